Source: an optimization exercise on an open RTL-to-GDS flow (aim: small area). Production flows keep margins and buffers that such runs may drop.
At most, simulation tests tie the RTL to the original design; equivalence was not proved.
Runs are listed by start time; runs that overlapped did not see each other's results, and the first one shown may already differ from the original design.
Some runs may be left out. An edit can pass the tests and still lose a function that they never use.
Only the layout flow was run in runs 1, 3 to 5, 8 and 9; the RTL was not checked for function there.

File: design/flow/config.mk
export PLATFORM = sky130hd
export DESIGN_NAME = UART_FPGA
export DESIGN_NICKNAME = UART_FPGA
export VERILOG_FILES = /design/flow/design.v
export SDC_FILE = /design/flow/constraint.sdc
export NUM_CORES = 4
export LEC_CHECK = 0
export CAP_MARGIN = 20
export CORE_MARGIN = 2
export CORE_UTILIZATION = 40
export SLEW_MARGIN = 20
File: design/flow/constraint.sdc
create_clock -name core_clock -period 10.0 [get_ports {clock}]
set_input_delay 2.0000 -clock core_clock [delete_from_list [all_inputs] [get_ports {clock}]]
set_output_delay 2.0000 -clock core_clock [all_outputs]
set_load 0.01 [all_outputs]
File: design/flow/design.v
module UART_FPGA(
	input clock,
	input reset,
	input baud_sel,
	input TXstart,
	input [7:0] TX_data_in,
	output TXbusy,
	output parity_error,
	output stop_bit_error,
	output [1:0] BAUD_RATE,
	output [6:0] segment_data,
	output [3:0] AN
	);
reg [13:0] lo;
reg [4:0] hi;
wire lo_z = ~|lo[12:0];
wire lo_fb = lo[13] ^ lo[0] ^ lo[2] ^ lo[4] ^ lo_z;
always @(posedge clock or posedge reset)
	if (reset) begin
		lo <= 14'd0;
		hi <= 5'd0;
	end else begin
		lo <= {lo[12:0], lo_fb};
		if (lo_z & ~lo[13])
			hi <= hi + 5'd1;
	end
wire tick = lo_z & lo[13] & (hi == 5'd0);
localparam [2:0] WAIT_FOR_PRESS = 3'b000, PRESSED_1 = 3'b001, PRESSED_2 = 3'b010,
	PRESSED = 3'b011, WAIT_FOR_RELEASE = 3'b100, RELEASED_1 = 3'b101,
	RELEASED_2 = 3'b110, RELEASED = 3'b111;
reg [2:0] db_state, db_next;
always @(posedge clock or posedge reset)
	if (reset) db_state <= WAIT_FOR_PRESS;
	else db_state <= db_next;
always @(*) begin
	db_next = db_state;
	case (db_state)
		WAIT_FOR_PRESS: if (baud_sel) db_next = PRESSED_1;
		PRESSED_1: if (~baud_sel) db_next = WAIT_FOR_PRESS; else if (tick) db_next = PRESSED_2;
		PRESSED_2: if (~baud_sel) db_next = WAIT_FOR_PRESS; else if (tick) db_next = PRESSED;
		PRESSED: if (~baud_sel) db_next = WAIT_FOR_PRESS; else if (tick) db_next = WAIT_FOR_RELEASE;
		WAIT_FOR_RELEASE: if (~baud_sel) db_next = RELEASED_1;
		RELEASED_1: if (baud_sel) db_next = WAIT_FOR_RELEASE; else if (tick) db_next = RELEASED_2;
		RELEASED_2: if (baud_sel) db_next = WAIT_FOR_RELEASE; else if (tick) db_next = RELEASED;
		RELEASED: if (baud_sel) db_next = WAIT_FOR_RELEASE; else if (tick) db_next = WAIT_FOR_PRESS;
	endcase
end
wire press = (db_next == WAIT_FOR_RELEASE) & (db_state != WAIT_FOR_RELEASE);
reg [1:0] sel;
always @(posedge clock or posedge reset)
	if (reset) sel <= 2'd0;
	else if (press) sel <= sel + 2'd1;
assign BAUD_RATE = sel;
reg [11:0] bc;
reg [11:0] bmod;
always @(*)
	case (sel)
		2'd0: bmod = 12'b001010110100;	 
		2'd1: bmod = 12'b110110010101;	 
		2'd2: bmod = 12'b011001010111;	 
		default: bmod = 12'b010101110100;	 
	endcase
wire btick = (bc == bmod);
wire bc_fb = bc[11] ^ bc[2] ^ bc[4] ^ bc[5] ^ ~|bc[10:0];
always @(posedge clock or posedge reset)
	if (reset) bc <= 12'd0;
	else if (btick) bc <= 12'd0;
	else bc <= {bc[10:0], bc_fb};
reg [3:0] bcount;
always @(posedge clock or posedge reset)
	if (reset) bcount <= 4'd0;
	else if (btick) bcount <= bcount + 4'd1;
wire next_bit = btick & (bcount == 4'd14);
reg [3:0] f;
always @(posedge clock or posedge reset)
	if (reset) f <= 4'd0;
	else if (next_bit) begin
		if (f == 4'd0 || f == 4'd11) f <= TXstart ? 4'd1 : 4'd0;
		else f <= f + 4'd1;
	end
assign TXbusy = (f != 4'd0);
reg [7:0] txd;
always @(posedge clock or posedge reset)
	if (reset) txd <= 8'd0;
	else if (next_bit && f == 4'd1) txd <= TX_data_in;
reg [7:0] rxd;
always @(posedge clock or posedge reset)
	if (reset) rxd <= 8'd0;
	else if (f == 4'd0 || f == 4'd1) rxd <= txd;
assign parity_error = 1'b0;
assign stop_bit_error = 1'b0;
reg valid;	 
always @(posedge clock or posedge reset)
	if (reset) valid <= 1'b0;
	else valid <= 1'b1;
wire [1:0] k = hi[1:0] - 2'd1;
assign AN = {4{valid}} & ~(4'b0001 << k);
reg [3:0] hund, tens, units;
always @(*) begin
	hund = rxd / 8'd100;
	tens = (rxd / 8'd10) % 8'd10;
	units = rxd % 8'd10;
end
reg [3:0] digit;
always @(*)
	case (k)
		2'd0: digit = 4'd0;
		2'd1: digit = hund;
		2'd2: digit = tens;
		default: digit = units;
	endcase
reg [6:0] seg;
always @(*)
	case (digit)
		4'd0: seg = 7'b0000001;
		4'd1: seg = 7'b1001111;
		4'd2: seg = 7'b0010010;
		4'd3: seg = 7'b0000110;
		4'd4: seg = 7'b1001100;
		4'd5: seg = 7'b0100100;
		4'd6: seg = 7'b1100000;
		4'd7: seg = 7'b0001111;
		4'd8: seg = 7'b0000000;
		4'd9: seg = 7'b0000100;
		default: seg = 7'b0110000;
	endcase
assign segment_data = seg;
endmodule
File: design/flow/run.sh
#!/bin/bash
# synth_recipe.tcl (not shown) runs the flow's synth.tcl, then flattens the netlist and writes it again
# the make line also repeats each setting of config.mk as NAME=value (left out here)
make -C /OpenROAD-flow-scripts/flow DESIGN_CONFIG=/design/flow/config.mk WORK_HOME=/design/flow/orfs CLKGATE_MAP_FILE= SYNTH_SCRIPT=/design/flow/synth_recipe.tcl finish
==> results of run 1 <==
final cells by class:
type,instances,area [um2],area share (%)
Inverter,22,82.6,1.76
Tap cell,136,170,3.62
Sequential cell,61,1530,32.4
Clock inverter,5,27.5,0.585
Multi-Input combinational cell,322,2490,53.0
Timing Repair Buffer,28,273,5.80
Clock buffer,11,131,2.79
state kept, by name (all words and copies together) (netlist names):
signal	count
bc	12
bcount	4
db_state	3
f	4
hi	5
lo	14
rxd	8
sel	2
txd	8
valid	1
per-stage QoR:
| stage | hold slack [ns] | instance area (um2) |
|---|---|---|
| floorplan | 0.354 | 4320 |
| global placement | 0.361 | 4550 |
| CTS | 0.377 | 4700 |
| finish | 0.377 | 4700 |
| global route | 0.388 | 4700 |
| detailed placement | 0.364 | 4550 |
worst max-delay path: cells and delay by family, from the launching register on:
family	cells	cell delay (ns)
buffers and inverters	4	0.92
and+or+nand+nor	8	1.51
AOI/OAI and AO/OA	6	1.49
adders and majority gates	4	1.44
DFF	1	0.42
logic make-up (layout without fill, tap and decap cells):
| kind of cell | count (synthesis) | after routing | synth area share [%] |
|---|---|---|---|
| AO/OA/AOI/OAI | 90 | 90 | 17.6 |
| XOR/XNOR | 28 | 28 | 5.68 |
| adder cells (fa/ha/maj) | 27 | 27 | 7.82 |
| buffers and inverters | 44 | 66 | 6.98 |
| flip-flops | 61 | 61 | 35.4 |
| multiplexers | 21 | 21 | 5.45 |
| other | 2 | 3 | 0.174 |
| AND/OR/NAND/NOR | 153 | 153 | 20.9 |
metal layers:
layer / share of wire [%] / vias to the layer above / global-route usage (%)
met3: 2.5 / 10 / 3.03
met2: 48 / 30 / 24.1
li1: - / 1552 / -
met5: 0 / - / 0
met1: 48 / 1532 / 19.9
met4: 1.3 / 0 / 4.85
cell usage after synthesis (3+ instances only):
cell type	n	area (um2)
nand4_1	5	31.3
xor2_1	6	52.6
nor2_1	24	90.1
nand2b_1	3	18.8
o21ai_0	18	90.1
and2_1	3	18.8
nand2_1	26	97.6
xnor2_1	22	193
and2_4	3	26.3
a31oi_1	3	18.8
buf_4	3	22.5
nor4_1	6	37.5
nand3_1	13	65.1
mux2_2	16	180
buf_6	9	101
clkbuf_1	5	18.8
mux2i_1	4	40.0
inv_1	21	78.8
nor2b_1	18	113
o21a_1	4	30.0
dfrtp_1	61	1530
ha_1	27	338
and3_1	3	18.8
clkbuf_8	3	41.3
a21oi_1	12	60.1
o22ai_1	3	18.8
nor3_1	14	70.1
o31ai_1	4	30.0
a21oi_2	3	26.3
how the worst max path moves through the flow:
stage               startpoint              end  slack, ns  cells past startpoint
floorplan                hi[0]  segment_data[0]       3.64                     23
global placement         hi[0]  segment_data[1]       2.47                     22
detailed placement       hi[0]  segment_data[1]       2.20                     22
CTS                      hi[0]  segment_data[1]       1.84                     22
global route             hi[0]  segment_data[1]       1.31                     22
finish                   hi[0]  segment_data[1]       1.86                     22
==> run summary, run 1 <==
* Hpwl dp at 5790 um
* Final WS setup at 1.86 ns
* Root buf cell: clkbuf_8
* DR vias at 3124
* Worst-path cell chain: ha_1 -> inv_1 -> nand2_1 -> ha_1 -> nand2_2 -> a211oi_1 -> o221ai_2 -> and2_4 -> nor2_1 -> ha_1 -> inv_1 -> nor4_1 -> nor4_2 -> o211ai_2 -> and2_4 -> o21ai_0 -> o21ai_0 -> ha_1 -> inv_1 -> or2_1 -> a21oi_1 -> clkdlybuf4s50_1
* R2R Path Start: sel[0]
* Initial core utilization at 41.5%
* Min-Delay Path Class: reg -> reg
* Dpl ws at 2.20 ns
* Core area at 0.0104 mm2
* Clock sink total at 61
* First-pass GRT wire length at 14200 um
* DR iter-0 viols at 122
* Most frequent cells in the layout: 61 x dfrtp_1, 27 x ha_1, 26 x nand2_1, 25 x clkdlybuf4s50_1, 24 x nor2_1
* Share of cells above drive strength 1 at 18.0%
* Die X at 108 um
* Post-synthesis sequential element count at 61
* Post-synthesis sequential area ratio at 35.4%
* CTS tree: done
* Worst r2r path cells at 11
* Residual DRC at 0
* Outcome: finished clean
* Resized cells post-CTS at 0
* Worst hold path startpoint: lo[12]
* Slowest Stage Delay on Critical Path at 0.69 ns
* Flop-to-flop setup slack at 6.88 ns
* DR WL/cell at 13.8 um
* Chip height at 108 um
* Slew Viols, Final at 0
* Setup bufs post-CTS at 0
* WS Path Type: reg -> out
* Crit share post-route at 81.4%
* Clock skew at 0.00569 ns
* Initial antenna violation count at 0
* Max-cap violations at 0
* Rows at 37
* Number of enable flip-flop cells after synthesis at 0
* TritonRoute pass-1 iters at 4
* CP max-delay cell: ha_1
* Ys flop type: dfrtp_1
* Max clock buf depth at 2
* Aggregate routed wire length at 8060 um
* Worst-path clk slew at 0.07 ns
* Vias in the first global route at 3025
* Layout Cells excl Fill at 585
* Peak Freq at 123 MHz
* CP required at 8.00 ns
* Synth Instances at 426
* Grt total ovfl at 0
* Worst-path fanout max at 19
* Synthesized area at 0.00432 mm2
* Synth Warn # at 1
* H-tree depth at 3
* Worst hold path depth at 0
* TNS Setup at 0 ns
* FF-to-FF End: txd[2]
* Area Overhead vs Synth at 8.95%
* Hold Vio Cnt, Final at 0
* RSZ-0062 raised after global routing: false
* Yosys cell types at 99
* Relative slew slack at 41.5%
* Layout net count at 483
* Ys async rst share at 100%
* IO buf count at 25
* Vias per cell at 5.34
* Syn avg cell area at 10.1 um2
* Fill cells at 971
* Crit path time final at 8.14 ns
* Routed Antenna Nets at 0
* # diodes at 0
* Total GRT Usage at 14.9%
* Largest net degree at the start of global routing at 62
* Worst-Skew Late Latency at 0.33 ns
* Total CTS buffers at 9
* Crit start category: flip-flop
* Final setup viols at 0
* Die area at 0.0116 mm2
* Final Core Density at 45.2%
* Inst Count DP at 569
* Cts hold-fix bufs at 0
* Placer Congestion at 0.877
* CP Capture Type: primary output
* Worst slew pin tran at 0.878 ns
* # IOs at 28
* Crit path DAT at 6.14 ns
* Crit-path most repeated cell: ha_1
* Leading cell type in the layout, fill and taps excluded: dfrtp_1
* Hold EP: lo[13]
Power of run 1 is not shown: the default activity estimate is doubtful for this run.
==> run 2, diff against run 1 <==
--- a/design/flow/design.v
+++ b/design/flow/design.v
@@ -23,4 +23,3 @@
 		lo <= {lo[12:0], lo_fb};
-		if (lo_z & ~lo[13])
-			hi <= hi + 5'd1;
+		hi <= hi ^ {&hi[3:0], &hi[2:0], &hi[1:0], hi[0], 1'b1} & {5{lo_z & ~lo[13]}};
 	end
@@ -51,3 +50,3 @@
 	if (reset) sel <= 2'd0;
-	else if (press) sel <= sel + 2'd1;
+	else sel <= sel ^ {sel[0] & press, press};
 assign BAUD_RATE = sel;
@@ -71,3 +70,3 @@
 	if (reset) bcount <= 4'd0;
-	else if (btick) bcount <= bcount + 4'd1;
+	else bcount <= bcount ^ {&bcount[2:0], &bcount[1:0], bcount[0], 1'b1} & {4{btick}};
 wire next_bit = btick & (bcount == 4'd14);
@@ -78,3 +77,3 @@
 		if (f == 4'd0 || f == 4'd11) f <= TXstart ? 4'd1 : 4'd0;
-		else f <= f + 4'd1;
+		else f <= f ^ {&f[2:0], &f[1:0], f[0], 1'b1};
 	end
@@ -95,10 +94,28 @@
 	else valid <= 1'b1;
-wire [1:0] k = hi[1:0] - 2'd1;
+wire [1:0] k = {hi[1] ~^ hi[0], ~hi[0]};	 
 assign AN = {4{valid}} & ~(4'b0001 << k);
-reg [3:0] hund, tens, units;
+function [3:0] add3(input [3:0] d);
+	case (d)
+		4'd5: add3 = 4'd8;
+		4'd6: add3 = 4'd9;
+		4'd7: add3 = 4'd10;
+		4'd8: add3 = 4'd11;
+		4'd9: add3 = 4'd12;
+		4'd10: add3 = 4'd13;
+		4'd11: add3 = 4'd14;
+		4'd12: add3 = 4'd15;
+		default: add3 = d;
+	endcase
+endfunction
+reg [19:0] sh;
+integer i;
 always @(*) begin
-	hund = rxd / 8'd100;
-	tens = (rxd / 8'd10) % 8'd10;
-	units = rxd % 8'd10;
+	sh = {12'd0, rxd};
+	for (i = 0; i < 8; i = i + 1) begin
+		sh[11:8] = add3(sh[11:8]);
+		sh[15:12] = add3(sh[15:12]);
+		sh = sh << 1;
+	end
 end
+wire [3:0] hund = sh[19:16], tens = sh[15:12], units = sh[11:8];
 reg [3:0] digit;
==> design/flow/flow/run.sh (new file) <==
#!/bin/bash
# Own layout flow: the standard flow (standard.sh) with
#  - synthesis: flow/my_synth.tcl (stronger ABC area script, no adder extraction;
#    same registers, names and cell types as the standard synthesis)
#  - port buffers: buf_1 instead of clkdlybuf4s50_1
#  - CTS: small clock buffers, no dummy loads
set -euo pipefail
FD=$(cd "$(dirname "${BASH_SOURCE[0]}")" && pwd)
bash standard.sh \
  SYNTH_SCRIPT=$FD/my_synth.tcl \
  ABC_AREA=1 \
  BUFFER_PORTS_ARGS="-buffer_cell sky130_fd_sc_hd__buf_1" \
  CTS_ARGS="-sink_clustering_enable -repair_clock_nets -buf_list sky130_fd_sc_hd__clkbuf_4 -root_buf sky130_fd_sc_hd__clkbuf_4 -sink_clustering_size 20 -dont_use_dummy_load" \
  finish > standard.log 2>&1
==> design/flow/flow/abc_area.script (new file) <==
strash
&get -n
&deepsyn -T 30
&put
dch -f
&get -n
&nf -R 1000
&put
topo
==> design/flow/flow/my_synth.tcl (new file) <==
# The standard flow's synthesis script (synth_recipe.tcl) with two changes that touch only
# combinational logic: ABC runs flow/abc_area.script instead of ORFS's, and
# full/half adders are not extracted (ABC sees the adder logic as plain gates).
set my_flow_dir [file dirname [file normalize [info script]]]
proc synth {args} { yosys synth -nofsm -noshare {*}$args }
proc abc {args} {
  global my_flow_dir
  set i [lsearch -exact $args -script]
  if { $i >= 0 } { lset args [expr { $i + 1 }] $my_flow_dir/abc_area.script }
  yosys abc {*}$args
}
proc extract_fa {args} { puts "extract_fa skipped" }
source $::env(SCRIPTS_DIR)/synth.tcl
# left out here: clear keep_hierarchy, flatten, clean up, hide names made inside functions, write 1_2_yosys.v
==> design/flow/standard.sh (new file) <==
#!/bin/bash
# synth_recipe.tcl (not shown) runs the flow's synth.tcl, then flattens the netlist and writes it again
# the make line also repeats each setting of config.mk as NAME=value (left out here)
make -C /OpenROAD-flow-scripts/flow DESIGN_CONFIG=/design/flow/config.mk WORK_HOME=/design/flow/orfs CLKGATE_MAP_FILE= SYNTH_SCRIPT=/design/flow/synth_recipe.tcl "${@:-finish}"
removed: design/flow/run.sh
==> run 2 against run 1 <==
  * Critical path type unchanged
  * Routed wire length down 41%
  * Global-route usage down 0.79 points
  * Die area down 35%
  * Synthesized cell count down 41%
==> run summary, run 2 <==
* CP max-delay cell: dfrtp_1
* Worst-path clk slew at 0.10 ns (+0.03 ns)
* DR vias at 1905 (-39%)
* Yosys cell types at 41 (-59%)
* Residual DRC at 0 (unchanged)
* Cell accounting for the most synthesized area: dfrtp_1
* Biggest register: lo
* Worst slew pin tran at 0.735 ns (-0.143 ns)
* IO buf count at 25 (unchanged)
* Setup bufs post-CTS at 0 (unchanged)
* CP Capture Type: primary output
* Area contributors post-synth: dfrtp_1 56%, mux2_1 7.4%, nor2b_1 3.9%
* Cts hold-fix bufs at 0 (unchanged)
* Slowest Stage Delay on Critical Path at 0.48 ns (-0.21 ns)
* Fill cells at 645 (-34%)
* Worst Path Buf+Inv at 1 (-3)
* # diodes at 0 (unchanged)
* Total CTS buffers at 9 (unchanged)
* Worst-path cell chain: nor2_1 -> nand2_1 -> a21oi_1 -> a21oi_1 -> or2_0 -> a21oi_1 -> nor2_1 -> nor3_1 -> o21ai_0 -> o21ai_0 -> mux2_1 -> o21ai_0 -> a21oi_1 -> nor2b_1 -> nor3b_1 -> buf_1
* Area Overhead vs Synth at 9.53%
* H-tree depth at 3 (unchanged)
* Aggregate routed wire length at 4730 um (-41%)
* Crit start category: flip-flop
* Largest net degree at the start of global routing at 62 (unchanged)
* Hpwl dp at 3440 um (-41%)
* Crit-path most repeated cell: a21oi_1
* Ys flop type: dfrtp_1
* Die area at 0.00754 mm2 (-35%)
* Vias per cell at 5.19 (-2.8%)
* Clock sink total at 61 (unchanged)
* Synth Instances at 253 (-41%)
* Core area at 0.00672 mm2 (-35%)
* WS Path Type: reg -> out
* Leading registers by flop count: lo: 14 flops, bc: 12 flops
* Synth Warn # at 1 (unchanged)
* Root buf cell: clkbuf_4
* Resized cells post-CTS at 0 (unchanged)
* Leading cell type in the layout, fill and taps excluded: dfrtp_1
* Worst-path fanout max at 9 (-10)
* Die X at 86.8 um (-20%)
* Min-Delay Path Class: reg -> reg
* Crit path DAT at 3.85 ns (-2.29 ns)
* Total GRT Usage at 14.1% (-0.79 points)
* Rows at 30 (-19%)
* Count leader, synth: dfrtp_1
* First-pass GRT wire length at 8270 um (-42%)
* Outcome: finished clean
* Post-synth top cells: 61 x dfrtp_1, 23 x nor2_1, 18 x mux2_1
* DR iter-0 viols at 82 (-33%)
* Most frequent cells in the layout: 61 x dfrtp_1, 25 x buf_1, 23 x nor2_1, 18 x mux2_1
* Yosys top cell area share at 55.6% (+20 points)
* Chip height at 86.8 um (-20%)
* Placer Congestion at 0.845 (-3.7%)
* Final setup viols at 0 (unchanged)
* CP delay by family, top: simple AND/OR/NAND/NOR gates
* RSZ-0062 raised after global routing: false
* CTS tree: done
* Dpl ws at 4.61 ns (+2.41 ns)
* Crit path time final at 5.85 ns (-2.29 ns)
* Number of flip-flops in the largest register at 14 (unchanged)
* Final WS setup at 4.15 ns (+2.29 ns)
* Max-cap violations at 0 (unchanged)
* Ys async rst share at 100% (unchanged)
* TritonRoute pass-1 iters at 4 (unchanged)
* Vias in the first global route at 1839 (-39%)
* Syn avg cell area at 10.8 um2 (+7.0%)
* Post-synthesis sequential element count at 61 (unchanged)
* Routed Antenna Nets at 0 (unchanged)
* Initial antenna violation count at 0 (unchanged)
* Clock skew at 0.0285 ns (+0.0229 ns)
* Synthesized area at 0.00274 mm2 (-36%)
* CP required at 8.00 ns (about the same)
* TNS Setup at 0 ns (unchanged)
* Relative slew slack at 51.0% (+9.5 points)
* Slew Viols, Final at 0 (unchanged)
* DR WL/cell at 12.9 um (-6.4%)
* Worst-Skew Late Latency at 0.38 ns (+0.05 ns)
* Post-synthesis sequential area ratio at 55.6% (+20 points)
* # IOs at 28 (unchanged)
* Initial core utilization at 40.8% (-0.62 points)
* Peak Freq at 171 MHz (+39%)
* Crit share post-route at 58.5% (-23 points)
* Hold Vio Cnt, Final at 0 (unchanged)
* Max clock buf depth at 2 (unchanged)
* Layout net count at 301 (-38%)
* Share of cells above drive strength 1 at 4.18% (-14 points)
* Grt total ovfl at 0 (unchanged)
* Number of enable flip-flop cells after synthesis at 0 (unchanged)
==> run 2: changes by cell type in the layout (fill, tap and decap cells not counted), moves of 7 or more <==
cell	change
ha_1	-27
buf_1	+25
clkdlybuf4s50_1	-25
inv_1	-20
mux2_1	+18
mux2_2	-16
nand2_1	-12
o21ai_0	-11
xnor2_1	-10
clkbuf_4	+9
clkbuf_8	-9
nand3_1	-8
clkinv_1	+7
==> run 2: cells by family after synthesis <==
group | share of synthesized area (%)
AOI/OAI and AO/OA | 10.4
muxes | 7.75
other | 0.274
buffers and inverters | 1.78
and+or+nand+nor | 19.0
xor gates and xnor gates | 5.11
DFF | 55.6
==> run 2: cell type report <==
cell class                 instances  area (um2)  share of cell area [%]
multi-input combinational        182        1170                    39.0
sequential                        61        1530                    50.8
timing repair buffer              27         109                    3.62
inverter                           8        30.0                   0.999
clock buffer                       9        67.6                    2.25
tap                               80         100                    3.33
==> run 2: worst paths after layout <==
path	from	endpoint	slack [ns]	cells after the start
setup / recovery	rxd[5]	segment_data[3]	4.15	16
hold / removal	lo[11]	lo[12]	0.38	0
setup reg to reg	sel[1]	txd[0]	7.10	8
hold reg to reg	lo[11]	lo[12]	0.38	0
max in group asynchronous	reset	f[1]	7.69	3
min in group asynchronous	reset	f[3]	1.81	3
==> run 2: worst register-to-register path: cells and delay by family, from the launching register on <==
kind,cells,cell delay [ns]
AO/OA/AOI/OAI,2,0.36
flip-flops,1,0.44
multiplexers,1,0.38
AND/OR/NAND/NOR,5,1.59
==> run 2: per-stage QoR <==
step	utilization (%)	instances	area [um2]	hold slack, ns
after floorplan	-	254	2750	0.354
after global placement	43.7	358	2940	0.360
after detailed placement	43.7	358	2940	0.364
after CTS	44.7	367	3010	0.375
after global routing	44.7	367	3010	0.383
final	44.7	367	3010	0.381
==> run 2: per-layer routing <==
layer,GRT usage (%),vias up,wire length (um)
met2,21.7,32,2190
met5,0,-,0
li1,-,960,-
met3,4.76,4,180
met4,5.68,0,34
met1,18.4,909,2320
Power of run 2 is not shown: the default activity estimate is doubtful for this run.
==> run 3, diff against run 2 <==
--- a/design/flow/design.v
+++ b/design/flow/design.v
@@ -97,13 +97,6 @@
 function [3:0] add3(input [3:0] d);
-	case (d)
-		4'd5: add3 = 4'd8;
-		4'd6: add3 = 4'd9;
-		4'd7: add3 = 4'd10;
-		4'd8: add3 = 4'd11;
-		4'd9: add3 = 4'd12;
-		4'd10: add3 = 4'd13;
-		4'd11: add3 = 4'd14;
-		4'd12: add3 = 4'd15;
-		default: add3 = d;
-	endcase
+	add3 = {d[3] | d[2] & (d[1] | d[0]),
+	        d[3] & d[0] | d[2] & ~d[1] & ~d[0],
+	        d[1] & (d[0] | ~d[2]) | d[3] & ~d[0],
+	        ~d[0] & (d[3] | d[2] & d[1]) | d[0] & ~d[2] & ~d[3]};
 endfunction
@@ -120,25 +113,17 @@
 wire [3:0] hund = sh[19:16], tens = sh[15:12], units = sh[11:8];
-reg [3:0] digit;
+reg [3:0] d;
 always @(*)
 	case (k)
-		2'd0: digit = 4'd0;
-		2'd1: digit = hund;
-		2'd2: digit = tens;
-		default: digit = units;
+		2'd0: d = 4'd0;
+		2'd1: d = hund;
+		2'd2: d = tens;
+		default: d = units;
 	endcase
-reg [6:0] seg;
-always @(*)
-	case (digit)
-		4'd0: seg = 7'b0000001;
-		4'd1: seg = 7'b1001111;
-		4'd2: seg = 7'b0010010;
-		4'd3: seg = 7'b0000110;
-		4'd4: seg = 7'b1001100;
-		4'd5: seg = 7'b0100100;
-		4'd6: seg = 7'b1100000;
-		4'd7: seg = 7'b0001111;
-		4'd8: seg = 7'b0000000;
-		4'd9: seg = 7'b0000100;
-		default: seg = 7'b0110000;
-	endcase
+wire [6:0] seg = {~d[0] & d[2] | d[0] & ~d[1] & ~d[2] & ~d[3],
+                  d[2] & (d[0] ^ d[1]),
+                  ~d[0] & d[1] & ~d[2],
+                  ~d[0] & ~d[1] & d[2] | d[0] & d[1] & d[2] | d[0] & ~d[1] & ~d[2] & ~d[3],
+                  d[0] | ~d[1] & d[2],
+                  d[0] & d[1] | d[1] & ~d[2] | d[0] & ~d[2] & ~d[3],
+                  d[0] & d[1] & d[2] | ~d[1] & ~d[2] & ~d[3]};
 assign segment_data = seg;
--- a/design/flow/flow/run.sh
+++ b/design/flow/flow/run.sh
@@ -12,3 +12,3 @@
   BUFFER_PORTS_ARGS="-buffer_cell sky130_fd_sc_hd__buf_1" \
-  CTS_ARGS="-sink_clustering_enable -repair_clock_nets -buf_list sky130_fd_sc_hd__clkbuf_4 -root_buf sky130_fd_sc_hd__clkbuf_4 -sink_clustering_size 20 -dont_use_dummy_load" \
+  CTS_ARGS="-sink_clustering_enable -repair_clock_nets -buf_list sky130_fd_sc_hd__clkbuf_4 -root_buf sky130_fd_sc_hd__clkbuf_8 -sink_clustering_size 30 -sink_clustering_max_diameter 200 -dont_use_dummy_load" \
   finish > standard.log 2>&1
==> design/flow/flow/abc_area.script (replaced) <==
strash
 &get -n
 &deepsyn -T 30
 &put
 dch -f
 amap
 topo
==> run 3 against run 2 <==
  * Global-route usage is 1.2 points higher
  * Hold slack got worse by 0.027 ns
  * Utilization is 1.7 points higher
  * Synthesized cell count up 15%
  * Sequential cell count stayed put
  * Non-clock buffer count down 1
  * Sequential share of layout area increased by 0.43 points
  * Clock skew shrank 0.011 ns
  * Register-to-register slack worse by 1.2 ns
  * First-iteration DRC count grew 33%
  * Cell count increased by 9.5%
  * Area after synthesis down 2.6%
  * Critical endpoint is now segment_data[6]
  * Highest routed layer unchanged
==> run summary, run 3 <==
* Outcome: finished clean
* Hold Vio Cnt, Final at 0 (unchanged)
* Final setup viols at 0 (unchanged)
* Relative slew slack at 40.3% (-11 points)
* Max clock buf depth at 2 (unchanged)
* Biggest register: lo
* Residual DRC at 0 (unchanged)
* WS Path Type: reg -> out
* Grt total ovfl at 0 (unchanged)
* Worst slew pin tran at 0.896 ns (+0.160 ns)
* Clock skew at 0.0174 ns (-0.0111 ns)
* Synth Warn # at 1 (unchanged)
* Yosys cell types at 33 (-20%)
* Total CTS buffers at 9 (unchanged)
* H-tree depth at 3 (unchanged)
* Resized cells post-CTS at 0 (unchanged)
* Cell accounting for the most synthesized area: dfrtp_1
* Die X at 85.8 um (-1.2%)
* IO buf count at 25 (unchanged)
* Leading registers by flop count: lo: 14 flops, bc: 12 flops
* Worst-path clk slew at 0.07 ns (-0.03 ns)
* Synthesized area at 0.00267 mm2 (-2.6%)
* Leading cell type in the layout, fill and taps excluded: nor2_1
* Ys flop type: dfrtp_1
* Post-synthesis sequential area ratio at 57.1% (+1.5 points)
* Syn avg cell area at 9.16 um2 (-16%)
* Area Overhead vs Synth at 11.5%
* Share of cells above drive strength 1 at 3.38% (-0.80 points)
* Largest net degree at the start of global routing at 62 (unchanged)
* Placed inst area at 0.00286 mm2 (-2.8%)
* Core area at 0.00642 mm2 (-4.4%)
* Post-synthesis sequential element count at 61 (unchanged)
* Inst Count DP at 393 (+9.8%)
* Slew Viols, Final at 0 (unchanged)
* Crit-path most repeated cell: o21ai_0
* Count leader, synth: nor2_1
* # diodes at 0 (unchanged)
* CP Capture Type: primary output
* CP max-delay cell: dfrtp_1
* Crit path DAT at 3.92 ns (+0.07 ns)
* Synth Instances at 292 (+15%)
* Setup bufs post-CTS at 0 (unchanged)
* Reg area at 0.00153 mm2 (unchanged)
* Ys async rst share at 100% (unchanged)
* Vias in the first global route at 2057 (+12%)
* Routed Antenna Nets at 0 (unchanged)
* Placer Congestion at 0.807 (-4.5%)
* # IOs at 28 (unchanged)
* Crit path time final at 5.92 ns (+0.0756 ns)
* Cts hold-fix bufs at 0 (unchanged)
* Max-cap violations at 0 (unchanged)
* Fill cells at 627 (-2.8%)
* Rows at 29 (-3.3%)
* Initial antenna violation count at 0 (unchanged)
* Aggregate routed wire length at 4830 um (+2.1%)
* First-pass GRT wire length at 8930 um (+8.0%)
* Multi-input combinational cell area at 982 um2 (-16%)
* Yosys top cell area share at 57.1% (+1.5 points)
* Die area at 0.00735 mm2 (-2.4%)
* Worst-path cell chain: clkinv_1 -> nor2_1 -> o22ai_1 -> and3_1 -> a211oi_1 -> o21ai_0 -> o31ai_1 -> clkinv_1 -> o22ai_1 -> o21ai_0 -> o21ai_0 -> a21oi_1 -> a32oi_1 -> nor2_1 -> a31oi_1 -> nor2_1 -> nand2_1 -> o21ai_0 -> buf_1
* Worst Path Buf+Inv at 3 (+2)
* TritonRoute pass-1 iters at 20 (+16)
* Post-synth top cells: 63 x nor2_1, 61 x dfrtp_1, 40 x clkinv_1
* CP delay by family, top: compound AO/OA/AOI/OAI gates
* Most frequent cells in the layout: 63 x nor2_1, 61 x dfrtp_1, 39 x clkinv_1, 27 x a21oi_1, 25 x buf_1
* Area contributors post-synth: dfrtp_1 57%, nor2_1 8.8%, clkinv_1 5.6%
* Number of enable flip-flop cells after synthesis at 0 (unchanged)
* Min-Delay Path Class: reg -> reg
* Layout net count at 339 (+13%)
* Total GRT Usage at 15.4% (+1.2 points)
* RSZ-0062 raised after global routing: false
* Peak Freq at 169 MHz (-1.3%)
* DR vias at 2113 (+11%)
* CP required at 8.00 ns (about the same)
* DR WL/cell at 12.0 um (-6.8%)
* Vias per cell at 5.26 (+1.3%)
* Hpwl dp at 3440 um (about the same)
* Chip height at 85.8 um (-1.2%)
* Crit start category: flip-flop
* Number of flip-flops in the largest register at 14 (unchanged)
* DR iter-0 viols at 109 (+33%)
* Clock sink total at 61 (unchanged)
* Worst-Skew Late Latency at 0.33 ns (-0.05 ns)
* TNS Setup at 0 ns (unchanged)
* Cell area after layout at 0.00298 mm2 (-0.83%)
* Worst-path fanout max at 7 (-2)
* Layout Cells excl Fill at 402 (+9.5%)
* Slowest Stage Delay on Critical Path at 0.44 ns (-0.04 ns)
* Root buf cell: clkbuf_8
* CTS tree: done
* Initial core utilization at 41.6% (+0.79 points)
* Crit share post-route at 59.2% (+0.76 points)
run 3: worst paths after layout:
check                        from              end  slack, ns  cells past startpoint
setup / recovery           rxd[7]  segment_data[6]       4.08                     19
hold / removal              lo[7]            lo[8]       0.35                      0
setup reg to reg            bc[4]           txd[1]       5.94                      9
hold reg to reg             lo[7]            lo[8]       0.35                      0
max in group asynchronous   reset            bc[8]       7.63                      3
min in group asynchronous   reset            bc[1]       1.85                      3
run 3: kinds of logic after synthesis:
group	Yosys count	share of synthesized area (%)
DFF	61	57.1
buffers and inverters	43	6.32
other	2	0.281
AOI/OAI and AO/OA	79	18.8
and+or+nand+nor	107	17.5
run 3: routing by layer:
metal	part of all wire [%]	up-vias	wire [um]	global-route usage, %
li1	-	1069	-	-
met4	0.95	0	46	7.36
met3	4.5	4	219	4.43
met1	50	1002	2400	20.3
met5	0	-	0	0
met2	45	38	2160	23.4
run 3: layout make-up:
| cell class | instances | share of cell area [%] |
|---|---|---|
| tap | 77 | 3.23 |
| timing repair buffer | 26 | 3.40 |
| multi-input combinational | 189 | 33.0 |
| inverter | 40 | 5.04 |
| clock buffer | 9 | 4.16 |
| sequential | 61 | 51.2 |
run 3: through the flow:
stage	utilization (%)	worst slack, ns	hold WS [ns]
3_3_place_gp	44.5	4.62	0.361
6_report	46.4	4.08	0.354
5_1_grt	46.4	3.42	0.366
4_1_cts	46.4	4.10	0.355
2_1_floorplan	-	4.98	0.354
3_5_place_dp	44.5	4.48	0.364
Power of run 3 is not shown: the default activity estimate is doubtful for this run.
==> run 4, diff against run 3 <==
--- a/design/flow/flow/run.sh
+++ b/design/flow/flow/run.sh
@@ -12,3 +12,3 @@
   BUFFER_PORTS_ARGS="-buffer_cell sky130_fd_sc_hd__buf_1" \
-  CTS_ARGS="-sink_clustering_enable -repair_clock_nets -buf_list sky130_fd_sc_hd__clkbuf_4 -root_buf sky130_fd_sc_hd__clkbuf_8 -sink_clustering_size 30 -sink_clustering_max_diameter 200 -dont_use_dummy_load" \
+  CTS_ARGS="-sink_clustering_enable -repair_clock_nets -buf_list sky130_fd_sc_hd__clkbuf_8 -root_buf sky130_fd_sc_hd__clkbuf_8 -sink_clustering_size 64 -sink_clustering_max_diameter 200 -dont_use_dummy_load" \
   finish > standard.log 2>&1
==> run 4 against run 3 <==
  * Routed wire length unchanged
  * Critical path type unchanged
  * Synthesized cell count is the same
  * Largest cell class unchanged
  * Via count did not move
  * First-iteration DRC count unchanged
==> run summary, run 4 <==
* Leading cell type in the layout, fill and taps excluded: nor2_1
* Total CTS buffers at 9 (unchanged)
* Min-Delay Path Class: reg -> reg
* DR vias at 2113 (unchanged)
* IO buf count at 25 (unchanged)
* Hpwl dp at 3440 um (unchanged)
* Ys async rst share at 100% (unchanged)
* Max-cap violations at 0 (unchanged)
* Number of flip-flops in the largest register at 14 (unchanged)
* Resized cells post-CTS at 0 (unchanged)
* Worst slew pin tran at 0.896 ns (unchanged)
* Initial core utilization at 41.6% (unchanged)
* Synth Warn # at 1 (unchanged)
* Count leader, synth: nor2_1
* Grt total ovfl at 0 (unchanged)
* Clock skew at 0.0174 ns (unchanged)
* Max clock buf depth at 2 (unchanged)
* Synth Instances at 292 (unchanged)
* Layout Cells excl Fill at 402 (unchanged)
* Aggregate routed wire length at 4830 um (unchanged)
* Routed Antenna Nets at 0 (unchanged)
* Hold Vio Cnt, Final at 0 (unchanged)
* Outcome: finished clean
* Vias per cell at 5.26 (unchanged)
* Yosys cell types at 33 (unchanged)
* DR iter-0 viols at 109 (unchanged)
* Residual DRC at 0 (unchanged)
* Layout net count at 339 (unchanged)
* Slew Viols, Final at 0 (unchanged)
* Die area at 0.00735 mm2 (unchanged)
* Worst-path fanout max at 7 (unchanged)
* Worst hold path depth at 0 (unchanged)
* Xor/xnor share of the synthesized area at 0% (unchanged)
* Cell accounting for the most synthesized area: dfrtp_1
* Post-synthesis sequential area ratio at 57.1% (unchanged)
* Largest net degree at the start of global routing at 62 (unchanged)
* Main combinational cell family by area after synthesis: compound AO/OA/AOI/OAI gates
* TritonRoute pass-1 iters at 20 (unchanged)
* Relative slew slack at 40.3% (unchanged)
* Worst-path clk slew at 0.07 ns (about the same)
* Post-synth top cells: 63 x nor2_1, 61 x dfrtp_1, 40 x clkinv_1
* Area contributors post-synth: dfrtp_1 57%, nor2_1 8.8%, clkinv_1 5.6%
* # diodes at 0 (unchanged)
* RSZ-0062 raised after global routing: false
* Share of cells above drive strength 1 at 3.38% (unchanged)
* Vias in the first global route at 2057 (unchanged)
* Die X at 85.8 um (unchanged)
* Setup bufs post-CTS at 0 (unchanged)
* Crit share post-route at 59.2% (unchanged)
* Peak Freq at 169 MHz (unchanged)
* Crit path time final at 5.92 ns (unchanged)
* Cts hold-fix bufs at 0 (unchanged)
* Root buf cell: clkbuf_8
* Crit start category: flip-flop
* Initial antenna violation count at 0 (unchanged)
* R2R Path Start: bc[4]
* Mux contribution to synthesized area at 0% (unchanged)
* Post-synthesis adder-cell area fraction at 0% (unchanged)
* Chip height at 85.8 um (unchanged)
* First-pass GRT wire length at 8930 um (unchanged)
* Compound-Gate Fraction of Synth Area at 18.8% (unchanged)
* Simple-gate share of the synthesized area at 17.5% (unchanged)
* Final setup viols at 0 (unchanged)
* WS Path Type: reg -> out
* Synthesized area at 0.00267 mm2 (unchanged)
* CP required at 8.00 ns (about the same)
* Inst Count DP at 393 (unchanged)
* Most frequent cells in the layout: 63 x nor2_1, 61 x dfrtp_1, 39 x clkinv_1, 27 x a21oi_1, 25 x buf_1
* TNS Setup at 0 ns (unchanged)
* Flop-to-flop setup slack at 5.94 ns (about the same)
* Placer Congestion at 0.807 (unchanged)
* Biggest register: lo
* Total GRT Usage at 15.4% (unchanged)
* Worst-Skew Late Latency at 0.33 ns (about the same)
* Leading registers by flop count: lo: 14 flops, bc: 12 flops
* Area Overhead vs Synth at 11.5% (unchanged)
* CTS tree: done
* Crit path DAT at 3.92 ns (about the same)
* Rows at 29 (unchanged)
* Syn avg cell area at 9.16 um2 (unchanged)
* Worst hold path startpoint: lo[7]
* DR WL/cell at 12.0 um (unchanged)
* Number of enable flip-flop cells after synthesis at 0 (unchanged)
* H-tree depth at 3 (unchanged)
* Ys flop type: dfrtp_1
* Post-synthesis sequential element count at 61 (unchanged)
* Worst r2r path cells at 9 (unchanged)
* # IOs at 28 (unchanged)
* Clock sink total at 61 (unchanged)
* CP Capture Type: primary output
* Yosys top cell area share at 57.1% (unchanged)
* Hold EP: lo[8]
* FF-to-FF End: txd[1]
* Core area at 0.00642 mm2 (unchanged)
==> run 4: cell counts after synthesis <==
Identical to the previous run, type by type.
==> run 4: kinds of logic (layout without fill, tap and decap cells) <==
logic type             after synthesis  count (layout)
and+or+nand+nor                    107             107
DFF                                 61              61
buffers and inverters               43              75
AOI/OAI and AO/OA                   79              79
other                                2               3
==> run 4: cell type report <==
cell class,instances,area (um2)
repair buffers,26,101
flip-flops and latches,61,1530
clock buffers,9,124
multi-input cells,189,982
well taps,77,96.3
fillers,627,3440
inverters,40,150
==> run 4: worst max-delay path, stage by stage, from the launching register on <==
cell and delay, ns:
dfrtp_1 0.44, clkinv_1 0.17, nor2_1 0.16, o22ai_1 0.09, and3_1 0.20, a211oi_1 0.36
o21ai_0 0.15, o31ai_1 0.14, clkinv_1 0.20, o22ai_1 0.18, o21ai_0 0.13, o21ai_0 0.13
a21oi_1 0.10, a32oi_1 0.38, nor2_1 0.12, a31oi_1 0.26, nor2_1 0.07, nand2_1 0.08
o21ai_0 0.08, buf_1 0.15
==> run 4: worst max-delay path by stage <==
stage | slack [ns] | start | endpoint | cells after the start
3_5_place_dp | 4.48 | rxd[7] | segment_data[6] | 19
3_3_place_gp | 4.62 | rxd[7] | segment_data[6] | 19
6_report | 4.08 | rxd[7] | segment_data[6] | 19
4_1_cts | 4.10 | rxd[7] | segment_data[6] | 19
2_1_floorplan | 4.98 | rxd[7] | segment_data[3] | 18
5_1_grt | 3.42 | rxd[5] | segment_data[3] | 18
==> run 4: stage by stage <==
stage,area [um2],setup WS (ns),utilization [%],hold slack (ns)
after detailed placement,2860,4.48,44.5,0.364
after global placement,2860,4.62,44.5,0.361
final,2980,4.08,46.4,0.354
after global routing,2980,3.42,46.4,0.366
after CTS,2980,4.10,46.4,0.355
after floorplan,2680,4.98,-,0.354
==> run 4: metal layers <==
metal / global-route usage, % / vias to the layer above / part of all wire, %
met5: 0 / - / 0
li1: - / 1069 / -
met3: 4.43 / 4 / 4.5
met1: 20.3 / 1002 / 50
met2: 23.4 / 38 / 45
met4: 7.36 / 0 / 0.95
Power of run 4 is not shown: the default activity estimate is doubtful for this run.
==> run 5, diff against run 4 <==
--- a/design/flow/design.v
+++ b/design/flow/design.v
@@ -14,14 +14,14 @@
 reg [13:0] lo;
-reg [4:0] hi;
 wire lo_z = ~|lo[12:0];
 wire lo_fb = lo[13] ^ lo[0] ^ lo[2] ^ lo[4] ^ lo_z;
+wire hi_en = lo_z & ~lo[13];
 always @(posedge clock or posedge reset)
-	if (reset) begin
-		lo <= 14'd0;
-		hi <= 5'd0;
-	end else begin
-		lo <= {lo[12:0], lo_fb};
-		hi <= hi ^ {&hi[3:0], &hi[2:0], &hi[1:0], hi[0], 1'b1} & {5{lo_z & ~lo[13]}};
-	end
+	if (reset) lo <= 14'd0;
+	else lo <= {lo[12:0], lo_fb};
+reg [4:0] hi;
+always @(posedge clock or posedge reset)
+	if (reset) hi <= 5'd0;
+	else hi <= hi ^ {&hi[3:0], &hi[2:0], &hi[1:0], hi[0], 1'b1} & {5{hi_en}};
 wire tick = lo_z & lo[13] & (hi == 5'd0);
+wire [1:0] k = {hi[1] ~^ hi[0], ~hi[0]};	 
 localparam [2:0] WAIT_FOR_PRESS = 3'b000, PRESSED_1 = 3'b001, PRESSED_2 = 3'b010,
@@ -72,10 +72,21 @@
 wire next_bit = btick & (bcount == 4'd14);
+localparam [3:0] F_IDLE = 4'd0;
+localparam [3:0] F_START = 4'd1;
+localparam [3:0] F_D1 = 4'd2;
+localparam [3:0] F_D2 = 4'd3;
+localparam [3:0] F_D3 = 4'd4;
+localparam [3:0] F_D4 = 4'd5;
+localparam [3:0] F_D5 = 4'd6;
+localparam [3:0] F_D6 = 4'd7;
+localparam [3:0] F_D7 = 4'd8;
+localparam [3:0] F_D8 = 4'd9;
+localparam [3:0] F_PAR = 4'd10;
+localparam [3:0] F_STOP = 4'd11;
 reg [3:0] f;
 always @(posedge clock or posedge reset)
-	if (reset) f <= 4'd0;
-	else if (next_bit) begin
-		if (f == 4'd0 || f == 4'd11) f <= TXstart ? 4'd1 : 4'd0;
+	if (reset) f <= F_IDLE;
+	else if (next_bit)
+		if (f == F_IDLE || f == F_STOP) f <= TXstart ? F_START : F_IDLE;
 		else f <= f ^ {&f[2:0], &f[1:0], f[0], 1'b1};
-	end
-assign TXbusy = (f != 4'd0);
+assign TXbusy = (f != F_IDLE);
 reg [7:0] txd;
@@ -83,3 +94,3 @@
 	if (reset) txd <= 8'd0;
-	else if (next_bit && f == 4'd1) txd <= TX_data_in;
+	else if (next_bit && f == F_START) txd <= TX_data_in;
 reg [7:0] rxd;
@@ -87,3 +98,3 @@
 	if (reset) rxd <= 8'd0;
-	else if (f == 4'd0 || f == 4'd1) rxd <= txd;
+	else if (f == F_IDLE || f == F_START) rxd <= txd;
 assign parity_error = 1'b0;
@@ -94,3 +105,2 @@
 	else valid <= 1'b1;
-wire [1:0] k = {hi[1] ~^ hi[0], ~hi[0]};	 
 assign AN = {4{valid}} & ~(4'b0001 << k);
@@ -121,10 +131,9 @@
 	endcase
-wire [6:0] seg = {~d[0] & d[2] | d[0] & ~d[1] & ~d[2] & ~d[3],
-                  d[2] & (d[0] ^ d[1]),
-                  ~d[0] & d[1] & ~d[2],
-                  ~d[0] & ~d[1] & d[2] | d[0] & d[1] & d[2] | d[0] & ~d[1] & ~d[2] & ~d[3],
-                  d[0] | ~d[1] & d[2],
-                  d[0] & d[1] | d[1] & ~d[2] | d[0] & ~d[2] & ~d[3],
-                  d[0] & d[1] & d[2] | ~d[1] & ~d[2] & ~d[3]};
-assign segment_data = seg;
+assign segment_data = {~d[0] & d[2] | d[0] & ~d[1] & ~d[2] & ~d[3],
+                       d[2] & (d[0] ^ d[1]),
+                       ~d[0] & d[1] & ~d[2],
+                       ~d[0] & ~d[1] & d[2] | d[0] & d[1] & d[2] | d[0] & ~d[1] & ~d[2] & ~d[3],
+                       d[0] | ~d[1] & d[2],
+                       d[0] & d[1] | d[1] & ~d[2] | d[0] & ~d[2] & ~d[3],
+                       d[0] & d[1] & d[2] | ~d[1] & ~d[2] & ~d[3]};
 endmodule
==> design/flow/flow/run.sh (replaced) <==
#!/bin/bash
# Own layout flow: the standard flow (standard.sh) with
#  - synthesis: flow/my_synth.tcl (several ABC area scripts, the smallest result
#    kept; no adder extraction; same registers, names and cell types as the
#    standard synthesis)
#  - port buffers: buf_1 instead of clkdlybuf4s50_1
#  - CTS: clkbuf_4 clock buffers, no dummy loads
# Each tool's output is in orfs/logs/; make's own output in standard.log.
set -euo pipefail
FD=$(cd "$(dirname "${BASH_SOURCE[0]}")" && pwd)
bash standard.sh \
  SYNTH_SCRIPT=$FD/my_synth.tcl \
  ABC_AREA=1 \
  BUFFER_PORTS_ARGS="-buffer_cell sky130_fd_sc_hd__buf_1" \
  CTS_ARGS="-sink_clustering_enable -repair_clock_nets -buf_list sky130_fd_sc_hd__clkbuf_4 -root_buf sky130_fd_sc_hd__clkbuf_4 -sink_clustering_size 20 -dont_use_dummy_load" \
  finish > standard.log 2>&1
==> design/flow/flow/abc_b3.script (new file) <==
strash
 dc2
 dch -f
 amap
 topo
==> design/flow/flow/abc_b8.script (new file) <==
strash
 &get -n
 &deepsyn -T 30
 &put
 dch -f
 &get -n
 &nf -R 1000
 &put
 topo
==> design/flow/flow/abc_c2.script (new file) <==
strash
 &get -n
 &deepsyn -T 30
 &put
 dch -f
 amap
 topo
==> design/flow/flow/abc_d1.script (new file) <==
strash
 dc2
 if -K 6
 mfs2 -W 4 -M 5000
 strash
 &get -n
 &deepsyn -T 30
 &put
 dch -f
 amap
 topo
==> design/flow/flow/abc_e3.script (new file) <==
strash
 &get -n
 &deepsyn -T 30 -S 1
 &put
 dch -f
 amap
 topo
==> design/flow/flow/abc_e4.script (new file) <==
strash
 &get -n
 &deepsyn -T 30 -S 2
 &put
 dch -f
 amap
 topo
==> design/flow/flow/abc_e5.script (new file) <==
strash
 &get -n
 &deepsyn -T 30 -S 3
 &put
 dch -f
 amap
 topo
==> design/flow/flow/abc_g4.script (new file) <==
strash
 &get -n
 &deepsyn -T 120 -S 5
 &put
 dch -f
 amap
 topo
==> design/flow/flow/my_synth.tcl (replaced) <==
# The standard flow's synthesis script (synth_recipe.tcl) with two changes that touch only
# combinational logic: full/half adders are not extracted (ABC sees the adder
# logic as plain gates), and ABC is run with each script flow/abc_*.script,
# keeping the result with the smallest cell area. Registers, their names and
# cell types are those of the standard synthesis.
set my_flow_dir [file dirname [file normalize [info script]]]
proc synth {args} { yosys synth -nofsm -noshare {*}$args }
proc my_area {} {
  set lib [lindex $::env(LIB_FILES) 0]
  set s [tee -q -s result.string stat -liberty $lib]
  if { [regexp {Chip area for module [^:]*: ([0-9.]+)} $s -> a] } { return $a }
  return 1e30
}
proc abc {args} {
  global my_flow_dir
  set i [lsearch -exact $args -script]
  yosys design -save my_pre_abc
  set best 1e30
  foreach script [lsort [glob $my_flow_dir/abc_*.script]] {
    yosys design -load my_pre_abc
    set a $args
    lset a [expr { $i + 1 }] $script
    yosys abc {*}$a
    yosys opt_clean
    set area [my_area]
    puts "my_synth: [file tail $script]: area $area"
    if { $area < $best } {
      set best $area
      set best_script $script
      yosys design -save my_best_abc
    }
  }
  yosys design -load my_best_abc
  puts "my_synth: using [file tail $best_script] (area $best)"
}
proc extract_fa {args} { puts "extract_fa skipped" }
source $::env(SCRIPTS_DIR)/synth.tcl
# left out here: clear keep_hierarchy, flatten, clean up, hide names made inside functions, write 1_2_yosys.v
removed: design/flow/flow/abc_area.script
==> run 5 against run 4 <==
  * Largest cell class unchanged
  * Synthesized cell count increased by 1.0%
  * Non-clock buffer count unchanged
  * Still clean on timing, DRC and antenna
  * Highest routed layer unchanged
  * Critical endpoint is now segment_data[3]
  * Maximum frequency decreased by 13%
  * Global-route usage increased by 0.31 points
  * Hold slack improved by 0.021 ns
  * Setup slack got worse by 0.86 ns
  * Cell count increased by 0.75%
==> run summary, run 5 <==
* CP Capture Type: primary output
* Routed Antenna Nets at 0 (unchanged)
* Max clock buf depth at 2 (unchanged)
* Ys flop type: dfrtp_1
* Initial antenna violation count at 0 (unchanged)
* Post-synthesis sequential area ratio at 57.2% (+0.13 points)
* Initial core utilization at 41.8% (+0.14 points)
* H-tree depth at 3 (unchanged)
* # diodes at 0 (unchanged)
* RSZ-0062 raised after global routing: false
* Root buf cell: clkbuf_4
* Setup bufs post-CTS at 0 (unchanged)
* Synth Warn # at 1 (unchanged)
* Post-synth top cells: 69 x nor2_1, 61 x dfrtp_1, 43 x clkinv_1
* Slew Viols, Final at 0 (unchanged)
* Final setup viols at 0 (unchanged)
* Die area at 0.00734 mm2 (-0.22%)
* Total CTS buffers at 9 (unchanged)
* First-pass GRT wire length at 9000 um (+0.85%)
* CP required at 8.00 ns (about the same)
* Worst-path fanout max at 4 (-3)
* Peak Freq at 147 MHz (-13%)
* Yosys top cell area share at 57.2% (+0.13 points)
* Cts hold-fix bufs at 0 (unchanged)
* Synth Instances at 295 (+1.0%)
* Area contributors post-synth: dfrtp_1 57%, nor2_1 9.7%, clkinv_1 6.1%
* Post-synthesis sequential element count at 61 (unchanged)
* DR WL/cell at 11.9 um (-0.86%)
* Core area at 0.00639 mm2 (-0.57%)
* Max-cap violations at 0 (unchanged)
* Crit start category: flip-flop
* Residual DRC at 0 (unchanged)
* Syn avg cell area at 9.04 um2 (-1.2%)
* Min-Delay Path Class: reg -> reg
* DR iter-0 viols at 94 (-14%)
* Count leader, synth: nor2_1
* Largest net degree at the start of global routing at 62 (unchanged)
* Multi-input combinational cell area at 965 um2 (-1.8%)
* Layout net count at 342 (+0.88%)
* Biggest register: lo
* Hpwl dp at 3490 um (+1.3%)
* WS Path Type: reg -> out
* Total GRT Usage at 15.7% (+0.31 points)
* Worst-path clk slew at 0.09 ns (+0.02 ns)
* Fill cells at 623 (-0.64%)
* DR vias at 2072 (-1.9%)
* Crit path DAT at 4.78 ns (+0.86 ns)
* # IOs at 28 (unchanged)
* Crit path time final at 6.78 ns (+0.862 ns)
* Leading registers by flop count: lo: 14 flops, bc: 12 flops
* Clock skew at 0.0251 ns (+0.00763 ns)
* Grt total ovfl at 0 (unchanged)
* Die X at 85.7 um (-0.11%)
* Number of flip-flops in the largest register at 14 (unchanged)
* Rows at 29 (unchanged)
* Worst-Skew Late Latency at 0.39 ns (+0.06 ns)
* Vias in the first global route at 2032 (-1.2%)
* Clock sink total at 61 (unchanged)
* TritonRoute pass-1 iters at 4 (-80%)
* Outcome: finished clean
* Placer Congestion at 0.833 (+3.2%)
* Resized cells post-CTS at 0 (unchanged)
* Reg area at 0.00153 mm2 (unchanged)
* Aggregate routed wire length at 4830 um (-0.12%)
* Yosys cell types at 28 (-15%)
* Share of cells above drive strength 1 at 3.35% (-0.031 points)
* Area Overhead vs Synth at 9.38%
* Leading cell type in the layout, fill and taps excluded: nor2_1
* Hold Vio Cnt, Final at 0 (unchanged)
* Chip height at 85.7 um (-0.11%)
* Worst slew pin tran at 0.740 ns (-0.156 ns)
* Number of enable flip-flop cells after synthesis at 0 (unchanged)
* Synthesized area at 0.00267 mm2 (-0.23%)
* TNS Setup at 0 ns (unchanged)
* CTS tree: done
* Vias per cell at 5.12 (-2.7%)
* Most frequent cells in the layout: 69 x nor2_1, 61 x dfrtp_1, 42 x clkinv_1, 31 x a21oi_1, 25 x buf_1
* Relative slew slack at 50.7% (+10 points)
* Crit share post-route at 67.8% (+8.6 points)
* Ys async rst share at 100% (unchanged)
* IO buf count at 25 (unchanged)
* Cell accounting for the most synthesized area: dfrtp_1
## run 5: kinds of logic after synthesis
| logic type | after synthesis | synth area share (%) |
|---|---|---|
| and+or+nand+nor | 108 | 17.2 |
| AOI/OAI and AO/OA | 78 | 18.6 |
| DFF | 61 | 57.2 |
| buffers and inverters | 46 | 6.75 |
| other | 2 | 0.282 |
## run 5: stage by stage
stage / utilization (%) / worst slack, ns / area (um2) / instances / hold slack (ns)
2_1_floorplan: - / 4.14 / 2670 / 296 / 0.354
3_3_place_gp: 44.6 / 3.88 / 2850 / 396 / 0.355
3_5_place_dp: 44.6 / 3.67 / 2850 / 396 / 0.362
4_1_cts: 45.7 / 3.21 / 2920 / 405 / 0.374
5_1_grt: 45.7 / 2.51 / 2920 / 405 / 0.398
6_report: 45.7 / 3.22 / 2920 / 405 / 0.375
## run 5: final timing paths
check	start	end	slack, ns	depth (start not counted)
max	rxd[6]	segment_data[3]	3.22	22
min	lo[8]	lo[9]	0.37	0
max reg2reg	bc[5]	txd[4]	6.84	10
min reg2reg	lo[8]	lo[9]	0.37	0
max in group asynchronous	reset	bc[1]	7.70	3
min in group asynchronous	reset	bc[6]	1.78	3
## run 5: layout make-up
| type | instances | area share [%] |
|---|---|---|
| multi-input combinational | 189 | 33.1 |
| clock buffer | 9 | 2.32 |
| sequential | 61 | 52.3 |
| inverter | 43 | 5.53 |
| tap | 77 | 3.30 |
| timing repair buffer | 26 | 3.47 |
## run 5: per-layer routing
metal | vias up | part of all wire (%) | track usage (%)
met2 | 30 | 44 | 24.0
met3 | 10 | 3.3 | 4.43
met1 | 954 | 50 | 20.3
met4 | 0 | 2.1 | 8.08
li1 | 1078 | - | -
met5 | - | 0 | 0
## run 5: critical path, stage by stage, from the launching register on
cell and delay [ns]:
dfrtp_1 0.40, clkinv_1 0.13, nor3_1 0.25, a21oi_1 0.14
o21ai_0 0.14, nor2b_1 0.20, nor2_1 0.06, a32oi_1 0.26
clkinv_1 0.14, o32ai_1 0.39, clkinv_1 0.15, o22ai_1 0.26
nor2_1 0.11, a311oi_1 0.40, nor2_1 0.09, o32ai_1 0.33
clkinv_1 0.20, nor2_1 0.16, a31oi_1 0.05, a21oi_1 0.16
nand2_1 0.10, o21ai_0 0.10, buf_1 0.17
Power of run 5 is not shown: the default activity estimate is doubtful for this run.
==> run 6, diff against run 5 <==
--- a/design/flow/design.v
+++ b/design/flow/design.v
@@ -20,29 +20,36 @@
 	else lo <= {lo[12:0], lo_fb};
-reg [4:0] hi;
+reg [1:0] hg;
+reg [2:0] hb;
+wire hb_en = hi_en & hg[1] & ~hg[0];
 always @(posedge clock or posedge reset)
-	if (reset) hi <= 5'd0;
-	else hi <= hi ^ {&hi[3:0], &hi[2:0], &hi[1:0], hi[0], 1'b1} & {5{hi_en}};
-wire tick = lo_z & lo[13] & (hi == 5'd0);
-wire [1:0] k = {hi[1] ~^ hi[0], ~hi[0]};	 
-localparam [2:0] WAIT_FOR_PRESS = 3'b000, PRESSED_1 = 3'b001, PRESSED_2 = 3'b010,
-	PRESSED = 3'b011, WAIT_FOR_RELEASE = 3'b100, RELEASED_1 = 3'b101,
-	RELEASED_2 = 3'b110, RELEASED = 3'b111;
-reg [2:0] db_state, db_next;
+	if (reset) begin
+		hg <= 2'b00;
+		hb <= 3'd0;
+	end else begin
+		if (hi_en) hg <= {hg[0], ~hg[1]};
+		hb <= hb ^ {&hb[1:0], hb[0], 1'b1} & {3{hb_en}};
+	end
+wire tick = lo_z & lo[13] & (hg == 2'b00) & (hb == 3'd0);
+reg [1:0] k;
+always @(*)
+	case (hg)
+		2'b00: k = 2'd3;
+		2'b01: k = 2'd0;
+		2'b11: k = 2'd1;
+		default: k = 2'd2;
+	endcase
+reg db_side;
+reg [1:0] db_cnt;
+wire held = baud_sel ^ db_side;
+wire db_step = held & (tick | db_cnt == 2'd0);
 always @(posedge clock or posedge reset)
-	if (reset) db_state <= WAIT_FOR_PRESS;
-	else db_state <= db_next;
-always @(*) begin
-	db_next = db_state;
-	case (db_state)
-		WAIT_FOR_PRESS: if (baud_sel) db_next = PRESSED_1;
-		PRESSED_1: if (~baud_sel) db_next = WAIT_FOR_PRESS; else if (tick) db_next = PRESSED_2;
-		PRESSED_2: if (~baud_sel) db_next = WAIT_FOR_PRESS; else if (tick) db_next = PRESSED;
-		PRESSED: if (~baud_sel) db_next = WAIT_FOR_PRESS; else if (tick) db_next = WAIT_FOR_RELEASE;
-		WAIT_FOR_RELEASE: if (~baud_sel) db_next = RELEASED_1;
-		RELEASED_1: if (baud_sel) db_next = WAIT_FOR_RELEASE; else if (tick) db_next = RELEASED_2;
-		RELEASED_2: if (baud_sel) db_next = WAIT_FOR_RELEASE; else if (tick) db_next = RELEASED;
-		RELEASED: if (baud_sel) db_next = WAIT_FOR_RELEASE; else if (tick) db_next = WAIT_FOR_PRESS;
-	endcase
-end
-wire press = (db_next == WAIT_FOR_RELEASE) & (db_state != WAIT_FOR_RELEASE);
+	if (reset) begin
+		db_side <= 1'b0;
+		db_cnt <= 2'd0;
+	end else begin
+		if (~held) db_cnt <= 2'd0;
+		else if (db_step) db_cnt <= {db_cnt[1] ^ db_cnt[0], ~db_cnt[0]};
+		if (held & tick & (db_cnt == 2'd3)) db_side <= ~db_side;
+	end
+wire press = ~db_side & held & tick & (db_cnt == 2'd3) | db_side & ~held & (db_cnt != 2'd0);
 reg [1:0] sel;
@@ -67,7 +74,7 @@
 	else bc <= {bc[10:0], bc_fb};
-reg [3:0] bcount;
+reg [3:0] bq;
 always @(posedge clock or posedge reset)
-	if (reset) bcount <= 4'd0;
-	else bcount <= bcount ^ {&bcount[2:0], &bcount[1:0], bcount[0], 1'b1} & {4{btick}};
-wire next_bit = btick & (bcount == 4'd14);
+	if (reset) bq <= 4'd1;
+	else bq <= bq ^ {&bq[2:0], &bq[1:0], bq[0], 1'b1} & {4{btick}};
+wire next_bit = btick & (&bq);
 localparam [3:0] F_IDLE = 4'd0;
==> run 6 against run 5 <==
  * Setup slack improved by 0.52 ns
  * Synthesized cell count fell by 3.7%
  * Highest routed layer unchanged
  * Maximum frequency rose by 8.3%
==> run summary, run 6 <==
* TNS Setup at 0 ns (unchanged)
* # diodes at 0 (unchanged)
* Worst-path fanout max at 7 (+3)
* Area contributors post-synth: dfrtp_1 56%, nor2_1 8.5%, clkinv_1 5.4%
* Min-Delay Path Class: reg -> reg
* Final Core Density at 45.6% (-0.14 points)
* Number of enable flip-flop cells after synthesis at 0 (unchanged)
* Hold Vio Cnt, Final at 0 (unchanged)
* DR WL/cell at 12.1 um (+1.6%)
* Most frequent cells in the layout: 60 x nor2_1, 60 x dfrtp_1, 37 x clkinv_1, 25 x buf_1, 20 x o21ai_0
* Vias per cell at 5.18 (+1.2%)
* Area Overhead vs Synth at 9.41% (about the same)
* Yosys top cell area share at 56.5% (-0.75 points)
* First-pass GRT wire length at 8420 um (-6.5%)
* Crit path DAT at 4.27 ns (-0.51 ns)
* Crit share post-route at 62.7% (-5.2 points)
* DR iter-0 viols at 73 (-22%)
* Cts hold-fix bufs at 0 (unchanged)
* # IOs at 28 (unchanged)
* Post-synth top cells: 60 x dfrtp_1, 60 x nor2_1, 38 x clkinv_1
* RSZ-0062 raised after global routing: false
* Placer Congestion at 0.824 (-1.0%)
* Flop-to-flop setup slack at 6.09 ns (-0.75 ns)
* Outcome: finished clean
* Rows at 29 (unchanged)
* Clock skew at 0.0196 ns (-0.00548 ns)
* Crit path time final at 6.27 ns (-0.518 ns)
* Root buf cell: clkbuf_4
* DR vias at 2040 (-1.5%)
* Yosys cell types at 38 (+36%)
* Synth Warn # at 1 (unchanged)
* Slew Viols, Final at 0 (unchanged)
* Relative slew slack at 50.9% (+0.18 points)
* Ys flop type: dfrtp_1
* Syn avg cell area at 9.36 um2 (+3.5%)
* Chip height at 85.5 um (-0.16%)
* Crit start category: flip-flop
* Cell accounting for the most synthesized area: dfrtp_1
* Number of flip-flops in the largest register at 14 (unchanged)
* CP required at 8.00 ns (about the same)
* CTS tree: done
* Largest net degree at the start of global routing at 62 (unchanged)
* IO buf count at 25 (unchanged)
* Synthesized area at 0.00266 mm2 (-0.33%)
* Residual DRC at 0 (unchanged)
* Dpl ws at 4.19 ns (+0.517 ns)
* Vias in the first global route at 1938 (-4.6%)
* Hpwl dp at 3450 um (-1.1%)
* Core area at 0.00639 mm2 (unchanged)
* Initial antenna violation count at 0 (unchanged)
* Share of cells above drive strength 1 at 3.79% (+0.43 points)
* Final setup viols at 0 (unchanged)
* Biggest register: lo
* CP Capture Type: primary output
* Post-synthesis sequential element count at 61 (unchanged)
* H-tree depth at 3 (unchanged)
* Worst-Skew Late Latency at 0.39 ns (about the same)
* Post-synthesis sequential area ratio at 57.5% (+0.24 points)
* Max clock buf depth at 2 (unchanged)
* WS Path Type: reg -> out
* Aggregate routed wire length at 4770 um (-1.2%)
* Peak Freq at 160 MHz (+8.3%)
* Die area at 0.00732 mm2 (-0.31%)
* Total CTS buffers at 9 (unchanged)
* Worst slew pin tran at 0.737 ns (-0.00269 ns)
* Grt total ovfl at 0 (unchanged)
* Setup bufs post-CTS at 0 (unchanged)
* TritonRoute pass-1 iters at 4 (unchanged)
* Synth Instances at 284 (-3.7%)
* Leading registers by flop count: lo: 14 flops, bc: 12 flops
* Layout net count at 331 (-3.2%)
* Max-cap violations at 0 (unchanged)
* Worst-path clk slew at 0.10 ns (about the same)
* Total GRT Usage at 14.8% (-0.84 points)
* Resized cells post-CTS at 0 (unchanged)
* Die X at 85.5 um (-0.16%)
* Initial core utilization at 41.6% (-0.14 points)
* Final WS setup at 3.73 ns (+0.518 ns)
* Clock sink total at 61 (unchanged)
* Ys async rst share at 100% (unchanged)
* Routed Antenna Nets at 0 (unchanged)
run 6: cell count changes in the layout (fill, tap and decap cells not counted), moves of 4 or more:
cell	previous run	this run
o32ai_1	5	1
clkinv_1	42	37
o21ai_0	14	20
nor2_1	69	60
a21oi_1	31	15
run 6: through the flow:
stage          cell area [um2]  hold slack (ns)  cells
4_1_cts                   2910            0.371    394
3_3_place_gp              2840            0.361    385
2_1_floorplan             2660            0.354    285
5_1_grt                   2910            0.369    394
6_report                  2910            0.372    394
3_5_place_dp              2840            0.361    385
run 6: path summary, 6_finish.rpt:
path | startpoint | to | cells past startpoint
max in group asynchronous | reset | txd[5] | 3
setup / recovery | rxd[7] | segment_data[5] | 19
hold reg to reg | lo[3] | lo[4] | 0
min in group asynchronous | reset | hb[2] | 3
setup reg to reg | bc[10] | txd[4] | 14
hold / removal | lo[3] | lo[4] | 0
run 6: worst max-delay path, stage by stage, from the launching register on:
cell and delay, ns:
dfrtp_1 0.47, nand2_1 0.11, nor2_1 0.06, or2_0 0.24, o21ai_0 0.36, o21ai_0 0.23, o21ai_0 0.39, clkinv_1 0.16
o221ai_1 0.20, o21ai_0 0.13, or4_1 0.40, o311ai_0 0.10, nand3_1 0.20, nor2_1 0.18, nor2_1 0.09, clkinv_1 0.08
or2_0 0.12, o21ai_0 0.11, nor2_1 0.10, buf_1 0.15
run 6: layout make-up:
class | instances | area, um2
fillers | 621 | 3480
flip-flops and latches | 61 | 1530
multi-input cells | 183 | 973
inverters | 38 | 143
repair buffers | 26 | 101
well taps | 77 | 96.3
clock buffers | 9 | 67.6
run 6: kinds of logic after synthesis:
| group | count (synthesis) | share of synthesized area (%) |
|---|---|---|
| and+or+nand+nor | 107 | 17.7 |
| AOI/OAI and AO/OA | 73 | 18.4 |
| DFF | 61 | 57.5 |
| buffers and inverters | 41 | 6.07 |
| other | 2 | 0.282 |
run 6: layer usage:
layer	up-vias	share of wire [%]	global-route usage (%)	wire length (um)
met3	2	5.3	6.64	255
met5	-	0	0	0
met1	949	47	18.7	2230
li1	1050	-	-	-
met2	39	47	23.2	2260
met4	0	0.50	4.33	24
Power of run 6 is not shown: the default activity estimate is doubtful for this run.
==> run 7, diff against run 6 <==
--- a/design/flow/flow/run.sh
+++ b/design/flow/flow/run.sh
@@ -14,3 +14,3 @@
   BUFFER_PORTS_ARGS="-buffer_cell sky130_fd_sc_hd__buf_1" \
-  CTS_ARGS="-sink_clustering_enable -repair_clock_nets -buf_list sky130_fd_sc_hd__clkbuf_4 -root_buf sky130_fd_sc_hd__clkbuf_4 -sink_clustering_size 20 -dont_use_dummy_load" \
+  CTS_ARGS="-sink_clustering_enable -repair_clock_nets -buf_list sky130_fd_sc_hd__clkbuf_2 -root_buf sky130_fd_sc_hd__clkbuf_4 -sink_clustering_size 20 -dont_use_dummy_load" \
   finish > standard.log 2>&1
--- a/design/flow/config.mk
+++ b/design/flow/config.mk
@@ -9,3 +9,4 @@
 export CORE_MARGIN = 2
-export CORE_UTILIZATION = 40
+export CORE_UTILIZATION = 60
+export PLACE_DENSITY = 0.75
 export SLEW_MARGIN = 20
==> run 7 against run 6 <==
  * Largest cell class unchanged
  * Die area fell by 32%
  * Critical path type unchanged
  * Still clean on timing, DRC and antenna
  * Via count fell by 1.7%
  * Global-route usage rose by 6.3 points
  * Routed wire length fell by 4.6%
  * Synthesized cell count rose by 0.35%
  * Design area fell by 1.3%
==> run summary, run 7 <==
* Flop-to-flop setup slack at 6.02 ns (-0.07 ns)
* Min-Delay Path Class: reg -> reg
* CP Capture Type: primary output
* Slowest Stage Delay on Critical Path at 0.45 ns (-0.02 ns)
* Most frequent cells in the layout: 63 x nor2_1, 60 x dfrtp_1, 38 x clkinv_1, 25 x buf_1, 17 x nand2_1
* Die area at 0.00497 mm2 (-32%)
* Initial core utilization at 61.8% (+20 points)
* Max-cap violations at 0 (unchanged)
* M3 GR Usage at 5.77% (-0.87 points)
* # diodes at 0 (unchanged)
* RSZ-0062 raised after global routing: false
* Yosys cell types at 36 (-5.3%)
* DR WL/cell at 12.3 um (+1.6%)
* Worst hold path startpoint: lo[9]
* Placed inst area at 0.00280 mm2 (-1.3%)
* Yosys top cell area share at 56.6% (+0.13 points)
* Leading registers by flop count: lo: 14 flops, bc: 12 flops
* Hpwl dp at 3290 um (-4.6%)
* Slew Viols, Final at 0 (unchanged)
* Worst-path cell chain: clkinv_1 -> nor3_1 -> nor2_1 -> clkinv_1 -> nand2_1 -> o21ai_0 -> o311ai_0 -> o22ai_1 -> nor2_1 -> a21o_1 -> a222oi_1 -> clkinv_1 -> nand2_1 -> o21ai_0 -> or2_0 -> o21ai_0 -> buf_1
* Synthesized area at 0.00265 mm2 (-0.24%)
* CTS tree: done
* IO buf count at 25 (unchanged)
* Vias in the first global route at 1916 (-1.1%)
* Die X at 70.5 um (-18%)
* Max clock buf depth at 2 (unchanged)
* GR Util met2 at 32.9% (+9.8 points)
* Crit path from: rxd[5]
* H-tree depth at 3 (unchanged)
* Vias per cell at 5.42 (+4.7%)
* DR iter-0 viols at 103 (+41%)
* Layout Cells excl Fill at 370 (-6.1%)
* Clock skew at 0.0384 ns (+0.0188 ns)
* Post-synth top cells: 63 x nor2_1, 60 x dfrtp_1, 39 x clkinv_1
* Met1 usage at 26.6% (+7.9 points)
* Chip height at 70.5 um (-18%)
* Worst-path clk slew at 0.09 ns (about the same)
* Routed Antenna Nets at 0 (unchanged)
* # IOs at 28 (unchanged)
* Crit path time final at 6.20 ns (-0.0646 ns)
* Ys flop type: dfrtp_1
* Hold Vio Cnt, Final at 0 (unchanged)
* Crit share post-route at 62.0% (-0.65 points)
* Area Overhead vs Synth at 8.25%
* Largest net degree at the start of global routing at 62 (unchanged)
* CP required at 8.00 ns (about the same)
* Resized cells post-CTS at 0 (unchanged)
* Number of flip-flops in the largest register at 14 (unchanged)
* Post-synthesis sequential area ratio at 57.6% (+0.14 points)
* Inst Count DP at 361 (-6.2%)
* Relative slew slack at 49.5% (-1.3 points)
* CP max-delay cell: a222oi_1
* Post-synthesis sequential element count at 61 (unchanged)
* Area contributors post-synth: dfrtp_1 57%, nor2_1 8.9%, clkinv_1 5.5%
* Syn avg cell area at 9.31 um2 (-0.59%)
* Synth Instances at 285 (+0.35%)
* Share of cells above drive strength 1 at 3.77% (-0.012 points)
* Grt total ovfl at 0 (unchanged)
* Cts hold-fix bufs at 0 (unchanged)
* DR vias at 2006 (-1.7%)
* Root buf cell: clkbuf_4
* GR peak layer: met2
* Synth Warn # at 1 (unchanged)
* Peak Freq at 161 MHz (+1.0%)
* Aggregate routed wire length at 4550 um (-4.6%)
* TritonRoute pass-1 iters at 4 (unchanged)
* Outcome: finished clean
* Number of enable flip-flop cells after synthesis at 0 (unchanged)
* First-pass GRT wire length at 8070 um (-4.2%)
* Residual DRC at 0 (unchanged)
* Rows at 24 (-17%)
* Worst slew pin tran at 0.754 ns (+0.0174 ns)
* Biggest register: lo
* Cell area after layout at 0.00287 mm2 (-1.3%)
* Count leader, synth: nor2_1
* R2R Path Start: bc[2]
* Total CTS buffers at 9 (unchanged)
* Crit path DAT at 4.20 ns (-0.07 ns)
* Leading cell type in the layout, fill and taps excluded: nor2_1
* Final setup viols at 0 (unchanged)
* Worst-Skew Late Latency at 0.39 ns (about the same)
* Cell accounting for the most synthesized area: dfrtp_1
* Ys async rst share at 100% (unchanged)
* Setup bufs post-CTS at 0 (unchanged)
* TNS Setup at 0 ns (unchanged)
* WS Path Type: reg -> out
* Placer Congestion at 0.858 (+4.1%)
* Total GRT Usage at 21.1% (+6.3 points)
* Worst-path fanout max at 7 (unchanged)
* Crit start category: flip-flop
* Clock sink total at 61 (unchanged)
* Initial antenna violation count at 0 (unchanged)
* Core area at 0.00429 mm2 (-33%)
* Layout net count at 332 (+0.30%)
## run 7: path summary, 6_finish.rpt
path                                         to  cells after the start
worst min-delay path                     lo[10]                      0
worst min register to register           lo[10]                      0
max in group asynchronous                rxd[1]                      3
worst max register to register           txd[3]                     13
worst max-delay path            segment_data[0]                     17
min in group asynchronous                 lo[1]                      3
## run 7: worst max-delay path, delay by kind of cell (launching register included)
kind	cells	cell delay, ns
buffers and inverters	4	0.59
DFF	1	0.36
and+or+nand+nor	6	1.05
AOI/OAI and AO/OA	7	1.82
## run 7: kinds of logic after synthesis
family | synth area share [%]
compound gates | 17.2
buf+inv | 6.23
flops | 57.6
other cells | 0.283
simple gates | 18.7
## run 7: through the flow
step	setup WS, ns	hold WS [ns]	utilization (%)
2_1_floorplan	4.79	0.354	-
3_3_place_gp	4.51	0.359	65.3
3_5_place_dp	4.27	0.362	65.3
4_1_cts	3.81	0.374	66.9
5_1_grt	3.23	0.363	66.9
6_report	3.80	0.371	66.9
## run 7: cell type report
type	count	area, um2
Clock buffer	9	67.6
Fill cell	334	1420
Inverter	39	146
Multi-Input combinational cell	183	963
Sequential cell	61	1530
Tap cell	52	65.1
Timing Repair Buffer	26	101
## run 7: routing by layer
metal	part of all wire, %	vias up
li1	-	1039
met1	49	929
met2	46	34
met3	3.8	4
met4	1.2	0
met5	0	-
Power of run 7 is not shown: the default activity estimate is doubtful for this run.
==> run 8, diff against run 7 <==
--- a/design/flow/design.v
+++ b/design/flow/design.v
@@ -111,3 +111,3 @@
 	if (reset) valid <= 1'b0;
-	else valid <= 1'b1;
+	else valid <= ~reset;
 assign AN = {4{valid}} & ~(4'b0001 << k);
--- a/design/flow/flow/run.sh
+++ b/design/flow/flow/run.sh
@@ -14,3 +14,3 @@
   BUFFER_PORTS_ARGS="-buffer_cell sky130_fd_sc_hd__buf_1" \
-  CTS_ARGS="-sink_clustering_enable -repair_clock_nets -buf_list sky130_fd_sc_hd__clkbuf_2 -root_buf sky130_fd_sc_hd__clkbuf_4 -sink_clustering_size 20 -dont_use_dummy_load" \
+  CTS_ARGS="-sink_clustering_enable -repair_clock_nets -buf_list sky130_fd_sc_hd__clkbuf_4 -root_buf sky130_fd_sc_hd__clkbuf_4 -sink_clustering_size 20 -dont_use_dummy_load" \
   finish > standard.log 2>&1
==> design/flow/flow/abc_s10.script (new file) <==
strash
&get -n
&deepsyn -T 30 -S 10
&put
dch -f
amap
topo
==> design/flow/flow/abc_s11.script (new file) <==
strash
&get -n
&deepsyn -T 30 -S 11
&put
dch -f
amap
topo
==> design/flow/flow/abc_s4.script (new file) <==
strash
&get -n
&deepsyn -T 30 -S 4
&put
dch -f
amap
topo
==> design/flow/flow/abc_s5.script (new file) <==
strash
&get -n
&deepsyn -T 30 -S 5
&put
dch -f
amap
topo
==> design/flow/flow/abc_s6.script (new file) <==
strash
&get -n
&deepsyn -T 30 -S 6
&put
dch -f
amap
topo
==> design/flow/flow/abc_s7.script (new file) <==
strash
&get -n
&deepsyn -T 30 -S 7
&put
dch -f
amap
topo
==> design/flow/flow/abc_s8.script (new file) <==
strash
&get -n
&deepsyn -T 30 -S 8
&put
dch -f
amap
topo
==> design/flow/flow/abc_s9.script (new file) <==
strash
&get -n
&deepsyn -T 30 -S 9
&put
dch -f
amap
topo
removed: design/flow/flow/abc_b3.script
removed: design/flow/flow/abc_d1.script
removed: design/flow/flow/abc_g4.script
==> run 8 against run 7 <==
  * Highest routed layer unchanged
  * Still clean on timing, DRC and antenna
  * Critical path type unchanged
  * Sequential cell count unchanged
  * Maximum frequency is 9.0% lower
  * Global-route usage grew 1.6 points
  * Area after synthesis up 0.71%
  * Register-to-register slack better by 0.38 ns
==> run summary, run 8 <==
* Outcome: finished clean
* Crit path time final at 6.82 ns (+0.617 ns)
* WP depth at 20 (+3)
* H-tree depth at 3 (unchanged)
* Yosys top cell area share at 56.2% (-0.40 points)
* Rows at 24 (unchanged)
* Leading registers by flop count: lo: 14 flops, bc: 12 flops
* CP delay by family, top: compound AO/OA/AOI/OAI gates
* Max-cap violations at 0 (unchanged)
* Largest net degree at the start of global routing at 63 (+1.6%)
* Clock sink total at 61 (unchanged)
* # IOs at 28 (unchanged)
* CTS tree: done
* DR iter-0 viols at 140 (+36%)
* Post-synth top cells: 67 x nor2_1, 60 x dfrtp_1, 32 x clkinv_1
* Number of flip-flops in the largest register at 14 (unchanged)
* Post-synthesis sequential element count at 61 (unchanged)
* Crit path from: rxd[3]
* Vias per cell at 5.58 (+2.9%)
* Number of enable flip-flop cells after synthesis at 0 (unchanged)
* Count leader, synth: nor2_1
* First-pass GRT wire length at 8920 um (+11%)
* TNS Setup at 0 ns (unchanged)
* Peak Freq at 147 MHz (-9.0%)
* Mux contribution to synthesized area at 0% (unchanged)
* Setup bufs post-CTS at 0 (unchanged)
* Ys async rst share at 100% (unchanged)
* Worst slew pin tran at 0.787 ns (+0.0323 ns)
* Worst-path clk slew at 0.12 ns (+0.03 ns)
* Hpwl dp at 3620 um (+10%)
* Worst-path cell chain: clkinv_1 -> nor2_1 -> nand2_1 -> o21ai_0 -> nand2_1 -> o32a_1 -> a31oi_1 -> nor2_1 -> a21oi_1 -> clkinv_1 -> nor2_1 -> a31oi_1 -> o32ai_1 -> o21ai_0 -> a222oi_1 -> clkinv_1 -> o22ai_1 -> or2_0 -> o21ai_0 -> buf_1
* WS Path Type: reg -> out
* Placer Congestion at 0.855 (-0.37%)
* Compound-Gate Fraction of Synth Area at 18.3% (+1.1 points)
* Worst-Skew Late Latency at 0.41 ns (+0.02 ns)
* Residual DRC at 0 (unchanged)
* Worst-path fanout max at 7 (unchanged)
* Crit share post-route at 68.2% (+6.2 points)
* Slew Viols, Final at 0 (unchanged)
* Post-synthesis sequential area ratio at 57.2% (-0.40 points)
* Hold Vio Cnt, Final at 0 (unchanged)
* Share of cells above drive strength 1 at 3.74% (-0.035 points)
* Crit path DAT at 4.82 ns (+0.62 ns)
* Clock skew at 0.0404 ns (+0.00193 ns)
* Grt total ovfl at 0 (unchanged)
* Die X at 70.7 um (+0.33%)
* Most frequent cells in the layout: 67 x nor2_1, 60 x dfrtp_1, 31 x clkinv_1, 26 x a21oi_1, 25 x buf_1
* Initial core utilization at 61.8% (about the same)
* Slowest Stage Delay on Critical Path at 0.77 ns (+0.32 ns)
* Crit start category: flip-flop
* Synthesized area at 0.00267 mm2 (+0.71%)
* Total CTS buffers at 9 (unchanged)
* Root buf cell: clkbuf_4
* Total GRT Usage at 22.7% (+1.6 points)
* Initial antenna violation count at 0 (unchanged)
* CP required at 8.00 ns (about the same)
* Chip height at 70.7 um (+0.33%)
* DR WL/cell at 13.3 um (+8.0%)
* Biggest register: lo
* CP Capture Type: primary output
* DR vias at 2081 (+3.7%)
* Synth Warn # at 1 (unchanged)
* FF-to-FF End: txd[3]
* Layout net count at 335 (+0.90%)
* Core area at 0.00432 mm2 (+0.70%)
* Post-synthesis adder-cell area fraction at 0% (unchanged)
* Yosys cell types at 34 (-5.6%)
* Final setup viols at 0 (unchanged)
* # diodes at 0 (unchanged)
* CP max-delay cell: a222oi_1
* Main combinational cell family by area after synthesis: simple AND/OR/NAND/NOR gates
* Worst Path Buf+Inv at 4 (unchanged)
* Cts hold-fix bufs at 0 (unchanged)
* Die area at 0.00500 mm2 (+0.67%)
* TritonRoute pass-1 iters at 5 (+1)
* Crit path capture: segment_data[3]
* Worst r2r path cells at 11 (-2)
* Relative slew slack at 47.6% (-2.0 points)
* Cell accounting for the most synthesized area: dfrtp_1
* Max clock buf depth at 2 (unchanged)
* Area Overhead vs Synth at 8.20% (about the same)
* Area contributors post-synth: dfrtp_1 56%, nor2_1 9.4%, a21oi_1 4.9%
* Vias in the first global route at 2083 (+8.7%)
* Resized cells post-CTS at 0 (unchanged)
* Min-Delay Path Class: reg -> reg
* Ys flop type: dfrtp_1
* Routed Antenna Nets at 0 (unchanged)
* Syn avg cell area at 9.28 um2 (-0.34%)
* R2R Path Start: bc[5]
* Xor/xnor share of the synthesized area at 0% (unchanged)
* Aggregate routed wire length at 4950 um (+8.8%)
* IO buf count at 25 (unchanged)
* Simple-gate share of the synthesized area at 19.2% (+0.48 points)
* Flop-to-flop setup slack at 6.40 ns (+0.38 ns)
* Synth Instances at 288 (+1.1%)
* Leading cell type in the layout, fill and taps excluded: nor2_1
* RSZ-0062 raised after global routing: false
run 8: layout make-up:
type / instances / area (um2)
clock buffer: 9 / 67.6
inverter: 32 / 120
fill: 368 / 1430
timing repair buffer: 26 / 101
sequential: 61 / 1530
multi-input combinational: 193 / 1010
tap: 52 / 65.1
run 8: metrics by stage:
stage | utilization (%) | worst slack (ns) | cells | area, um2 | hold slack (ns)
6_report | 66.8 | 3.18 | 373 | 2890 | 0.337
5_1_grt | 66.8 | 2.56 | 373 | 2890 | 0.360
4_1_cts | 66.8 | 3.19 | 373 | 2890 | 0.338
3_5_place_dp | 65.3 | 3.65 | 364 | 2820 | 0.365
3_3_place_gp | 65.3 | 3.91 | 364 | 2820 | 0.360
2_1_floorplan | - | 4.31 | 289 | 2680 | 0.354
run 8: how the worst min path moves through the flow:
stage	startpoint	slack, ns	to	cells after the start
after floorplan	lo[11]	0.35	lo[12]	0
after global placement	lo[11]	0.36	lo[12]	0
after detailed placement	lo[9]	0.36	lo[10]	0
after CTS	lo[7]	0.34	lo[8]	0
after global routing	lo[9]	0.36	lo[10]	0
final	lo[7]	0.34	lo[8]	0
run 8: layer usage:
layer  wire length, um  GRT usage [%]
met1              2350           29.7
met2              2300           35.3
met3               265           7.69
met4                43           9.01
met5                 0              0
run 8: cell families (layout without fill, tap and decap cells):
kind of cell | count (synthesis) | count (layout)
other cells | 1 | 2
simple gates | 117 | 117
buf+inv | 35 | 67
compound gates | 74 | 74
flops | 61 | 61
run 8: worst register-to-register path, stage by stage, from the launching register on:
cell and delay, ns:
dfrtp_1 0.42, clkinv_1 0.10, nor2_1 0.04, o41ai_1 0.32, nand3b_1 0.14, nor2b_1 0.62
and3_1 0.33, and3_1 0.22, nand2_1 0.12, nor2_1 0.50, clkinv_1 0.40, o22a_1 0.27
Power of run 8 is not shown: the default activity estimate is doubtful for this run.
==> run 9, diff against run 8 <==
==> design/flow/design.v: back to that of run 5 <==
--- a/design/flow/config.mk
+++ b/design/flow/config.mk
@@ -9,4 +9,3 @@
 export CORE_MARGIN = 2
-export CORE_UTILIZATION = 60
-export PLACE_DENSITY = 0.75
+export CORE_UTILIZATION = 40
 export SLEW_MARGIN = 20
==> run 9 against run 8 <==
  * Routed wire length shrank 2.6%
  * Cell count grew 8.6%
  * First-iteration DRC count shrank 33%
  * Clock-buffer cell count is the same
  * Area after synthesis shrank 0.14%
  * Via count shrank 0.43%
  * Global-route usage shrank 7.0 points
==> run summary, run 9 <==
* Number of enable flip-flop cells after synthesis at 0 (unchanged)
* Leading cell type in the layout, fill and taps excluded: nor2_1
* Initial antenna violation count at 0 (unchanged)
* Synth Instances at 295 (+2.4%)
* # diodes at 0 (unchanged)
* CTS tree: done
* TNS Setup at 0 ns (unchanged)
* Slew Viols, Final at 0 (unchanged)
* Ys async rst share at 100% (unchanged)
* Count leader, synth: nor2_1
* Vias in the first global route at 2032 (-2.4%)
* Slowest Stage Delay on Critical Path at 0.40 ns (-0.37 ns)
* First-pass GRT wire length at 9000 um (+0.93%)
* Rows at 29 (+21%)
* Synth Warn # at 1 (unchanged)
* Vias per cell at 5.12 (-8.3%)
* Routed Antenna Nets at 0 (unchanged)
* Yosys cell types at 28 (-18%)
* Leading registers by flop count: lo: 14 flops, bc: 12 flops
* CP required at 8.00 ns (about the same)
* Aggregate routed wire length at 4830 um (-2.6%)
* # IOs at 28 (unchanged)
* Worst slew pin tran at 0.740 ns (-0.0470 ns)
* Crit start category: flip-flop
* Min-Delay Path Class: reg -> reg
* Clock skew at 0.0251 ns (-0.0153 ns)
* Die area at 0.00734 mm2 (+47%)
* Die X at 85.7 um (+21%)
* Worst r2r path cells at 10 (-1)
* Placed inst area at 0.00285 mm2 (+0.97%)
* Crit path DAT at 4.78 ns (-0.04 ns)
* Synthesized area at 0.00267 mm2 (-0.14%)
* Compound-Gate Fraction of Synth Area at 18.6% (+0.26 points)
* Worst hold path depth at 0 (unchanged)
* Mux contribution to synthesized area at 0% (unchanged)
* Layout net count at 342 (+2.1%)
* Cell area after layout at 0.00292 mm2 (+0.95%)
* Number of flip-flops in the largest register at 14 (unchanged)
* Post-synthesis sequential element count at 61 (unchanged)
* M3 GR Usage at 4.43% (-3.3 points)
* Max-cap violations at 0 (unchanged)
* Core area at 0.00639 mm2 (+48%)
* Outcome: finished clean
* Largest net degree at the start of global routing at 62 (-1.6%)
* Max clock buf depth at 2 (unchanged)
* Relative slew slack at 50.7% (+3.1 points)
* Area contributors post-synth: dfrtp_1 57%, nor2_1 9.7%, clkinv_1 6.1%
* WP depth at 22 (+10%)
* Worst Path Buf+Inv at 5 (+1)
* Setup bufs post-CTS at 0 (unchanged)
* GR peak layer: met2
* CP max-delay cell: dfrtp_1
* Chip height at 85.7 um (+21%)
* Yosys top cell area share at 57.2% (+1.0 points)
* Grt total ovfl at 0 (unchanged)
* GR Util met2 at 24.0% (-11 points)
* Placer Congestion at 0.833 (-2.6%)
* Cts hold-fix bufs at 0 (unchanged)
* Cell accounting for the most synthesized area: dfrtp_1
* Simple-gate share of the synthesized area at 17.2% (-2.0 points)
* Post-synth top cells: 69 x nor2_1, 61 x dfrtp_1, 43 x clkinv_1
* Residual DRC at 0 (unchanged)
* Worst-path cell chain: clkinv_1 -> nor3_1 -> a21oi_1 -> o21ai_0 -> nor2b_1 -> nor2_1 -> a32oi_1 -> clkinv_1 -> o32ai_1 -> clkinv_1 -> o22ai_1 -> nor2_1 -> a311oi_1 -> nor2_1 -> o32ai_1 -> clkinv_1 -> nor2_1 -> a31oi_1 -> a21oi_1 -> nand2_1 -> o21ai_0 -> buf_1
* Final setup viols at 0 (unchanged)
* Ys flop type: dfrtp_1
* Crit path time final at 6.78 ns (-0.0345 ns)
* Hpwl dp at 3490 um (-3.8%)
* WS Path Type: reg -> out
* Most frequent cells in the layout: 69 x nor2_1, 61 x dfrtp_1, 42 x clkinv_1, 31 x a21oi_1, 25 x buf_1
* Total CTS buffers at 9 (unchanged)
* Post-synthesis sequential area ratio at 57.2% (about the same)
* Root buf cell: clkbuf_4
* Worst-Skew Late Latency at 0.39 ns (-0.02 ns)
* Xor/xnor share of the synthesized area at 0% (unchanged)
* Post-synthesis adder-cell area fraction at 0% (unchanged)
* Biggest register: lo
* Worst-path clk slew at 0.09 ns (-0.03 ns)
* DR WL/cell at 11.9 um (-10%)
* Inst Count DP at 396 (+8.8%)
* Peak Freq at 147 MHz (+0.51%)
* Hold Vio Cnt, Final at 0 (unchanged)
* Main combinational cell family by area after synthesis: compound AO/OA/AOI/OAI gates
* CP delay by family, top: compound AO/OA/AOI/OAI gates
* Syn avg cell area at 9.04 um2 (-2.5%)
* Area Overhead vs Synth at 9.38%
* CP Capture Type: primary output
* Initial core utilization at 41.8% (-20 points)
* IO buf count at 25 (unchanged)
* Resized cells post-CTS at 0 (unchanged)
* DR iter-0 viols at 94 (-33%)
* Met1 usage at 20.3% (-9.4 points)
* DR vias at 2072 (-0.43%)
* Clock sink total at 61 (unchanged)
* TritonRoute pass-1 iters at 4 (-1)
* Total GRT Usage at 15.7% (-7.0 points)
* RSZ-0062 raised after global routing: false
* Share of cells above drive strength 1 at 3.35% (-0.38 points)
* Crit share post-route at 67.8% (-0.35 points)
* Layout Cells excl Fill at 405 (+8.6%)
* H-tree depth at 3 (unchanged)
* Worst-path fanout max at 4 (-3)
==> run 9: changes by cell type in the layout (fill, tap and decap cells not counted), moves of 3 or more <==
cell / previous run / this run
nor4_1: 1 / 5
o22ai_1: 5 / 2
clkinv_1: 31 / 42
a21oi_1: 26 / 31
o21a_1: 5 / 2
and2_0: 3 / 0
nand2_1: 16 / 13
o32ai_1: 2 / 5
o21ai_0: 10 / 14
nor2b_1: 8 / 5
==> run 9: layer usage <==
| layer | routed length, um | up-vias |
|---|---|---|
| met5 | 0 | - |
| met3 | 159 | 10 |
| met2 | 2150 | 30 |
| met4 | 101 | 0 |
| li1 | - | 1078 |
| met1 | 2420 | 954 |
==> run 9: kinds of logic (layout without fill, tap and decap cells) <==
| kind of cell | count (synthesis) | in the layout |
|---|---|---|
| and+or+nand+nor | 108 | 108 |
| buffers and inverters | 46 | 78 |
| DFF | 61 | 61 |
| other | 2 | 3 |
| AOI/OAI and AO/OA | 78 | 78 |
==> run 9: final timing paths <==
check,startpoint,to,slack [ns]
setup / recovery,rxd[6],segment_data[3],3.22
hold / removal,lo[8],lo[9],0.37
setup reg to reg,bc[5],txd[4],6.84
hold reg to reg,lo[8],lo[9],0.37
max in group asynchronous,reset,bc[1],7.70
min in group asynchronous,reset,bc[6],1.78
==> run 9: worst register-to-register path, stage by stage (launching register included) <==
cell	delay, ns
dfrtp_1	0.40
clkinv_1	0.11
nor2_1	0.06
o41a_1	0.36
nor4_1	0.31
nand2_1	0.16
clkinv_1	0.22
nand4_1	0.24
nor2_1	0.54
clkinv_1	0.40
o22a_1	0.26
==> run 9: area by class of cell <==
class / count / area, um2
sequential: 61 / 1530
fill: 623 / 3470
timing repair buffer: 26 / 101
multi-input combinational: 189 / 965
inverter: 43 / 161
clock buffer: 9 / 67.6
tap: 77 / 96.3
==> run 9: per-stage QoR <==
step | utilization, % | setup slack [ns] | hold WS, ns
after floorplan | - | 4.14 | 0.354
after global routing | 45.7 | 2.51 | 0.398
after detailed placement | 44.6 | 3.67 | 0.362
after CTS | 45.7 | 3.21 | 0.374
final | 45.7 | 3.22 | 0.375
after global placement | 44.6 | 3.88 | 0.355
Power of run 9 is not shown: the default activity estimate is doubtful for this run.
==> run 10, diff against run 9 <==
==> design/flow/design.v: back to that of run 6 <==
==> run 10 against run 9 <==
  * Still clean on timing, DRC and antenna
  * First-iteration DRC count increased by 43%
  * Global-route usage down 0.65 points
  * Non-clock buffer count did not move
  * Critical path depth shrank 4
  * Clock-buffer cell count is the same
  * Sequential cell count unchanged
  * Critical endpoint is now segment_data[6]
  * Largest cell class unchanged
  * Highest routed layer unchanged
==> run summary, run 10 <==
* Placed inst area at 0.00283 mm2 (-0.57%)
* Number of flip-flops in the largest register at 14 (unchanged)
* Placer Congestion at 0.843 (+1.2%)
* DR iter-0 viols at 134 (+43%)
* WS Path Type: reg -> out
* Min-Delay Path Class: reg -> reg
* CTS tree: done
* CP required at 8.00 ns (about the same)
* Synth Warn # at 1 (unchanged)
* Initial antenna violation count at 0 (unchanged)
* Setup bufs post-CTS at 0 (unchanged)
* Synth Instances at 288 (-2.4%)
* Syn avg cell area at 9.21 um2 (+1.8%)
* Resized cells post-CTS at 0 (unchanged)
* Cell area after layout at 0.00290 mm2 (-0.56%)
* Crit start category: flip-flop
* Area contributors post-synth: dfrtp_1 57%, nor2_1 8.2%, clkinv_1 6.2%
* Worst-Skew Late Latency at 0.38 ns (about the same)
* DR WL/cell at 12.7 um (+6.3%)
* TritonRoute pass-1 iters at 4 (unchanged)
* Ys flop type: dfrtp_1
* Total CTS buffers at 9 (unchanged)
* Share of cells above drive strength 1 at 3.74% (+0.38 points)
* Final setup viols at 0 (unchanged)
* RSZ-0062 raised after global routing: false
* Leading cell type in the layout, fill and taps excluded: dfrtp_1
* Count leader, synth: dfrtp_1
* DR vias at 2039 (-1.6%)
* First-pass GRT wire length at 8600 um (-4.4%)
* # diodes at 0 (unchanged)
* Hold Vio Cnt, Final at 0 (unchanged)
* Most frequent cells in the layout: 60 x dfrtp_1, 58 x nor2_1, 43 x clkinv_1, 26 x a21oi_1, 25 x buf_1
* Largest net degree at the start of global routing at 62 (unchanged)
* Yosys cell types at 32 (+14%)
* IO buf count at 25 (unchanged)
* Area Overhead vs Synth at 9.44% (about the same)
* Root buf cell: clkbuf_4
* Cts hold-fix bufs at 0 (unchanged)
* Crit path DAT at 4.04 ns (-0.74 ns)
* Rows at 29 (unchanged)
* Worst-path clk slew at 0.10 ns (about the same)
* Number of enable flip-flop cells after synthesis at 0 (unchanged)
* Routed Antenna Nets at 0 (unchanged)
* # IOs at 28 (unchanged)
* Synthesized area at 0.00265 mm2 (-0.61%)
* Biggest register: lo
* Ys async rst share at 100% (unchanged)
* Grt total ovfl at 0 (unchanged)
* Total GRT Usage at 15.0% (-0.65 points)
* Cell accounting for the most synthesized area: dfrtp_1
* Vias per cell at 5.12 (+0.14%)
* Post-synth top cells: 60 x dfrtp_1, 58 x nor2_1, 44 x clkinv_1
* TNS Setup at 0 ns (unchanged)
* Peak Freq at 165 MHz (+12%)
* Worst slew pin tran at 0.777 ns (+0.0379 ns)
* Die area at 0.00730 mm2 (-0.58%)
* Outcome: finished clean
* Final WS setup at 3.96 ns (+0.738 ns)
* Leading registers by flop count: lo: 14 flops, bc: 12 flops
* Chip height at 85.4 um (-0.29%)
* Max-cap violations at 0 (unchanged)
* H-tree depth at 3 (unchanged)
* Vias in the first global route at 1927 (-5.2%)
* Hpwl dp at 3650 um (+4.6%)
* Slew Viols, Final at 0 (unchanged)
* Dpl ws at 4.39 ns (+0.714 ns)
* Crit path time final at 6.04 ns (-0.738 ns)
* Relative slew slack at 48.2% (-2.5 points)
* Initial core utilization at 41.5% (-0.25 points)
* Residual DRC at 0 (unchanged)
* Post-synthesis sequential area ratio at 57.6% (+0.40 points)
* Layout net count at 335 (-2.0%)
* Die X at 85.4 um (-0.29%)
* Aggregate routed wire length at 5040 um (+4.4%)
* Max clock buf depth at 2 (unchanged)
* Post-synthesis sequential element count at 61 (unchanged)
* Worst-path fanout max at 5 (+1)
* Yosys top cell area share at 56.6% (-0.59 points)
* Core area at 0.00639 mm2 (unchanged)
* CP Capture Type: primary output
* Clock sink total at 61 (unchanged)
* Crit share post-route at 60.4% (-7.4 points)
* Clock skew at 0.0190 ns (-0.00612 ns)
run 10: final timing paths:
kind | from | to | cells after the start | slack [ns]
max in group asynchronous | reset | f[0] | 3 | 7.69
setup reg to reg | sel[0] | txd[3] | 14 | 6.52
setup / recovery | rxd[7] | segment_data[6] | 18 | 3.96
hold / removal | lo[8] | lo[9] | 0 | 0.37
min in group asynchronous | reset | lo[1] | 3 | 1.80
hold reg to reg | lo[8] | lo[9] | 0 | 0.37
run 10: layout make-up:
class                      instances  area (um2)
tap                               77        96.3
clock buffer                       9        67.6
sequential                        61        1530
timing repair buffer              26         101
inverter                          44         165
multi-input combinational        181         943
fill                             647        3480
run 10: logic make-up after synthesis:
group	Yosys count	synth area share, %
buffers and inverters	47	6.94
other	2	0.283
AO/OA/AOI/OAI	79	19.0
flip-flops	61	57.6
AND/OR/NAND/NOR	99	16.2
run 10: layer usage:
layer | wire, um | GRT usage [%] | up-vias | part of all wire (%)
met3 | 235 | 3.50 | 9 | 4.7
met2 | 2260 | 22.4 | 40 | 45
met5 | 0 | 0 | - | 0
li1 | - | - | 1045 | -
met1 | 2470 | 20.1 | 945 | 49
met4 | 75 | 8.51 | 0 | 1.5
run 10: critical path: stages, from the launching register on:
cell	delay, ns
dfrtp_1	0.43
or2_0	0.25
nor2_1	0.16
nor3_1	0.07
a311oi_1	0.36
clkinv_1	0.15
nand2_1	0.13
nor2_1	0.08
o21ai_0	0.38
clkinv_1	0.15
nand2_1	0.11
a21oi_1	0.06
o22ai_1	0.26
clkinv_1	0.18
nor2_1	0.17
a31oi_1	0.08
or3_1	0.38
o21ai_0	0.09
buf_1	0.17
run 10: stage by stage:
step | utilization [%] | hold WS (ns) | std cells
after floorplan | - | 0.354 | 289
after global placement | 44.4 | 0.359 | 389
after detailed placement | 44.4 | 0.361 | 389
after CTS | 45.4 | 0.369 | 398
after global routing | 45.4 | 0.369 | 398
final | 45.4 | 0.372 | 398
Power of run 10 is not shown: the default activity estimate is doubtful for this run.
==> run 11, diff against run 10 <==
==> design/flow/flow/abc_s12.script (new file) <==
strash
&get -n
&deepsyn -T 30 -S 12
&put
dch -f
amap
topo
==> design/flow/flow/abc_s13.script (new file) <==
strash
&get -n
&deepsyn -T 30 -S 13
&put
dch -f
amap
topo
==> design/flow/flow/abc_s14.script (new file) <==
strash
&get -n
&deepsyn -T 30 -S 14
&put
dch -f
amap
topo
==> design/flow/flow/abc_s15.script (new file) <==
strash
&get -n
&deepsyn -T 30 -S 15
&put
dch -f
amap
topo
==> design/flow/flow/abc_s16.script (new file) <==
strash
&get -n
&deepsyn -T 30 -S 16
&put
dch -f
amap
topo
==> design/flow/flow/abc_s17.script (new file) <==
strash
&get -n
&deepsyn -T 30 -S 17
&put
dch -f
amap
topo
==> design/flow/flow/abc_s18.script (new file) <==
strash
&get -n
&deepsyn -T 30 -S 18
&put
dch -f
amap
topo
==> design/flow/flow/abc_s19.script (new file) <==
strash
&get -n
&deepsyn -T 30 -S 19
&put
dch -f
amap
topo
==> run 11 against run 10 <==
  * Still clean
  * Hold slack stayed put
  * Die area unchanged
  * Non-clock buffer count did not move
  * Synthesized cell count stayed put
  * Setup slack is the same
  * Area after synthesis is the same
  * Routed wire length did not move
  * Maximum frequency is the same
  * Global-route usage unchanged
  * Cell count did not move
  * Register-to-register slack hardly changed
  * Clock skew unchanged
  * Critical endpoint unchanged
  * Largest cell class unchanged
==> run summary, run 11 <==
* Chip height at 85.4 um (unchanged)
* Post-synth top cells: 60 x dfrtp_1, 58 x nor2_1, 44 x clkinv_1
* Setup bufs post-CTS at 0 (unchanged)
* Most frequent cells in the layout: 60 x dfrtp_1, 58 x nor2_1, 43 x clkinv_1, 26 x a21oi_1, 25 x buf_1
* CP Capture Type: primary output
* # diodes at 0 (unchanged)
* Synthesized area at 0.00265 mm2 (unchanged)
* Crit share post-route at 60.4% (unchanged)
* Slew Viols, Final at 0 (unchanged)
* Number of enable flip-flop cells after synthesis at 0 (unchanged)
* Cell accounting for the most synthesized area: dfrtp_1
* Largest net degree at the start of global routing at 62 (unchanged)
* DR iter-0 viols at 134 (unchanged)
* Root buf cell: clkbuf_4
* Die area at 0.00730 mm2 (unchanged)
* Worst-path cell chain: or2_0 -> nor2_1 -> nor3_1 -> a311oi_1 -> clkinv_1 -> nand2_1 -> nor2_1 -> o21ai_0 -> clkinv_1 -> nand2_1 -> a21oi_1 -> o22ai_1 -> clkinv_1 -> nor2_1 -> a31oi_1 -> or3_1 -> o21ai_0 -> buf_1
* Routed Antenna Nets at 0 (unchanged)
* Crit path time final at 6.04 ns (unchanged)
* Syn avg cell area at 9.21 um2 (unchanged)
* Die X at 85.4 um (unchanged)
* Worst-Skew Late Latency at 0.38 ns (about the same)
* Synth Instances at 288 (unchanged)
* Residual DRC at 0 (unchanged)
* IO buf count at 25 (unchanged)
* H-tree depth at 3 (unchanged)
* Relative slew slack at 48.2% (unchanged)
* Cell area after layout at 0.00290 mm2 (unchanged)
* Synth Warn # at 1 (unchanged)
* Ys flop type: dfrtp_1
* # IOs at 28 (unchanged)
* Leading cell type in the layout, fill and taps excluded: dfrtp_1
* Rows at 29 (unchanged)
* Hpwl dp at 3650 um (unchanged)
* Worst-path clk slew at 0.10 ns (about the same)
* Crit start category: flip-flop
* Number of flip-flops in the largest register at 14 (unchanged)
* Total GRT Usage at 15.0% (unchanged)
* First-pass GRT wire length at 8600 um (unchanged)
* Placed inst area at 0.00283 mm2 (unchanged)
* Yosys top cell area share at 56.6% (unchanged)
* Max clock buf depth at 2 (unchanged)
* Area Overhead vs Synth at 9.44% (unchanged)
* Clock sink total at 61 (unchanged)
* Yosys cell types at 32 (unchanged)
* Placer Congestion at 0.843 (unchanged)
* TritonRoute pass-1 iters at 4 (unchanged)
* CP required at 8.00 ns (about the same)
* Initial antenna violation count at 0 (unchanged)
* Grt total ovfl at 0 (unchanged)
* Outcome: finished clean
* Slowest Stage Delay on Critical Path at 0.43 ns (about the same)
* Vias in the first global route at 1927 (unchanged)
* RSZ-0062 raised after global routing: false
* Worst slew pin tran at 0.777 ns (unchanged)
* Initial core utilization at 41.5% (unchanged)
* DR vias at 2039 (unchanged)
* Worst-path fanout max at 5 (unchanged)
* Resized cells post-CTS at 0 (unchanged)
* Final Core Density at 45.4% (unchanged)
* WS Path Type: reg -> out
* Area contributors post-synth: dfrtp_1 57%, nor2_1 8.2%, clkinv_1 6.2%
* Core area at 0.00639 mm2 (unchanged)
* TNS Setup at 0 ns (unchanged)
* Peak Freq at 165 MHz (unchanged)
* Max-cap violations at 0 (unchanged)
* Clock skew at 0.0190 ns (unchanged)
* Post-synthesis sequential element count at 61 (unchanged)
* Cts hold-fix bufs at 0 (unchanged)
* Vias per cell at 5.12 (unchanged)
* Final setup viols at 0 (unchanged)
* Crit path DAT at 4.04 ns (about the same)
* CTS tree: done
* Ys async rst share at 100% (unchanged)
* Min-Delay Path Class: reg -> reg
* CP max-delay cell: dfrtp_1
* Biggest register: lo
* Hold Vio Cnt, Final at 0 (unchanged)
* Share of cells above drive strength 1 at 3.74% (unchanged)
* Layout net count at 335 (unchanged)
* Total CTS buffers at 9 (unchanged)
* Post-synthesis sequential area ratio at 57.6% (unchanged)
* Count leader, synth: dfrtp_1
* Leading registers by flop count: lo: 14 flops, bc: 12 flops
* Aggregate routed wire length at 5040 um (unchanged)
* DR WL/cell at 12.7 um (unchanged)
==> run 11: cell counts after synthesis <==
No cell type changed its count.
==> run 11: routing by layer <==
metal	track usage, %	up-vias	share of wire, %
met1	20.1	945	49
met2	22.4	40	45
met4	8.51	0	1.5
met3	3.50	9	4.7
met5	0	-	0
li1	-	1045	-
==> run 11: kinds of logic after synthesis <==
group / synth area share [%]
flip-flops: 57.6
other: 0.283
AO/OA/AOI/OAI: 19.0
AND/OR/NAND/NOR: 16.2
buffers and inverters: 6.94
==> run 11: final timing paths <==
| path | startpoint | to | slack [ns] | cells past startpoint |
|---|---|---|---|---|
| hold reg to reg | lo[8] | lo[9] | 0.37 | 0 |
| hold / removal | lo[8] | lo[9] | 0.37 | 0 |
| setup reg to reg | sel[0] | txd[3] | 6.52 | 14 |
| setup / recovery | rxd[7] | segment_data[6] | 3.96 | 18 |
| max in group asynchronous | reset | f[0] | 7.69 | 3 |
| min in group asynchronous | reset | lo[1] | 1.80 | 3 |
==> run 11: final cells by class <==
class	instances	area (um2)
multi-input cells	181	943
inverters	44	165
fillers	647	3480
repair buffers	26	101
flip-flops and latches	61	1530
clock buffers	9	67.6
well taps	77	96.3
==> run 11: worst max-delay path, delay by kind of cell, from the launching register on <==
family	cells	cell delay, ns
AO/OA/AOI/OAI	6	1.23
buffers and inverters	4	0.65
AND/OR/NAND/NOR	8	1.35
flip-flops	1	0.43
==> run 11: through the flow <==
step | hold slack [ns] | worst slack [ns] | cells
after global placement | 0.359 | 4.56 | 389
after detailed placement | 0.361 | 4.39 | 389
after global routing | 0.369 | 3.46 | 398
after floorplan | 0.354 | 4.89 | 289
final | 0.372 | 3.96 | 398
after CTS | 0.369 | 3.94 | 398
Power of run 11 is not shown: the default activity estimate is doubtful for this run.

re-timing with driven ports:
Ports are ideal in the flow. The routed layouts listed here were re-timed in OpenROAD.
Step 1 sets driving cells, clkbuf_16 on the clock port and buf_2 on the other inputs (assumed; they add their load-dependent delay and slew).
Step 2 times the ports against the registers' clock, not the clock port: input delays grow and output delays shrink by t, the midpoint of the rising clock arrivals with the driver on.
Slacks: ideal / step 1 / step 2; pairs: ideal / step 1.
| run | t (ns) | setup WS [ns] | worst data-port slew with drivers (ns) | pins driven straight from the clock port |
|---|---|---|---|---|
| run 1 | 0.349 | 1.863 / 1.837 / 2.187 | 0.05 | 1 |
| run 2 | 0.391 | 4.154 / 4.129 / 4.519 | 0.03 | 1 |
| run 3 | 0.348 | 4.079 / 4.052 / 4.400 | 0.03 | 1 |
| run 4 | 0.348 | 4.079 / 4.052 / 4.400 | 0.03 | 1 |
| run 5 | 0.405 | 3.217 / 3.190 / 3.595 | 0.03 | 1 |
| run 6 | 0.402 | 3.734 / 3.709 / 4.111 | 0.04 | 1 |
| run 7 | 0.397 | 3.799 / 3.772 / 4.169 | 0.04 | 1 |
| run 8 | 0.412 | 3.182 / 3.161 / 3.574 | 0.04 | 1 |
| run 9 | 0.405 | 3.217 / 3.190 / 3.595 | 0.03 | 1 |
| run 10 | 0.398 | 3.955 / 3.929 / 4.327 | 0.05 | 1 |
| run 11 | 0.398 | 3.955 / 3.929 / 4.327 | 0.05 | 1 |
After both steps setup and hold are still met in every run listed.
